Background: an optimization exercise with open tools, aiming at small area. Do not read the settings as production practice. RTL that was checked went through simulation tests only; none was proved equivalent to the original. Runs are listed by start time; runs that overlapped did not see each other's results, and the first one shown may already differ from the original design. The series may have gaps, and a smaller design here may also do less where the tests do not look. For runs 8 and 9, only the layout was checked, not whether the RTL still works. The clock input has no modelled driver; a real chip could not lean on it and would need a root buffer or a full tree. No activity file was given, so power comes from the tool's default toggle rates.

**design/flow/run.sh**
```bash
#!/bin/bash
# synth_recipe.tcl (not shown) runs the flow's synth.tcl, then flattens the netlist and writes it again
# the make line also repeats each setting of config.mk as NAME=value (left out here)
make -C /OpenROAD-flow-scripts/flow DESIGN_CONFIG=/design/flow/config.mk WORK_HOME=/design/flow/orfs CLKGATE_MAP_FILE= SYNTH_SCRIPT=/design/flow/synth_recipe.tcl finish
```
**design/flow/config.mk**
```make
export PLATFORM = sky130hd
export DESIGN_NAME = Top_module
export DESIGN_NICKNAME = Top_module
export VERILOG_FILES = /design/flow/design.v
export SDC_FILE = /design/flow/constraint.sdc
export NUM_CORES = 4
export LEC_CHECK = 0
export CAP_MARGIN = 20
export CORE_MARGIN = 2
export CORE_UTILIZATION = 40
export SLEW_MARGIN = 20
```
**design/flow/constraint.sdc**
```tcl
create_clock -name core_clock -period 10.0 [get_ports {clk}]
set_input_delay 2.0000 -clock core_clock [delete_from_list [all_inputs] [get_ports {clk}]]
set_output_delay 2.0000 -clock core_clock [all_outputs]
set_load 0.01 [all_outputs]
```
**design/flow/design.v**
```verilog
`timescale 1ns / 1ps
module Top_module(
input clk,
input rst,
input sw,
input btnC,
input btnU,
input btnR,
output [6:0] seg,
output [3:0] an,
output [7:0] led );
wire [3:0] s1, s2, m1, m2, h1, h2;
reg hrup, minup;
wire btnCclr, btnUclr, btnRclr;
reg btnCclr_prev, btnUclr_prev, btnRclr_prev;
debounce dbC(btnC,clk, rst, btnCclr);
debounce dbU(btnU,clk, rst, btnUclr);
debounce dbR(btnR,clk, rst, btnRclr);
sevenseg_driver seg7(clk, rst, h2, h1, m2, m1, seg, an);
digital_clock clock(
    .clk(clk),
    .reset(rst),
    .en(sw),
    .rst(btnCclr),
    .hrup(hrup),
    .minup(minup),
    .s1(s1),
    .s2(s2),
    .m1(m1),
    .m2(m2),
    .h1(h1),
    .h2(h2)
);
always @(posedge clk)
begin 
if(rst)
begin
btnUclr_prev<=1'b0;
btnRclr_prev<=1'b0;
hrup<=1'b0;
minup<=1'b0;
end
else
begin
btnUclr_prev<=btnUclr;
btnRclr_prev<=btnRclr;
if(btnUclr_prev==1'b0 && btnUclr==1'b1) hrup <=1'b1; else hrup<=1'b0;
if(btnRclr_prev==1'b0 && btnRclr==1'b1) minup <=1'b1; else minup<=1'b0;
end
end
assign led[7:0]={s2,s1};
endmodule
`timescale 1ns / 1ps
module digital_clock(
input clk,
input reset,
input en,
input rst,
input hrup,
input minup,
output[3:0] s1,
output[3:0] s2,
output[3:0] m1,
output[3:0] m2,
output[3:0] h1,
output[3:0] h2
);
reg[5:0] hour, min, sec; 
reg[6:0] clkc;
localparam onesec=99;  
always @ (posedge clk)
begin
if(reset==1'b1)
begin
{hour,min,sec}<=0;
clkc<=0;
end
else if(rst==1'b1)
{hour,min,sec}<=0;
else if (minup==1'b1)
begin
if(min==6'd59)
min<=0;
else min<=min+1'd1;
end
else if(hrup ==1'b1)
begin
if(hour==23)
hour<=0;
else hour<=hour+1'd1;
end 
else if(en==1'b1)
if(clkc==onesec)
begin
clkc<=0;
if(sec==6'd59)
begin
sec<=0;
if(min==6'd59)
begin min<=0;
if(hour==6'd23)
hour<=0;
else
hour<=hour+1'd1;
end
else 
min<=min+1'd1;
end
else
sec<=sec+1'd1;
end
else
clkc<=clkc+1;
end
binarytoBCD secs(.binary({6'd0,sec}), .thos(),.huns(),.tens(s2),. ones(s1));
binarytoBCD mins(.binary({6'd0,min}), .thos(),.huns(),.tens(m2),. ones(m1));
binarytoBCD hours(.binary({6'd0,hour}), .thos(),.huns(),.tens(h2),. ones(h1));
endmodule
`timescale 1ns / 1ps
module sevenseg_driver(
input clk,
input clr,
input [3:0] in1,
input [3:0] in2,
input [3:0] in3,
input [3:0] in4,
output reg [6:0] seg,
output reg [3:0]  an
);
wire [6:0] seg1, seg2, seg3, seg4;
reg [3:0] segclk;
wire segtick = (segclk==4'b0111);
localparam LEFT=2'b00, MIDLEFT=2'b01, MIDRIGHT =2'b10, RIGHT=2'b11;
reg [1:0] state;
always@(posedge clk)
if(clr==1)
segclk<=4'b0000;
else
segclk<=segclk+1'b1;
always@(posedge clk)
begin 
if(clr==1)
begin
seg<=7'b0000000;
an<=4'b0000;
state<=LEFT;
end
else if(segtick)
begin 
case(state)
            LEFT: begin
                seg <= seg1;
                an <= 4'b0111;
                state <= MIDLEFT;
            end
            MIDLEFT: begin
                seg <= seg2;
                an <= 4'b1011;
                state <= MIDRIGHT;
            end
            MIDRIGHT: begin
                seg <= seg3;
                an <= 4'b1101;
                state <= RIGHT;
            end
            RIGHT: begin
                seg <= seg4;
                an <= 4'b1110;
                state <= LEFT;
            end
        endcase
end 
end
Decoder_7_segment a(in1,seg1);
Decoder_7_segment b(in2,seg2);
Decoder_7_segment c(in3,seg3);
Decoder_7_segment d(in4,seg4);
endmodule
`timescale 1ns / 1ps
module debounce(
input pb, clk_in, rst,
output led);
wire clk_out, tick;
wire Q1, Q2, Q2_bar;
Slow_Clock_4Hz u1(clk_in, rst, clk_out, tick);
D_FF d1(clk_in, rst, tick, pb, Q1);
D_FF d2(clk_in, rst, tick, Q1, Q2);
assign Q2_bar=~Q2;
assign led= Q1 & Q2_bar;
endmodule
`timescale 1ns / 1ps
module Slow_Clock_4Hz(
input clk_in,
input rst,
output reg clk_out,
output tick);
localparam DIV = 9;  
reg [3:0] count;
assign tick = (count==DIV) && !clk_out;
always @(posedge clk_in)
begin
if(rst)
begin
count<=0;
clk_out<=1'b0;
end
else
begin
count<=count+1;
if(count==DIV)
begin
count<=0;
clk_out<=~clk_out;
end
end
end
endmodule
`timescale 1ns / 1ps
module D_FF(
input clk,
input rst,
input en,
input D,
output reg Q
);
always@(posedge clk)
begin
if(rst)
Q<=1'b0;
else if(en)
Q<=D;
end
endmodule
`timescale 1ns / 1ps
module binarytoBCD(
input [11:0] binary,
output reg[3:0] thos,  
output reg[3:0] huns,
output reg[3:0] tens,
output reg[3:0] ones
);
reg[11:0]bcd_data;
always @(binary)
begin
bcd_data=binary;
thos=bcd_data/1000;
bcd_data=bcd_data%1000;
huns=bcd_data/100;
bcd_data=bcd_data%100;
tens= bcd_data/10;
ones=bcd_data%10;
end
endmodule
`timescale 1ns / 1ps
module Decoder_7_segment(
input [3:0] in,  
output reg [6:0] seg);  
always @(in)
begin 
case(in)
0:seg =7'b0000001; 
1:seg =7'b1001111; 
2:seg =7'b0010010;
3:seg =7'b0000110;
4:seg =7'b1001100;
5:seg =7'b0100100;
6:seg =7'b0100000;
7:seg =7'b0001111;
8:seg =7'b0000000;
9:seg =7'b0010000;
default: seg=7'b0101010;
endcase
end
endmodule
```
==> flow_metrics.tcl, run 1 <==
set metrics [dict create \
    syn_to_final_growth_pct 13.0 \
    fp.dieW_um 110 \
    fmax_mhz 188 \
    start_util_pct 41.2 \
    seqCellArea_um2 1340 \
    syn_area_per_cell_um2 8.28 \
    placed_cells_incl_taps 687 \
    antennaDiodeCount 0 \
    htreeDepth 3 \
    dp_hpwl_um 7050 \
    place.gp.congestion 0.877 \
    multi_input_area_um2 2930 \
    irDropWorstVdd_mv 0.108 \
    hold_path.class "reg2reg" \
    yosysWarnings 7 \
    grt_pass1_wl_um 15700 \
    post-route-drc-count 0 \
    postSynthCellCount 545 \
    leakagePower_nw 2.02 \
    crit_required_ns 8.00 \
    antenna_found_initial 0 \
    drv_cap 0 \
    cts_tree "built" \
    syn_area_um2 4510 \
    fill_cells 1076 \
    numCtsBuffers 9 \
    drive_gt1_share_pct 6.04 \
    routed_wire_length_per_instance_um 13.0 \
    cts_sinks 67 \
    fin_skew_ns 0.00693 \
    layout_min_cycle_time_ns 5.32 \
    clock-root-buffer "clkbuf_16" \
    drt_iter0_markers 204 \
    io_pins 25 \
    worst_slack_ns 4.68 \
    grt.overflow.total 0 \
    worstMarginPinSlew_ns 0.659 \
    clockBufferDepth 2 \
    cp.arrival_ns 3.32 \
    viasPerCell 5.24 \
    crit_type "reg2out" \
    drt_pre_antenna_iters 4 \
    place_ws_ns 4.99 \
    routed_wl_um 9160 \
    setup_viol 0 \
    grt_pass1_vias 3532 \
    outcome "finished clean" \
    syn-num-nets 606 \
    layout_common_cells "nor2_1 (73), dfxtp_1 (67), ha_1 (55)" \
    layout.cells.non_filler 703 \
    slew_headroom_pct 56.0 \
    ctsResizeCount 0 \
    hold_buffers 0 \
    dieArea_um2 12100 \
    grt_max_degree 34 \
    clock_latency_ns 0.33 \
    num_vias 3681 \
    grt.total_usage_pct 16.2 \
    path_clk_slew_ns 0.06 \
    ant_nets 0 \
    rows 38 \
    fin_setup_tns_ns 0 \
    ys_seq_area_share_pct 29.7 \
    total_power_mw 0.586 \
    die_h_um 110 \
    hold_violations 0 \
    synth.distinct_cells 71 \
    synth.ff_latch_count 67 \
    async_flop_share_pct 0 \
    synth_edf_count 0 \
    ys.flop_type "dfxtp_1" \
    portBuffers 23 \
    nets 619 \
    critPathCaptureType "primary output" \
    finalCritPeriodShare_pct 53.2 \
    coreArea_um2 10900 \
    final_core_util_pct 46.6 \
    cp-start-kind "flop" \
    power_density_nw_per_um2 115 \
    layout_commonest_cell "nor2_1" \
    final_max_slew_viol_count 0 \
    critical_path.max_fanout 7 \
    rsz0062_at_grt "false" \
    post-cts-setup-buffers 0 \
]
-- kinds of logic (layout without fill, tap and decap cells) --
logic type / after synthesis / in the layout / synth area share, %
multiplexers: 13 / 13 / 3.00
other: 1 / 1 / 0.0831
AO/OA/AOI/OAI: 120 / 120 / 19.0
AND/OR/NAND/NOR: 196 / 196 / 20.7
flip-flops: 67 / 67 / 29.7
XOR/XNOR: 33 / 33 / 6.41
adder cells (fa/ha/maj): 57 / 57 / 15.7
buffers and inverters: 58 / 76 / 5.30
-- state kept, by name, indices dropped and copies added, names as in the netlist, 4 cells and up --
register and flops:
seg7.an 4, clock.hour 6, dbC.u1.count 4, dbR.u1.count 4
seg7.segclk 4, clock.min 6, clock.sec 6, dbU.u1.count 4
seg7.seg 7, clock.clkc 7
-- worst max-delay path, stage by stage (launching register included) --
cell             delay, ns
dfxtp_1               0.36
or2_2                 0.35
ha_1                  0.30
nand3b_1              0.16
a22oi_1               0.35
nor2_1                0.12
mux2_2                0.28
nor2_1                0.25
mux2i_1               0.24
clkdlybuf4s50_1       0.58
-- where the power goes --
| group | internal, mW | total (mW) | switching, mW | leakage, nW |
|---|---|---|---|---|
| combinational | 0.00913 | 0.0210 | 0.0119 | 1.34 |
| clock | 0.169 | 0.288 | 0.119 | 0.140 |
| sequential | 0.272 | 0.276 | 0.00412 | 0.542 |
-- cell usage after synthesis, types with 9 or more instances --
cell type | n | area [um^2]
dfxtp_1 | 67 | 1340
o21ai_0 | 26 | 130
nand3_1 | 18 | 90.1
xnor2_1 | 21 | 184
clkbuf_1 | 13 | 48.8
nor2b_1 | 12 | 75.1
xor2_1 | 12 | 105
a21oi_1 | 26 | 130
a211oi_1 | 9 | 67.6
ha_1 | 55 | 688
nor2_1 | 73 | 274
mux2i_1 | 9 | 90.1
nand2_1 | 44 | 165
inv_1 | 35 | 131
-- per-stage QoR --
step,area (um^2),hold slack (ns)
floorplan,4510,0.367
global placement,4820,0.376
detailed placement,4820,0.387
CTS,5100,0.403
global route,5100,0.416
finish,5100,0.398
-- layout make-up --
type                            instances  share of cell area (%)
Clock inverter                          7                    1.06
Multi-Input combinational cell        420                    57.5
Inverter                               36                    2.65
Sequential cell                        67                    26.3
Timing Repair Buffer                   24                    4.66
Tap cell                              140                    3.44
Clock buffer                            9                    4.42
-- final timing paths --
kind | endpoint | slack [ns] | cells past startpoint | startpoint
worst max-delay path | led[2] | 4.68 | 9 | clock.sec[3]
worst min-delay path | minup | 0.40 | 1 | btnRclr_prev
worst max register to register | seg7.seg[3] | 6.07 | 15 | clock.hour[3]
worst min register to register | minup | 0.40 | 1 | btnRclr_prev
-- metal layers --
layer	up-vias	GRT usage (%)	share of wire, %
met4	0	4.46	1.2
met3	11	3.70	3.1
met5	-	0	0
li1	1920	-	-
met1	1704	20.4	48
met2	46	27.7	48
==> run 2, diff against run 1 <==
==> design/flow/design.v (replaced) <==
`timescale 1ns / 1ps
module Top_module(
input clk,
input rst,
input sw,
input btnC,
input btnU,
input btnR,
output [6:0] seg,
output [3:0] an,
output [7:0] led );
reg [1:0] a;
reg [2:0] c;
reg [3:0] b;
wire a3    = a[1] & a[0];
wire c2    = ~c[2] & c[1] & ~c[0];
wire ph9   = ~a[1] & a[0] & c2;            
wire ph11  = a3 & c2;                      
wire stick = a3 & b[1] & b[0];             
always @(posedge clk)
if (rst) begin
  a <= 2'd0;
  c <= 3'd0;
  b <= 4'd2;
end else begin
  a <= a + 2'd1;
  if (a3) begin
    c <= c[2] ? 3'd0 : c + 3'd1;
    b <= b + 4'd1;
  end
end
localparam NONE = 2'd0, CLR = 2'd1, MIN = 2'd2, HR = 2'd3;
reg c1, u1, r1;
reg [1:0] act;
always @(posedge clk)
if (rst) begin
  c1 <= 1'b0; u1 <= 1'b0; r1 <= 1'b0;
  act <= NONE;
end else if (ph9) begin
  c1 <= btnC; u1 <= btnU; r1 <= btnR;
  if (btnC & ~c1)      act <= CLR;
  else if (btnR & ~r1) act <= MIN;
  else if (btnU & ~u1) act <= HR;
  else                 act <= NONE;
end
reg [6:0] pre;
reg [2:0] st; reg [3:0] so;
reg [2:0] mt; reg [3:0] mo;
reg [1:0] ht; reg [3:0] ho;
wire clr    = (act == CLR);
wire do_min = ph11 & (act == MIN);
wire do_hr  = ph11 & (act == HR);
wire run    = sw & ~clr & ~do_min & ~do_hr;
wire pre_top = pre[6] & pre[5] & pre[1] & pre[0];    
wire so9 = so[3] & so[0];
wire st5 = st[2] & st[0];
wire mo9 = mo[3] & mo[0];
wire mt5 = mt[2] & mt[0];
wire ho9 = ho[3] & ho[0];
wire h23 = ht[1] & ho[1] & ho[0];
wire s_inc = run & pre_top;
wire m_inc = do_min | (s_inc & so9 & st5);
wire h_inc = do_hr | (s_inc & so9 & st5 & mo9 & mt5);
always @(posedge clk)
if (rst) begin
  pre <= 7'd0;
  st <= 3'd0; so <= 4'd0; mt <= 3'd0; mo <= 4'd0; ht <= 2'd0; ho <= 4'd0;
end else if (clr) begin
  st <= 3'd0; so <= 4'd0; mt <= 3'd0; mo <= 4'd0; ht <= 2'd0; ho <= 4'd0;
end else begin
  if (run) pre <= pre_top ? 7'd0 : pre + 7'd1;
  if (s_inc) begin
    so <= so9 ? 4'd0 : so + 4'd1;
    if (so9) st <= st5 ? 3'd0 : st + 3'd1;
  end
  if (m_inc) begin
    mo <= mo9 ? 4'd0 : mo + 4'd1;
    if (mo9) mt <= mt5 ? 3'd0 : mt + 3'd1;
  end
  if (h_inc) begin
    if (h23) begin
      ht <= 2'd0; ho <= 4'd0;
    end else begin
      ho <= ho9 ? 4'd0 : ho + 4'd1;
      if (ho9) ht <= ht + 2'd1;
    end
  end
end
assign led = {1'b0, st, so};
reg [3:0] d;
wire [1:0] pos = b[3:2];
reg [3:0] dsel;
always @(*)
case (pos)
  2'd0: dsel = {2'b00, ht};
  2'd1: dsel = ho;
  2'd2: dsel = {1'b0, mt};
  default: dsel = mo;
endcase
always @(posedge clk)
if (rst) d <= 4'd15;
else if (stick) d <= dsel;
wire idle = d[3] & d[2];    
wire d3 = d[3], d2 = d[2], d1 = d[1], d0 = d[0];
assign seg[6] = ~(d3 | (~d2 & ~d0) | (d2 & d0) | d1);
assign seg[5] = ~(~d2 | (~d1 & ~d0) | (d1 & d0));
assign seg[4] = ~((~d3 & d0) | d2 | (~d1 & ~d0));
assign seg[3] = (~d3 & ~d2 & ~d1 & d0) | (~d3 & d2 & d1 & d0) | (d2 & ~d1 & ~d0);
assign seg[2] = (~d3 & d0) | (d2 & ~d1);
assign seg[1] = ~(d3 | (d2 & ~d1) | (d2 & ~d0) | (~d1 & ~d0));
assign seg[0] = ~(d3 | (~d2 & d1) | (d2 & ~d1) | (d2 & ~d0));
assign an = idle ? 4'b0000 :
            (pos == 2'd1) ? 4'b0111 :
            (pos == 2'd2) ? 4'b1011 :
            (pos == 2'd3) ? 4'b1101 : 4'b1110;
endmodule
==> run 2 against run 1 <==
Effect of this change: final area is 46% lower; global-route usage is 1.5 points lower; hold slack better by 0.064 ns; power is 42% lower; largest cell class unchanged; utilization is 0.56 points higher; critical endpoint is now seg[0]; via count is 50% lower; highest routed layer unchanged; flip-flop and latch count is 22 lower; cell count is 50% lower; die area is 46% lower.
==> flow_metrics.tcl, run 2 <==
set metrics [dict create \
    clock_latency_ns 0.30 \
    leakagePower_nw 1.02 \
    start_util_pct 40.8 \
    hold_path.class "reg2reg" \
    r2r_start "a[0]" \
    critical_path.max_fanout 12 \
    drt_iter0_markers 97 \
    nets 294 \
    layout.cells.non_filler 354 \
    crit_family "buffers and inverters" \
    synthTopCellsByArea "dfxtp_1 (38%), ha_1 (5.3%), a21oi_1 (4.0%)" \
    ys_seq_area_share_pct 38.0 \
    netlist.area_leader.share_pct 38.0 \
    async_flop_share_pct 0 \
    dieArea_um2 6560 \
    rows 28 \
    cp_num_cells 3 \
    grt_pass1_wl_um 7740 \
    yosysMostFrequentCell "dfxtp_1" \
    synth.distinct_cells 53 \
    path_clk_slew_ns 0.09 \
    clockBufferDepth 2 \
    dp_hpwl_um 3060 \
    drv_cap 0 \
    io_pins 25 \
    grt_max_degree 29 \
    crit_required_ns 8.00 \
    cts_sinks 45 \
    irDropWorstVdd_mv 0.0783 \
    final_max_slew_viol_count 0 \
    syn_area_per_cell_um2 8.95 \
    critPathCaptureType "primary output" \
    top_register "pre" \
    startpoint "d[2]" \
    layout_commonest_cell "dfxtp_1" \
    post-route-drc-count 0 \
    crit_type "reg2out" \
    hold_violations 0 \
    path_cells "or2_2 > a21oi_1 > clkdlybuf4s50_1" \
    r2r_slack_ns 7.93 \
    fill_cells 579 \
    routed_wire_length_per_instance_um 12.4 \
    cp.arrival_ns 1.75 \
    post-cts-setup-buffers 0 \
    ant_nets 0 \
    portBuffers 23 \
    numCtsBuffers 5 \
    fmax_mhz 267 \
    postSynthCellCount 265 \
    path_buf_inv 1 \
    antennaDiodeCount 0 \
    place.gp.congestion 0.736 \
    ys_top_cells_by_count "dfxtp_1 (45), nor2_1 (25), nand2_1 (21)" \
    worstMarginPinSlew_ns 0.577 \
    grt.overflow.total 0 \
    syn_to_final_growth_pct 15.7 \
    synth_edf_count 0 \
    outcome "finished clean" \
    power_density_nw_per_um2 124 \
    slowest_delay_ns 0.56 \
    antenna_found_initial 0 \
    fp.dieW_um 81.0 \
    grt_pass1_vias 1719 \
    cp-start-kind "flop" \
    worstRegToRegCells 6 \
    grt.total_usage_pct 14.7 \
    synth_top_area_cell "dfxtp_1" \
    layout_common_cells "dfxtp_1 (45), nor2_1 (25), clkdlybuf4s50_1 (23)" \
    num_vias 1833 \
    coreArea_um2 5820 \
    fin_skew_ns 0.00767 \
    routed_wl_um 4380 \
    r2r_end "st[2]" \
    synth.ff_latch_count 45 \
    syn_area_um2 2370 \
    placed_cells_incl_taps 346 \
    finalCritPeriodShare_pct 37.5 \
    hold_buffers 0 \
    crit_end "seg[0]" \
    rsz0062_at_grt "false" \
    drt_pre_antenna_iters 4 \
    fin_setup_tns_ns 0 \
    yosysWarnings 1 \
    setup_viol 0 \
    viasPerCell 5.18 \
    slew_headroom_pct 61.4 \
    layout_min_cycle_time_ns 3.75 \
    largest_reg_flops 7 \
    cts_tree "built" \
    ctsResizeCount 0 \
    drive_gt1_share_pct 9.32 \
    clock-root-buffer "clkbuf_8" \
    ys.flop_type "dfxtp_1" \
    die_h_um 81.0 \
    slowest_stage "clkdlybuf4s50_1" \
    htreeDepth 2 \
    syn-num-nets 281 \
]
-- run 2: worst register-to-register path, stage by stage (launching register included) --
cell and delay, ns:
dfxtp_1 0.34, ha_1 0.32, nor2b_4 0.21, a311oi_4 0.49, nor3b_4 0.37, o211a_1 0.20, nor3_1 0.04
-- run 2: metal layers --
layer  share of wire [%]  global-route usage [%]
met2                  44                    23.0
met1                  53                    20.5
met4                0.75                    3.56
met3                 2.1                    3.33
met5                   0                       0
-- run 2: final cells by class --
| cell class | instances | area, um^2 | share of cell area, % |
|---|---|---|---|
| Multi-Input combinational cell | 198 | 1380 | 50.3 |
| Timing Repair Buffer | 24 | 238 | 8.66 |
| Clock buffer | 5 | 68.8 | 2.51 |
| Tap cell | 75 | 93.8 | 3.42 |
| Inverter | 4 | 15.0 | 0.547 |
| Clock inverter | 3 | 46.3 | 1.69 |
| Sequential cell | 45 | 901 | 32.8 |
-- run 2: metrics by stage --
stage	worst slack (ns)	hold slack, ns	area, um^2	total power [mW]	utilization (%)
global route	6.07	0.496	2740	0.356	47.2
finish	6.25	0.462	2740	0.341	47.2
detailed placement	6.13	0.446	2630	0.206	45.2
floorplan	6.72	0.421	2370	0.200	-
global placement	6.15	0.433	2630	0.206	45.2
CTS	6.22	0.463	2740	0.346	47.2
-- run 2: where the power goes --
group / leakage (nW) / internal, mW / switching, mW / total [mW]
Sequential: 0.364 / 0.182 / 0.00294 / 0.185
Combinational: 0.603 / 0.00803 / 0.00898 / 0.0170
Clock: 0.0543 / 0.0748 / 0.0644 / 0.139
-- run 2: logic make-up (layout without fill, tap and decap cells) --
kind of cell,after synthesis,after routing,share of synthesized area [%]
DFF,45,45,38.0
other,1,1,0.158
xor gates and xnor gates,15,15,5.54
AOI/OAI and AO/OA,48,48,14.2
muxes,13,13,7.12
buffers and inverters,22,36,3.80
adders and majority gates,10,10,5.27
and+or+nand+nor,111,111,25.9
-- run 2: worst min path at each step --
| stage | from | end | slack (ns) | depth (start not counted) |
|---|---|---|---|---|
| floorplan | a[0] | a[0] | 0.42 | 1 |
| global placement | a[0] | a[0] | 0.43 | 1 |
| detailed placement | a[0] | a[0] | 0.45 | 1 |
| CTS | a[0] | a[0] | 0.46 | 1 |
| global route | a[0] | a[0] | 0.50 | 1 |
| finish | a[0] | a[0] | 0.46 | 1 |
==> run 3, diff against run 2 <==
--- a/design/flow/config.mk
+++ b/design/flow/config.mk
@@ -5,6 +5,7 @@
 export SDC_FILE = /design/flow/constraint.sdc
 export NUM_CORES = 4
 export LEC_CHECK = 0
+export ABC_AREA = 1
 export CAP_MARGIN = 20
 export CORE_MARGIN = 2
 export CORE_UTILIZATION = 40
==> run 3 against run 2 <==
Effect of this change: still clean on timing, DRC and antenna; combinational power shrank 3%; power up 0.56%; non-clock buffer count decreased by 1; area after synthesis decreased by 1.0%; first-iteration DRC count is 48% lower; synthesized cell count is 20% higher; global-route usage grew 0.54 points; clock-buffer cell count rose by 2; sequential share of layout area is 0.15 points lower; fmax shrank 0.20%; utilization up 2.3 points; largest cell class unchanged.
==> flow_metrics.tcl, run 3 <==
set metrics [dict create \
    synthMuxAreaShare_pct 0 \
    ctsResizeCount 0 \
    grt.overflow.total 0 \
    start_util_pct 42.1 \
    layout_min_cycle_time_ns 3.76 \
    crit_family "buffers and inverters" \
    fin_setup_tns_ns 0 \
    num_vias 2027 \
    hold_path.class "reg2reg" \
    synth_compound_area_share_pct 17.7 \
    final_max_slew_viol_count 0 \
    largest_reg_flops 7 \
    nets 358 \
    holdWs_ns 0.457 \
    postSynthCellCount 317 \
    post-cts-setup-buffers 0 \
    rows 27 \
    cp_num_cells 5 \
    cts_tree "built" \
    antennaDiodeCount 0 \
    fin_skew_ns 0.00903 \
    combPwrFrac_pct 4.8 \
    worstRegToRegCells 9 \
    ant_nets 0 \
    rsz0062_at_grt "false" \
    yosys.area_share.xor_xnor_pct 1.12 \
    routed_wire_length_per_instance_um 10.7 \
    numCtsBuffers 5 \
    outcome "finished clean" \
    dp_hpwl_um 3390 \
    routed_wl_um 4460 \
    final_core_util_pct 49.5 \
    portBuffers 23 \
    syn_area_per_cell_um2 7.41 \
    htreeDepth 2 \
    yosysWarnings 1 \
    placed_cells_incl_taps 407 \
    path_cells "inv_1 > o21ai_0 > nand2_1 > a21oi_1 > clkdlybuf4s50_1" \
    irDropWorstVdd_mv 0.0700 \
    critical_path.max_fanout 5 \
    synth_top_area_cell "dfxtp_1" \
    fmax_mhz 266 \
    netlist.area_leader.share_pct 38.4 \
    async_flop_share_pct 0 \
    viasPerCell 4.88 \
    ys.flop_type "dfxtp_1" \
    grt_pass1_wl_um 7800 \
    antenna_found_initial 0 \
    cts_sinks 45 \
    drive_gt1_share_pct 7.58 \
    crit_required_ns 8.00 \
    setup_viol 0 \
    syn_area_um2 2350 \
    layout_commonest_cell "nand2_1" \
    leakagePower_nw 1.19 \
    finalCritPeriodShare_pct 37.6 \
    cp.arrival_ns 1.76 \
    clock_latency_ns 0.30 \
    cp-start-kind "flop" \
    p_sw_mw 0.0730 \
    place.gp.congestion 0.789 \
    hold_buffers 0 \
    synth_top_family_by_area "simple AND/OR/NAND/NOR gates" \
    die_h_um 80.6 \
    syn_to_final_growth_pct 17.4 \
    grt.total_usage_pct 15.2 \
    grt_max_degree 15 \
    hold_violations 0 \
    drt_iter0_markers 50 \
    slowest_stage "clkdlybuf4s50_1" \
    yosys.area_share.simple_pct 27.7 \
    ys_top_cells_by_count "nand2_1 (55), inv_1 (48), dfxtp_1 (45)" \
    syn-num-nets 333 \
    fp.dieW_um 80.6 \
    synthAdderAreaFrac_pct 5.33 \
    coreArea_um2 5570 \
    layout_common_cells "nand2_1 (55), inv_1 (48), dfxtp_1 (45)" \
    post-route-drc-count 0 \
    fill_cells 586 \
    top_register "pre" \
    total_power_mw 0.343 \
    power_density_nw_per_um2 124 \
    layout.cells.non_filler 415 \
    critPathCaptureType "primary output" \
    clkPwrFrac_pct 41.6 \
    p_sw_share_pct 21.3 \
    ys_seq_area_share_pct 38.4 \
    grt_pass1_vias 1809 \
    io_pins 25 \
    synth.distinct_cells 39 \
    intPower_mw 0.270 \
    drv_cap 0 \
    slowest_delay_ns 0.54 \
    synth_edf_count 0 \
    clockBufferDepth 2 \
    clock-root-buffer "clkbuf_8" \
    hold_depth 2 \
    yosysMostFrequentCell "nand2_1" \
    dieArea_um2 6500 \
    path_clk_slew_ns 0.09 \
    drt_pre_antenna_iters 4 \
    crit_type "reg2out" \
    synth.ff_latch_count 45 \
    r2r_slack_ns 8.26 \
    synthTopCellsByArea "dfxtp_1 (38%), nand2_1 (8.8%), a21oi_1 (7.7%)" \
    p_seq_share_pct 53.6 \
    path_buf_inv 2 \
]
-- run 3: changes by cell type after synthesis, sizes merged, moves of 9 or more --
cell / previous run / this run
clkbuf: 13 / 1
nor2b: 11 / 0
inv: 4 / 50
nand3: 8 / 17
a21oi: 19 / 37
nand2: 21 / 59
mux2i: 10 / 0
nor2: 25 / 36
o21ai: 6 / 23
-- run 3: stage by stage --
stage               setup WS (ns)  area (um^2)
detailed placement           6.18         2640
global route                 6.01         2760
finish                       6.24         2760
global placement             6.31         2640
CTS                          6.22         2760
floorplan                    7.05         2350
-- run 3: kinds of logic (layout without fill, tap and decap cells) --
family                     count (synthesis)  count (layout)
and+or+nand+nor                          129             129
DFF                                       45              45
buffers and inverters                     56              82
other                                      1               1
adders and majority gates                 10              10
AOI/OAI and AO/OA                         73              73
xor gates and xnor gates                   3               3
-- run 3: worst paths after layout --
check	startpoint	endpoint
worst max-delay path	d[1]	seg[0]
worst min-delay path	c1	c1
worst max register to register	a[0]	pre[6]
worst min register to register	c1	c1
-- run 3: power groups by stage --
| stage | clock network [mW] | registers, mW | logic, mW |
|---|---|---|---|
| floorplan | 0 | 0.187 | 0.0120 |
| global placement | 0 | 0.188 | 0.0162 |
| detailed placement | 0 | 0.188 | 0.0167 |
| CTS | 0.147 | 0.184 | 0.0168 |
| global route | 0.153 | 0.184 | 0.0189 |
| finish | 0.142 | 0.184 | 0.0165 |
-- run 3: routing by layer --
layer / vias to the layer above / routed length [um] / track usage [%]
met4: 0 / 62 / 5.08
met2: 32 / 2050 / 25.8
met1: 900 / 2190 / 18.9
met5: - / 0 / 0
li1: 1089 / - / -
met3: 6 / 158 / 3.37
-- run 3: area by class of cell --
cell class                      instances  area (um^2)  area share, %
Clock buffer                            7         86.3           3.13
Clock inverter                          1         30.0           1.09
Inverter                               51          198           7.17
Multi-Input combinational cell        216         1220           44.3
Sequential cell                        45          901           32.7
Tap cell                               72         90.1           3.27
Timing Repair Buffer                   23          230           8.35
-- run 3: worst reg2reg max path, cell delays in order (launching register included) --
cell and delay (ns):
dfxtp_1 0.37, ha_1 0.36, nand2_4 0.11, o21ai_4 0.27, nor2_8 0.09, inv_6 0.09, nand2_1 0.07, inv_1 0.12
o21ai_0 0.09, a21oi_1 0.11
==> run 4, diff against run 3 <==
==> design/flow/flow/run.sh (new file) <==
#!/bin/bash
# Own layout flow: the standard synthesis, then its combinational logic re-mapped
# by ABC for area (registers, their names and cells untouched), then the standard
# ORFS layout with small port buffers and a small clock tree.
set -euo pipefail
WORK=$(pwd)
F=$WORK/flow
R=$WORK/orfs/results/$FLOW_PLATFORM/Top_module/base
YOSYS=${YOSYS_EXE:-$FLOW_HOME/../tools/install/yosys/bin/yosys}
LIB=$FLOW_HOME/platforms/$FLOW_PLATFORM/lib/sky130_fd_sc_hd__tt_025C_1v80.lib

bash standard.sh synth > $WORK/1_standard_synth.log 2>&1

cp $R/1_2_yosys.v $WORK/std_synth.v
DU=$(sed -n '/DONT_USE_CELLS += /,/^$/p' $FLOW_HOME/platforms/$FLOW_PLATFORM/config.mk | tr -d '\\' \
     | grep -o 'sky130_fd_sc_hd__[a-z0-9_]*' | sed 's/^/-dont_use /' | tr '\n' ' ')

best=""; best_area=""
for s in $F/a*.abc; do
  n=$(basename $s .abc)
  cat > $WORK/remap_$n.ys <<YS
read_liberty -ignore_miss_func $LIB
read_verilog $WORK/std_synth.v
hierarchy -top $FLOW_TOP
setattr -mod -set keep_hierarchy 1 sky130_fd_sc_hd__dfxtp_1 sky130_fd_sc_hd__dfxtp_2 sky130_fd_sc_hd__dfxtp_4 sky130_fd_sc_hd__conb_1
flatten
opt_clean
select $FLOW_TOP
abc -liberty $LIB $DU -script $s
opt_clean -purge
splitnets
opt_clean -purge
hilomap -singleton -hicell sky130_fd_sc_hd__conb_1 HI -locell sky130_fd_sc_hd__conb_1 LO
insbuf -buf sky130_fd_sc_hd__buf_4 A X
opt_clean -purge
select -clear
select $FLOW_TOP
write_verilog -noattr -nohex -nodec -selected $WORK/remap_$n.v
YS
  if $YOSYS -s $WORK/remap_$n.ys > $WORK/2_remap_$n.log 2>&1; then
    a=$(python3 $F/area.py $LIB $WORK/remap_$n.v)
    echo "$n $a" >> $WORK/remap_areas.txt
    if [[ -z "$best" ]] || python3 -c "import sys; sys.exit(0 if $a < $best_area else 1)"; then
      best=$n; best_area=$a
    fi
  fi
done
std_area=$(python3 $F/area.py $LIB $WORK/std_synth.v)
echo "standard $std_area; best $best $best_area" >> $WORK/remap_areas.txt
if [[ -n "$best" ]] && python3 -c "import sys; sys.exit(0 if $best_area < $std_area else 1)"; then
  cp $WORK/remap_$best.v $R/1_2_yosys.v
  rm -f $R/1_synth.odb $R/1_synth.sdc
fi

bash standard.sh \
  "BUFFER_PORTS_ARGS=-buffer_cell sky130_fd_sc_hd__buf_1" \
  "CTS_ARGS=${CTS_ARGS_OVERRIDE:--sink_clustering_enable -repair_clock_nets -dont_use_dummy_load}" \
  finish > $WORK/3_standard_layout.log 2>&1
==> design/flow/flow/a1.abc (new file) <==
strash
&get -n
&st
&dch -f
&nf -R 1000
&put
==> design/flow/flow/a2.abc (new file) <==
strash
&get -n
&st
&dch -f
&nf -R 1000
&put
strash
&get -n
&st
&dch -f
&nf -R 1000
&put
==> design/flow/flow/a3.abc (new file) <==
strash
&get -n
&st
&syn2
&dch -f
&nf -a -R 1000
&put
==> design/flow/flow/a4.abc (new file) <==
strash
&get -n
&st
&synch2
&dch -f
&nf -R 1000
&put
==> design/flow/flow/a5.abc (new file) <==
strash
dch -f
map -a
strash
dch -f
map -a
==> design/flow/flow/area.py (new file) <==
# Sum the liberty cell areas of a flat netlist: area.py LIB NETLIST
import re, sys
lib = open(sys.argv[1]).read()
areas = {m.group(1): float(m.group(2)) for m in
         re.finditer(r'cell\s*\(\s*"?(\w+)"?\s*\)\s*\{[^{}]*?area\s*:\s*([\d.]+)', lib, re.S)}
net = open(sys.argv[2]).read()
print("%.3f" % sum(areas.get(c, 1e6) for c in re.findall(r'^\s*(sky130_fd_sc_hd__\w+)\s', net, re.M)))
==> design/flow/standard.sh (new file) <==
#!/bin/bash
# synth_recipe.tcl (not shown) runs the flow's synth.tcl, then flattens the netlist and writes it again
# the make line also repeats each setting of config.mk as NAME=value (left out here)
make -C /OpenROAD-flow-scripts/flow DESIGN_CONFIG=/design/flow/config.mk WORK_HOME=/design/flow/orfs CLKGATE_MAP_FILE= SYNTH_SCRIPT=/design/flow/synth_recipe.tcl "${@:-finish}"
--- a/design/flow/config.mk
+++ b/design/flow/config.mk
@@ -5,7 +5,6 @@
 export SDC_FILE = /design/flow/constraint.sdc
 export NUM_CORES = 4
 export LEC_CHECK = 0
-export ABC_AREA = 1
 export CAP_MARGIN = 20
 export CORE_MARGIN = 2
 export CORE_UTILIZATION = 40
removed: design/flow/run.sh
==> run 4 against run 3 <==
Effect of this change: still clean on timing, DRC and antenna; combinational power shrank 34%; clock-buffer cell count shrank 2; worst setup slack gained 0.20 ns; via count shrank 20%.
==> flow_metrics.tcl, run 4 <==
set metrics [dict create \
    outcome "finished clean" \
    layout_commonest_cell "dfxtp_1" \
    fmax_mhz 281 \
    r2r_start "a[0]" \
    setup_viol 0 \
    viasPerCell 5.15 \
    hold_depth 2 \
    top_register "pre" \
    fp.dieW_um 74.5 \
    clockBufferDepth 2 \
    postSynthCellCount 227 \
    hold_buffers 0 \
    cp.arrival_ns 3.76 \
    grt_max_degree 23 \
    leakagePower_nw 0.740 \
    power_density_nw_per_um2 136 \
    numCtsBuffers 5 \
    final_core_util_pct 45.6 \
    fill_cells 513 \
    p_sw_mw 0.0652 \
    clkPwrFrac_pct 34.3 \
    worstRegToRegCells 6 \
    largest_reg_flops 7 \
    placement.cell_area_um2 2100 \
    syn_area_um2 1990 \
    ant_nets 0 \
    portBuffers 23 \
    fin_setup_tns_ns 0 \
    antenna_found_initial 0 \
    drt_iter0_markers 31 \
    post-route-drc-count 0 \
    drt_pre_antenna_iters 4 \
    rsz0062_at_grt "false" \
    crit_required_ns 10.20 \
    layout.cells.non_filler 314 \
    worstMarginPinSlew_ns 0.891 \
    r2r_slack_ns 7.68 \
    critical_path.max_fanout 22 \
    clock-root-buffer "clkbuf_8" \
    multi_input_area_um2 1000 \
    placed_cells_incl_taps 309 \
    io_pins 25 \
    p_seq_share_pct 62.0 \
    syn-num-nets 233 \
    worstHoldStart "pre[6]" \
    min_delay_worst_endpoint "pre[6]" \
    finalInstanceArea_um2 2170 \
    drv_cap 0 \
    htreeDepth 2 \
    hold_path.class "reg2reg" \
    coreArea_um2 4750 \
    final_max_slew_viol_count 0 \
    routed_wl_um 3670 \
    layout_min_cycle_time_ns 3.56 \
    combPwrFrac_pct 3.7 \
    grt_pass1_vias 1354 \
    num_vias 1618 \
    routed_wire_length_per_instance_um 11.7 \
    hold_violations 0 \
    drive_gt1_share_pct 2.83 \
    critPathCaptureType "flop" \
    slew_headroom_pct 40.6 \
    nets 255 \
    dieArea_um2 5550 \
    clock_latency_ns 0.30 \
    start_util_pct 41.8 \
    cts_sinks 45 \
    dp_hpwl_um 2570 \
    fin_skew_ns 0.0143 \
    rows 25 \
    grt.overflow.total 0 \
    r2r_end "mo[2]" \
    die_h_um 74.5 \
    grt_pass1_wl_um 6240 \
    syn_to_final_growth_pct 9.00 \
    cp-start-kind "input pin" \
    yosysWarnings 1 \
    seqCellArea_um2 901 \
    grt.total_usage_pct 14.8 \
    cts_tree "built" \
    antennaDiodeCount 0 \
    ctsResizeCount 0 \
    p_sw_share_pct 22.1 \
    crit_type "in2reg" \
    irDropWorstVdd_mv 0.0714 \
    finalCritPeriodShare_pct 35.6 \
    place.gp.congestion 0.745 \
    post-cts-setup-buffers 0 \
    intPower_mw 0.230 \
    holdWs_ns 0.481 \
    layout_common_cells "dfxtp_1 (45), nor2_1 (34), buf_1 (23)" \
    path_clk_slew_ns 0.08 \
    syn_area_per_cell_um2 8.76 \
]
run 4: cell types whose count changed in the layout (fill, tap and decap cells not counted), sizes merged, moves of 9 or more:
| cell | delta |
|---|---|
| o21ai | -16 |
| nor3 | +10 |
| nand3 | -14 |
| a21oi | -16 |
| buf | +23 |
| ha | -10 |
| clkdlybuf4s50 | -23 |
| nand2 | -52 |
| inv | -50 |
| and2 | +9 |
run 4: how the worst max path moves through the flow:
stage | slack, ns | end | startpoint
after detailed placement | 6.08 | ht[0] | rst
after global placement | 6.13 | ht[0] | rst
after global routing | 6.26 | ht[0] | rst
after floorplan | 6.73 | mo[2] | sw
after CTS | 6.41 | ht[0] | rst
final | 6.44 | ht[0] | rst
run 4: area by class of cell:
type	count	area share [%]
Multi-Input combinational cell	167	46.2
Sequential cell	45	41.6
Timing Repair Buffer	23	3.98
Tap cell	67	3.87
Clock buffer	5	3.18
Inverter	7	1.21
run 4: worst max-delay path: stages:
cell and delay, ns:
buf_1 0.65, nand2b_1 0.69, nor2_1 0.16, a22o_1 0.26
run 4: power by group through the flow:
| stage | registers [mW] | logic, mW | clock network, mW |
|---|---|---|---|
| after global placement | 0.187 | 0.0108 | 0 |
| final | 0.183 | 0.0109 | 0.101 |
| after global routing | 0.184 | 0.0126 | 0.110 |
| after detailed placement | 0.188 | 0.0110 | 0 |
| after CTS | 0.183 | 0.0111 | 0.106 |
| after floorplan | 0.187 | 0.00756 | 0 |
run 4: metal layers:
layer,up-vias,part of all wire [%],GRT usage (%)
met5,-,0,0
met4,0,1.6,7.14
met3,4,3.9,5.15
met2,24,43,22.0
met1,727,52,19.2
li1,863,-,-
run 4: through the flow:
| step | setup WS, ns | power, mW |
|---|---|---|
| 2_1_floorplan | 6.73 | 0.194 |
| 3_3_place_gp | 6.13 | 0.198 |
| 3_5_place_dp | 6.08 | 0.199 |
| 4_1_cts | 6.41 | 0.300 |
| 5_1_grt | 6.26 | 0.306 |
| 6_report | 6.44 | 0.295 |
==> run 5, diff against run 4 <==
--- a/design/flow/flow/run.sh
+++ b/design/flow/flow/run.sh
@@ -23,15 +23,16 @@
 read_verilog $WORK/std_synth.v
 hierarchy -top $FLOW_TOP
 setattr -mod -set keep_hierarchy 1 sky130_fd_sc_hd__dfxtp_1 sky130_fd_sc_hd__dfxtp_2 sky130_fd_sc_hd__dfxtp_4 sky130_fd_sc_hd__conb_1
-flatten
-opt_clean
+flatten -noscopeinfo
 select $FLOW_TOP
+rename -hide w:*.*
+opt_clean -purge
 abc -liberty $LIB $DU -script $s
 opt_clean -purge
 splitnets
 opt_clean -purge
 hilomap -singleton -hicell sky130_fd_sc_hd__conb_1 HI -locell sky130_fd_sc_hd__conb_1 LO
-insbuf -buf sky130_fd_sc_hd__buf_4 A X
+insbuf -buf sky130_fd_sc_hd__buf_1 A X
 opt_clean -purge
 select -clear
 select $FLOW_TOP
@@ -54,5 +55,5 @@
 
 bash standard.sh \
   "BUFFER_PORTS_ARGS=-buffer_cell sky130_fd_sc_hd__buf_1" \
-  "CTS_ARGS=${CTS_ARGS_OVERRIDE:--sink_clustering_enable -repair_clock_nets -dont_use_dummy_load}" \
+  "CTS_ARGS=$(cat $F/cts_args.txt)" \
   finish > $WORK/3_standard_layout.log 2>&1
==> design/flow/flow/a4.abc (replaced) <==
strash
&get -n
&fraig -x
&st
&dc2
&syn2
&dch -f
&nf -R 1000
&put
strash
&get -n
&st
&dch -f
&nf -R 1000
&put
==> design/flow/flow/a5.abc (replaced) <==
strash
&get -n
&st
&syn3
&dch -f
&nf -R 1000
&put
strash
&get -n
&st
&dch -f
&nf -R 1000
&put
==> design/flow/flow/area.py (replaced) <==
# Sum the liberty cell areas of a flat netlist: area.py LIB NETLIST
import re, sys
lib = open(sys.argv[1]).read()
areas = {m.group(1): float(m.group(2)) for m in
         re.finditer(r'cell\s*\(\s*"?(sky130_fd_sc_hd__\w+)"?\s*\)\s*\{(?:.*?)area\s*:\s*([\d.]+)', lib, re.S)}
net = open(sys.argv[2]).read()
print("%.3f" % sum(areas.get(c, 1e6) for c in re.findall(r'^\s*(sky130_fd_sc_hd__\w+)\s', net, re.M)))
==> design/flow/flow/cts_args.txt (new file) <==
-sink_clustering_enable -repair_clock_nets -dont_use_dummy_load -sink_clustering_size 50 -sink_clustering_max_diameter 500 -buf_list sky130_fd_sc_hd__clkbuf_8
==> run 5 against run 4 <==
Effect of this change: still clean; cell count decreased by 5.4%; synthesized cell count shrank 4.4%; die area fell by 6.0%; via count decreased by 4.3%; worst setup slack got worse by 0.53 ns; critical path type unchanged; critical endpoint is now ht[1].
==> flow_metrics.tcl, run 5 <==
set metrics [dict create \
    syn-num-nets 223 \
    use_met3_pct 5.14 \
    slowest_stage "and2_0" \
    syn_area_per_cell_um2 8.59 \
    finalCritPeriodShare_pct 40.8 \
    cts_tree "built" \
    htreeDepth 2 \
    cp-start-kind "input pin" \
    grt_pass1_vias 1369 \
    place_ws_ns 5.63 \
    grtUsageMet1_pct 21.4 \
    slowest_delay_ns 0.31 \
    fin_setup_tns_ns 0 \
    hold_buffers 0 \
    antennaDiodeCount 0 \
    drv_cap 0 \
    layout_min_cycle_time_ns 4.08 \
    outcome "finished clean" \
    worstMarginPinSlew_ns 0.518 \
    clockBufferDepth 2 \
    grt.overflow.total 0 \
    routed_wl_um 3550 \
    clock-root-buffer "clkbuf_8" \
    grt_util_met2_pct 21.0 \
    ctsResizeCount 0 \
    portBuffers 23 \
    rsz0062_at_grt "false" \
    io_pins 25 \
    start_util_pct 42.2 \
    clock_latency_ns 0.29 \
    grt_pass1_wl_um 6140 \
    drive_gt1_share_pct 2.45 \
    path_cells "buf_1 > and3_1 > and3_1 > and2_0 > and3_1 > nand2_1 > o22ai_1 > and2_0 > o21ai_0 > nand2_1 > o21ai_0 > a32o_1" \
    slew_headroom_pct 65.3 \
    fp.dieW_um 72.2 \
    path_clk_slew_ns 0.08 \
    multi_input_area_um2 947 \
    cpMostUsedCell "and3_1" \
    postSynthCellCount 217 \
    intPower_mw 0.230 \
    routed_wire_length_per_instance_um 12.0 \
    cp.arrival_ns 4.25 \
    critical_path.max_fanout 8 \
    irDropWorstVdd_mv 0.0856 \
    syn_area_um2 1860 \
    critPathCaptureType "flop" \
    yosysWarnings 1 \
    post-route-drc-count 0 \
    dp_hpwl_um 2520 \
    total_power_mw 0.293 \
    setup_viol 0 \
    place.gp.congestion 0.719 \
    top_register "pre" \
    rows 24 \
    ant_nets 0 \
    worst_slack_ns 5.92 \
    hold_violations 0 \
    nets 253 \
    path_buf_inv 1 \
    layout_commonest_cell "dfxtp_1" \
    viasPerCell 5.21 \
    drt_pre_antenna_iters 4 \
    fmax_mhz 245 \
    cts_sinks 45 \
    coreArea_um2 4410 \
    hold_path.class "reg2reg" \
    drt_iter0_markers 56 \
    grt_max_degree 24 \
    crit_required_ns 10.17 \
    crit_family "simple AND/OR/NAND/NOR gates" \
    numCtsBuffers 5 \
    leakagePower_nw 0.748 \
    crit_type "in2reg" \
    p_sw_mw 0.0625 \
    busiest_layer "met1" \
    fill_cells 440 \
    p_sw_share_pct 21.4 \
    num_vias 1548 \
    largest_reg_flops 7 \
    finalInstanceArea_um2 2090 \
    final_max_slew_viol_count 0 \
    post-cts-setup-buffers 0 \
    antenna_found_initial 0 \
    p_seq_share_pct 62.5 \
    fin_skew_ns 0.0167 \
    die_h_um 72.2 \
    placement.cell_area_um2 2020 \
    grt.total_usage_pct 14.9 \
    dieArea_um2 5220 \
    seqCellArea_um2 901 \
    syn_to_final_growth_pct 12.0 \
    combPwrFrac_pct 3.8 \
    layout_common_cells "dfxtp_1 (45), nor2_1 (37), a21oi_1 (26)" \
    clkPwrFrac_pct 33.7 \
    power_density_nw_per_um2 140 \
]
-- run 5: final timing paths --
kind              start    end  slack (ns)  depth (start not counted)
hold / removal    mt[1]  mt[1]        0.48                          1
hold reg to reg   mt[1]  mt[1]        0.48                          1
setup reg to reg   a[0]  mt[1]        6.81                         13
setup / recovery     sw  ht[1]        5.92                         12
-- run 5: final cells by class --
cell class / instances / area share (%)
Clock buffer: 5 / 3.30
Inverter: 3 / 0.540
Multi-Input combinational cell: 168 / 45.4
Sequential cell: 45 / 43.2
Tap cell: 52 / 3.12
Timing Repair Buffer: 24 / 4.50
-- run 5: metal layers --
layer	wire, um	vias to the layer above
met1	1880	687
li1	-	838
met4	26	0
met3	127	2
met2	1520	21
met5	0	-
-- run 5: worst register-to-register path, stage by stage, from the launching register on --
cell,delay (ns)
dfxtp_1,0.38
and2_0,0.38
nand3_1,0.22
and3_1,0.26
and3_1,0.19
and2_0,0.26
and3_1,0.28
nand2_1,0.11
o21ai_0,0.10
and2_0,0.28
and3_1,0.29
a21oi_1,0.17
o21ai_0,0.11
a21oi_1,0.11
-- run 5: power groups by stage --
stage	registers (mW)	clock network, mW	logic (mW)
after detailed placement	0.187	0	0.0112
final	0.183	0.0988	0.0110
after global placement	0.187	0	0.0110
after floorplan	0.187	0	0.00717
after CTS	0.183	0.103	0.0112
after global routing	0.183	0.111	0.0127
-- run 5: per-stage QoR --
step | util (%) | std cells | hold slack (ns)
global placement | 45.7 | 292 | 0.449
floorplan | - | 217 | 0.432
global route | 47.3 | 297 | 0.506
finish | 47.3 | 297 | 0.480
detailed placement | 45.7 | 292 | 0.459
CTS | 47.3 | 297 | 0.478
==> run 6, diff against run 5 <==
==> design/flow/flow/cts_args.txt (replaced) <==
-sink_clustering_enable -repair_clock_nets -dont_use_dummy_load -sink_clustering_size 50 -sink_clustering_max_diameter 1000 -buf_list sky130_fd_sc_hd__clkbuf_16
==> run 6 against run 5 <==
Effect of this change: cell count stayed put; sequential power hardly changed; hold slack worse by 0.0072 ns; still clean; worst setup slack worse by 0.037 ns; sequential share of layout area is 1.1 points lower; global-route usage is 0.15 points higher; via count is 1.3% higher; clock skew is 0.0048 ns lower.
==> flow_metrics.tcl, run 6 <==
set metrics [dict create \
    post-route-drc-count 0 \
    irDropWorstVdd_mv 0.103 \
    r2r_start "a[0]" \
    start_util_pct 42.2 \
    path_clk_slew_ns 0.06 \
    grt.overflow.total 0 \
    post-cts-setup-buffers 0 \
    holdWs_ns 0.473 \
    grt.total_usage_pct 15.0 \
    fin_skew_ns 0.0119 \
    cp.arrival_ns 4.28 \
    place.gp.congestion 0.719 \
    critPathCaptureType "flop" \
    syn-num-nets 223 \
    hold_violations 0 \
    power_density_nw_per_um2 159 \
    path_cells "buf_1 > and3_1 > and3_1 > and2_0 > and3_1 > nand2_1 > o22ai_1 > and2_0 > o21ai_0 > nand2_1 > o21ai_0 > a32o_1" \
    dp_hpwl_um 2520 \
    min_delay_worst_endpoint "a[0]" \
    finalCritPeriodShare_pct 41.2 \
    fmax_mhz 243 \
    routed_wire_length_per_instance_um 12.2 \
    leakagePower_nw 0.773 \
    top_register "pre" \
    crit_type "in2reg" \
    clock_latency_ns 0.28 \
    slowest_delay_ns 0.31 \
    syn_to_final_growth_pct 15.0 \
    grt_pass1_vias 1382 \
    rows 24 \
    layout_common_cells "dfxtp_1 (45), nor2_1 (37), a21oi_1 (26)" \
    clock-root-buffer "clkbuf_16" \
    hold_path.class "reg2reg" \
    slew_headroom_pct 65.9 \
    syn_area_um2 1860 \
    htreeDepth 2 \
    io_pins 25 \
    coreArea_um2 4410 \
    drive_gt1_share_pct 2.45 \
    crit_required_ns 10.16 \
    fill_cells 433 \
    hold_depth 1 \
    largest_reg_flops 7 \
    ctsResizeCount 0 \
    r2r_end "mt[1]" \
    finalInstanceArea_um2 2140 \
    die_h_um 72.2 \
    routed_wl_um 3630 \
    rsz0062_at_grt "false" \
    portBuffers 23 \
    worstHoldStart "a[0]" \
    nets 253 \
    outcome "finished clean" \
    layout.cells.non_filler 297 \
    syn_area_per_cell_um2 8.59 \
    placement.cell_area_um2 2020 \
    ant_nets 0 \
    grt_pass1_wl_um 6210 \
    dieArea_um2 5220 \
    final_max_slew_viol_count 0 \
    worstRegToRegCells 13 \
    slowest_stage "and2_0" \
    clockBufferDepth 2 \
    antenna_found_initial 0 \
    worstMarginPinSlew_ns 0.510 \
    drt_pre_antenna_iters 4 \
    drt_iter0_markers 74 \
    hold_buffers 0 \
    critical_path.max_fanout 8 \
    placed_cells_incl_taps 292 \
    drv_cap 0 \
    total_power_mw 0.341 \
    grt_max_degree 24 \
    setup_viol 0 \
    yosysWarnings 1 \
    layout_commonest_cell "dfxtp_1" \
    cpMostUsedCell "and3_1" \
    postSynthCellCount 217 \
    r2r_slack_ns 6.80 \
    layout_min_cycle_time_ns 4.12 \
    num_vias 1568 \
    cts_sinks 45 \
    antennaDiodeCount 0 \
    fin_setup_tns_ns 0 \
    cts_tree "built" \
    numCtsBuffers 5 \
    cp-start-kind "input pin" \
    fp.dieW_um 72.2 \
    viasPerCell 5.28 \
]
[run 6: worst max-delay path, delay by kind of cell]
family                 cells  cell delay, ns
AOI/OAI and AO/OA          4            0.72
buffers and inverters      1            0.07
and+or+nand+nor            7            1.49
[run 6: how the worst max path moves through the flow]
| stage | startpoint | end | slack, ns | cells past startpoint |
|---|---|---|---|---|
| final | sw | ht[1] | 5.88 | 12 |
| after detailed placement | sw | ht[1] | 5.63 | 12 |
| after global routing | sw | ht[1] | 5.52 | 12 |
| after CTS | sw | ht[1] | 5.89 | 12 |
| after global placement | sw | ht[1] | 5.71 | 12 |
| after floorplan | sw | ht[1] | 5.95 | 11 |
[run 6: routing by layer]
metal  wire (um)  vias up  GRT usage [%]
met5           0        -              0
met3         144        2           5.14
li1            -      842              -
met1        1900      704           21.3
met4          26        0           4.40
met2        1570       20           21.6
[run 6: where the power goes]
group	switching, mW	leakage [nW]	internal (mW)
Sequential	0.00184	0.364	0.181
Clock	0.0584	0.0616	0.0881
Combinational	0.00705	0.348	0.00404
[run 6: cell type report]
| class | count | area [um^2] | share of cell area [%] |
|---|---|---|---|
| Sequential cell | 45 | 901 | 42.0 |
| Timing Repair Buffer | 24 | 93.8 | 4.38 |
| Tap cell | 52 | 65.1 | 3.04 |
| Clock buffer | 5 | 125 | 5.84 |
| Inverter | 3 | 11.3 | 0.525 |
| Multi-Input combinational cell | 168 | 947 | 44.2 |
[run 6: per-stage QoR]
step           setup WS (ns)  utilization, %
2_1_floorplan           5.95               -
3_3_place_gp            5.71            45.7
3_5_place_dp            5.63            45.7
4_1_cts                 5.89            48.6
5_1_grt                 5.52            48.6
6_report                5.88            48.6
==> run 7, diff against run 6 <==
==> design/flow/flow/cts_args.txt (replaced) <==
-repair_clock_nets -dont_use_dummy_load -buf_list sky130_fd_sc_hd__clkbuf_16 -root_buf sky130_fd_sc_hd__clkbuf_16
==> run 7 against run 6 <==
Effect of this change: critical path type unchanged; die area unchanged; via count stayed put; largest cell class unchanged; clock skew unchanged; still clean on timing, DRC and antenna; critical path depth is the same.
==> flow_metrics.tcl, run 7 <==
set metrics [dict create \
    fmax_mhz 243 \
    final_max_slew_viol_count 0 \
    worst_slack_ns 5.88 \
    syn_to_final_growth_pct 15.0 \
    worstRegToRegCells 13 \
    path_clk_slew_ns 0.06 \
    drv_cap 0 \
    r2r_start "a[0]" \
    antennaDiodeCount 0 \
    hold_violations 0 \
    routed_wire_length_per_instance_um 12.2 \
    cpMostUsedCell "and3_1" \
    fp.dieW_um 72.2 \
    slew_headroom_pct 65.9 \
    slowest_delay_ns 0.31 \
    min_delay_worst_endpoint "a[0]" \
    num_vias 1568 \
    p_seq_share_pct 53.8 \
    grt.overflow.total 0 \
    largest_reg_flops 7 \
    clockBufferDepth 2 \
    yosysWarnings 1 \
    final_core_util_pct 48.6 \
    syn_area_um2 1860 \
    drive_gt1_share_pct 2.45 \
    power_density_nw_per_um2 159 \
    leakagePower_nw 0.773 \
    clock-root-buffer "clkbuf_16" \
    hold_buffers 0 \
    htreeDepth 2 \
    slowest_stage "and2_0" \
    clock_latency_ns 0.28 \
    postSynthCellCount 217 \
    viasPerCell 5.28 \
    antenna_found_initial 0 \
    start_util_pct 42.2 \
    setup_viol 0 \
    worstHoldStart "a[0]" \
    io_pins 25 \
    crit_required_ns 10.16 \
    place_ws_ns 5.63 \
    r2r_slack_ns 6.80 \
    cp.arrival_ns 4.28 \
    r2r_end "mt[1]" \
    dieArea_um2 5220 \
    cts_sinks 45 \
    grt_max_degree 24 \
    intPower_mw 0.274 \
    hold_path.class "reg2reg" \
    layout_commonest_cell "dfxtp_1" \
    finalCritPeriodShare_pct 41.2 \
    p_sw_mw 0.0673 \
    rows 24 \
    syn-num-nets 223 \
    dp_hpwl_um 2520 \
    layout_min_cycle_time_ns 4.12 \
    numCtsBuffers 5 \
    ctsResizeCount 0 \
    total_power_mw 0.341 \
    nets 253 \
    outcome "finished clean" \
    grt_pass1_wl_um 6210 \
    crit_family "simple AND/OR/NAND/NOR gates" \
    place.gp.congestion 0.719 \
    hold_depth 1 \
    post-route-drc-count 0 \
    drt_pre_antenna_iters 4 \
    clkPwrFrac_pct 43.0 \
    combPwrFrac_pct 3.3 \
    syn_area_per_cell_um2 8.59 \
    fin_skew_ns 0.0119 \
    path_cells "buf_1 > and3_1 > and3_1 > and2_0 > and3_1 > nand2_1 > o22ai_1 > and2_0 > o21ai_0 > nand2_1 > o21ai_0 > a32o_1" \
    die_h_um 72.2 \
    drt_iter0_markers 74 \
    post-cts-setup-buffers 0 \
    crit_type "in2reg" \
    ant_nets 0 \
    cp-start-kind "input pin" \
    grt_pass1_vias 1382 \
    path_buf_inv 1 \
    fin_setup_tns_ns 0 \
    irDropWorstVdd_mv 0.103 \
    grt.total_usage_pct 15.0 \
    routed_wl_um 3630 \
    rsz0062_at_grt "false" \
    layout_common_cells "dfxtp_1 (45), nor2_1 (37), a21oi_1 (26)" \
    top_register "pre" \
    coreArea_um2 4410 \
    critical_path.max_fanout 8 \
    cts_tree "built" \
    worstMarginPinSlew_ns 0.510 \
    p_sw_share_pct 19.7 \
    critPathCaptureType "flop" \
    portBuffers 23 \
]
## run 7: worst max-delay path by stage
stage | from | end | slack, ns | cells after the start
2_1_floorplan | sw | ht[1] | 5.95 | 11
3_3_place_gp | sw | ht[1] | 5.71 | 12
3_5_place_dp | sw | ht[1] | 5.63 | 12
4_1_cts | sw | ht[1] | 5.89 | 12
5_1_grt | sw | ht[1] | 5.52 | 12
6_report | sw | ht[1] | 5.88 | 12
## run 7: metal layers
metal	routed length, um	part of all wire (%)	track usage, %	up-vias
met5	0	0	0	-
li1	-	-	-	842
met1	1900	52	21.3	704
met4	26	0.72	4.40	0
met3	144	4.0	5.14	2
met2	1570	43	21.6	20
## run 7: area by class of cell
class	count	area [um^2]
sequential	45	901
multi-input combinational	168	947
fill	433	2270
inverter	3	11.3
clock buffer	5	125
timing repair buffer	24	93.8
tap	52	65.1
## run 7: stage by stage
step           cell area, um^2  cells  hold WS [ns]
4_1_cts                   2140    297         0.473
3_5_place_dp              2020    292         0.459
2_1_floorplan             1860    217         0.432
3_3_place_gp              2020    292         0.449
5_1_grt                   2140    297         0.499
6_report                  2140    297         0.473
## run 7: power by group through the flow
stage	registers (mW)	clock network (mW)	logic (mW)
final	0.183	0.147	0.0111
after global routing	0.184	0.160	0.0127
after CTS	0.183	0.151	0.0112
after detailed placement	0.187	0	0.0112
after global placement	0.187	0	0.0110
after floorplan	0.187	0	0.00717
## run 7: worst reg2reg max path: cells and delay by family (launching register included)
family	cells	cell delay (ns)
and+or+nand+nor	9	2.27
AOI/OAI and AO/OA	4	0.49
DFF	1	0.37
==> run 8, diff against run 7 <==
==> design/flow/design.v (replaced) <==
`timescale 1ns / 1ps
module Top_module(
input clk,
input rst,
input sw,
input btnC,
input btnU,
input btnR,
output [6:0] seg,
output [3:0] an,
output [7:0] led );
localparam C0 = 3'b000, C1 = 3'b001, C3 = 3'b010, C4 = 3'b011;
localparam C2 = 3'b100, C2M = 3'b101, C2H = 3'b110, C2C = 3'b111;
reg [1:0] a;
reg [2:0] c;
reg [3:0] b;
wire a3    = a[1] & ~a[0];                
wire ph9   = ~a[1] & a[0] & c[2];          
wire stick = a3 & b[1] & b[0];             
reg c1, u1, r1;
wire [1:0] pick = (btnC & ~c1) ? 2'b11 :
                  (btnR & ~r1) ? 2'b01 :
                  (btnU & ~u1) ? 2'b10 : 2'b00;
always @(posedge clk)
if (rst) begin
  a <= 2'd0;
  c <= C0;
  b <= 4'd2;
end else begin
  a <= {a[0], ~a[1]};
  if (ph9)
    c <= {1'b1, pick};
  else if (a3) begin
    case (c)
      C0: c <= C1;
      C1: c <= C2;
      C3: c <= C4;
      C4: c <= C0;
      default: c <= C3;
    endcase
  end
  if (a3) b <= b + 4'd1;
end
always @(posedge clk)
if (rst) begin
  c1 <= 1'b0; u1 <= 1'b0; r1 <= 1'b0;
end else if (ph9) begin
  c1 <= btnC; u1 <= btnU; r1 <= btnR;
end
reg [6:0] pre;
reg [2:0] st; reg [3:0] so;
reg [2:0] mt; reg [3:0] mo;
reg hx; reg [3:0] ho;
wire clr_now = (c == C2C);
wire clr_on  = ~hx & ho[3] & ho[2];
wire do_min = a3 & (c == C2M);
wire do_hr  = a3 & (c == C2H);
wire run    = sw & ~clr_now & ~clr_on & ~do_min & ~do_hr;
wire pre_top = pre[6] & pre[5] & pre[1] & pre[0];    
wire so9 = so[3] & so[0];
wire st5 = st[2] & st[0];
wire mo9 = mo[3] & mo[0];
wire mt5 = mt[2] & mt[0];
wire ho9 = ho[3] & ~ho[2] & ho[0];
wire h23 = hx & ho[3] & ho[2] & ho[1] & ho[0];
wire s_inc = run & pre_top;
wire m_inc = do_min | (s_inc & so9 & st5);
wire h_inc = do_hr | (s_inc & so9 & st5 & mo9 & mt5);
always @(posedge clk)
if (rst) begin
  pre <= 7'd0;
  st <= 3'd0; so <= 4'd0; mt <= 3'd0; mo <= 4'd0; hx <= 1'b0; ho <= 4'd0;
end else if (clr_now) begin
  st <= 3'd0; so <= 4'd0; mt <= 3'd0; mo <= 4'd0; hx <= 1'b0; ho <= 4'd12;
end else if (clr_on) begin
  if (ph9) ho <= 4'd0;
end else begin
  if (run) pre <= pre_top ? 7'd0 : pre + 7'd1;
  if (s_inc) begin
    so <= so9 ? 4'd0 : so + 4'd1;
    if (so9) st <= st5 ? 3'd0 : st + 3'd1;
  end
  if (m_inc) begin
    mo <= mo9 ? 4'd0 : mo + 4'd1;
    if (mo9) mt <= mt5 ? 3'd0 : mt + 3'd1;
  end
  if (h_inc) begin
    if (ho9) begin
      hx <= 1'b1; ho <= {hx, hx, 2'b00};
    end else begin
      if (h23) hx <= 1'b0;
      ho <= ho + 4'd1;
    end
  end
end
assign led = {1'b0, st, so};
reg [3:0] d;
wire [1:0] pos = b[3:2];
reg [3:0] dsel;
always @(*)
case (pos)
  2'd0: dsel = {2'b00, hx & ho[3] & ho[2], hx & ~(ho[3] & ho[2])};
  2'd1: dsel = {ho[3] & ~ho[2], ho[2] & ~ho[3], ho[1], ho[0]};
  2'd2: dsel = {1'b0, mt};
  default: dsel = mo;
endcase
always @(posedge clk)
if (rst) d <= 4'd15;
else if (stick) d <= dsel;
wire d3 = d[3], d2 = d[2], d1 = d[1], d0 = d[0];
assign seg[6] = ~(d3 | (~d2 & ~d0) | (d2 & d0) | d1);
assign seg[5] = ~(~d2 | (~d1 & ~d0) | (d1 & d0));
assign seg[4] = ~((~d3 & d0) | d2 | (~d1 & ~d0));
assign seg[3] = (~d3 & ~d2 & ~d1 & d0) | (~d3 & d2 & d1 & d0) | (d2 & ~d1 & ~d0);
assign seg[2] = (~d3 & d0) | (d2 & ~d1);
assign seg[1] = ~(d3 | (d2 & ~d1) | (d2 & ~d0) | (~d1 & ~d0));
assign seg[0] = ~(d3 | (~d2 & d1) | (d2 & ~d1) | (d2 & ~d0));
wire idle = d3 & d2;    
assign an = idle ? 4'b0000 :
            (pos == 2'd1) ? 4'b0111 :
            (pos == 2'd2) ? 4'b1011 :
            (pos == 2'd3) ? 4'b1101 : 4'b1110;
endmodule
--- a/design/flow/flow/run.sh
+++ b/design/flow/flow/run.sh
@@ -16,7 +16,7 @@
      | grep -o 'sky130_fd_sc_hd__[a-z0-9_]*' | sed 's/^/-dont_use /' | tr '\n' ' ')
 
 best=""; best_area=""
-for s in $F/a*.abc; do
+for s in $F/*.abc; do
   n=$(basename $s .abc)
   cat > $WORK/remap_$n.ys <<YS
 read_liberty -ignore_miss_func $LIB
@@ -53,7 +53,9 @@
   rm -f $R/1_synth.odb $R/1_synth.sdc
 fi
 
-bash standard.sh \
+HOOKS=()
+if [[ -f $F/post_cts.tcl ]]; then HOOKS+=("POST_CTS_TCL=$F/post_cts.tcl"); fi
+bash standard.sh "${HOOKS[@]}" \
   "BUFFER_PORTS_ARGS=-buffer_cell sky130_fd_sc_hd__buf_1" \
   "CTS_ARGS=$(cat $F/cts_args.txt)" \
   finish > $WORK/3_standard_layout.log 2>&1
==> design/flow/flow/cts_args.txt (replaced) <==
-sink_clustering_enable -repair_clock_nets -dont_use_dummy_load -buf_list sky130_fd_sc_hd__clkbuf_4
==> design/flow/flow/x17.abc (new file) <==
strash
&get -n
&st
&dch -f
&nf -p -R 1000
&put
strash
&get -n
&st
&dch -f
&nf -p -R 1000
&put
==> design/flow/flow/x89.abc (new file) <==
strash
&get -n
&st
&dc2
&dch -f
&nf -p -R 1000
&put
strash
&get -n
&st
&dc2
&dch -f
&nf -p -R 1000
&put
==> design/flow/flow/x9.abc (new file) <==
strash
&get -n
&st
&dch
&nf -p -R 1000
&put
strash
&get -n
&st
&dch
&nf -p -R 1000
&put
strash
&get -n
&st
&dch
&nf -p -R 1000
&put
--- a/design/flow/config.mk
+++ b/design/flow/config.mk
@@ -7,5 +7,6 @@
 export LEC_CHECK = 0
 export CAP_MARGIN = 20
 export CORE_MARGIN = 2
-export CORE_UTILIZATION = 40
+export CORE_UTILIZATION = 70
+export PLACE_DENSITY = 0.85
 export SLEW_MARGIN = 20
removed: design/flow/flow/a1.abc
removed: design/flow/flow/a3.abc
removed: design/flow/flow/a5.abc
==> run 8 against run 7 <==
Effect of this change: cell count decreased by 3.4%; worst setup slack improved by 0.46 ns; critical endpoint is now mt[1]; synthesized cell count is 6.0% higher; sequential share of layout area shrank 0.24 points; still clean; global-route usage is 10 points higher; critical path type unchanged; die area is 41% lower; first-iteration DRC count is 12% higher; highest routed layer unchanged; flip-flop and latch count down 3; final area down 6.1%.
==> flow_metrics.tcl, run 8 <==
set metrics [dict create \
    outcome "finished clean" \
    rsz0062_at_grt "false" \
    post-route-drc-count 0 \
    cts_sinks 42 \
    dp_hpwl_um 2610 \
    dieArea_um2 3080 \
    path_clk_slew_ns 0.12 \
    hold_violations 0 \
    drv_cap 0 \
    drt_pre_antenna_iters 4 \
    largest_reg_flops 7 \
    ant_nets 0 \
    nets 265 \
    cp-start-kind "input pin" \
    rows 18 \
    grt.total_usage_pct 25.5 \
    yosysWarnings 1 \
    setup_viol 0 \
    syn-num-nets 236 \
    antenna_found_initial 0 \
    viasPerCell 6.04 \
    fin_setup_tns_ns 0 \
    syn_to_final_growth_pct 8.50 \
    combPwrFrac_pct 4.5 \
    layout_common_cells "dfxtp_1 (42), a21oi_1 (35), nor2_1 (34)" \
    fmax_mhz 273 \
    clock_latency_ns 0.36 \
    intPower_mw 0.197 \
    antennaDiodeCount 0 \
    clkPwrFrac_pct 27.9 \
    grt.overflow.total 0 \
    routed_wire_length_per_instance_um 12.6 \
    p_seq_share_pct 67.6 \
    p_sw_share_pct 22.6 \
    finalInstanceArea_um2 2010 \
    irDropWorstVdd_mv 0.138 \
    crit_type "in2reg" \
    slew_headroom_pct 39.8 \
    worstMarginPinSlew_ns 0.902 \
    fp.dieW_um 55.5 \
    syn_area_per_cell_um2 8.06 \
    p_sw_mw 0.0575 \
    start_util_pct 74.2 \
    drive_gt1_share_pct 1.95 \
    place.gp.congestion 0.846 \
    die_h_um 55.5 \
    cts_tree "built" \
    place_ws_ns 6.03 \
    crit_required_ns 10.28 \
    grt_pass1_vias 1440 \
    final_max_slew_viol_count 0 \
    holdWs_ns 0.447 \
    power_density_nw_per_um2 127 \
    leakagePower_nw 0.705 \
    worst_slack_ns 6.34 \
    io_pins 25 \
    critPathCaptureType "flop" \
    fill_cells 181 \
    routed_wl_um 3620 \
    critical_path.max_fanout 5 \
    layout_commonest_cell "dfxtp_1" \
    fin_skew_ns 0.0245 \
    seqCellArea_um2 841 \
    grt_pass1_wl_um 6370 \
    drt_iter0_markers 83 \
    multi_input_area_um2 987 \
    hold_path.class "reg2reg" \
    finalCritPeriodShare_pct 36.6 \
    layout_min_cycle_time_ns 3.66 \
    cp.arrival_ns 3.94 \
    syn_area_um2 1850 \
    postSynthCellCount 230 \
    num_vias 1734 \
    grt_max_degree 23 \
    portBuffers 23 \
    coreArea_um2 2500 \
    placement.cell_area_um2 1970 \
    top_register "pre" \
]
==> run 8: cell count changes in the layout (fill, tap and decap cells not counted), sizes merged, moves of 4 or more <==
cell    previous run  this run
nor3              13         9
a211oi             6        11
o21ai             12        16
a21oi             26        35
nand2              6        13
nand3              3        12
and2               7         2
==> run 8: final cells by class <==
cell class,instances,share of cell area (%)
multi-input cells,181,49.1
flip-flops and latches,42,41.8
repair buffers,23,4.29
clock buffers,5,1.87
well taps,30,1.87
inverters,6,1.12
==> run 8: power by group through the flow <==
stage          registers, mW  clock network (mW)  logic (mW)
2_1_floorplan          0.176                   0     0.00772
3_3_place_gp           0.176                   0      0.0111
3_5_place_dp           0.176                   0      0.0114
5_1_grt                0.173              0.0785      0.0130
6_report               0.172              0.0710      0.0115
==> run 8: metal layers <==
layer	wire, um	track usage [%]	share of wire (%)	vias up
met4	71	11.5	2.0	0
met5	0	0	0	-
met3	222	7.49	6.1	12
met1	1740	34.7	48	770
met2	1590	37.4	44	53
li1	-	-	-	899
==> run 8: worst max-delay path, cell delays in order <==
cell and delay, ns:
buf_1 0.07, nand3_1 0.10, nor2_1 0.20, and3_1 0.28, nand3_1 0.12, o21ai_0 0.30
and2_0 0.30, and3_1 0.28, a21oi_1 0.09, a211oi_1 0.20
==> run 8: final timing paths <==
path	slack (ns)	startpoint	cells past startpoint	endpoint
setup / recovery	6.34	sw	10	mt[1]
hold / removal	0.45	a[1]	1	a[0]
setup reg to reg	7.28	a[1]	11	mt[1]
hold reg to reg	0.45	a[1]	1	a[0]
==> run 8: metrics by stage <==
stage	util, %	power (mW)	instances
after floorplan	-	0.183	230
after global placement	79.0	0.187	282
after detailed placement	79.0	0.188	282
after global routing	80.5	0.265	287
final	80.5	0.255	287
==> run 9, diff against run 8 <==
==> design/flow/flow/cts_args.txt (replaced) <==
-sink_clustering_enable -repair_clock_nets -dont_use_dummy_load -buf_list sky130_fd_sc_hd__clkbuf_8 -root_buf sky130_fd_sc_hd__clkbuf_4
==> run 9 against run 8 <==
Effect of this change: area after synthesis unchanged; utilization unchanged; hold slack unchanged; power unchanged; die area is the same; flip-flop and latch count did not move; via count did not move; critical path type unchanged; sequential power barely moved; cell count stayed put; critical path depth is the same.
==> flow_metrics.tcl, run 9 <==
set metrics [dict create \
    outcome "finished clean" \
    place_ws_ns 6.03 \
    fp.dieW_um 55.5 \
    ant_nets 0 \
    grt.total_usage_pct 25.5 \
    layout_commonest_cell "dfxtp_1" \
    routed_wire_length_per_instance_um 12.6 \
    placement.cell_area_um2 1970 \
    postSynthCellCount 230 \
    worst_slack_ns 6.34 \
    rows 18 \
    place.gp.congestion 0.846 \
    grt.overflow.total 0 \
    finalCritPeriodShare_pct 36.6 \
    hold_violations 0 \
    post-route-drc-count 0 \
    cp.arrival_ns 3.94 \
    antennaDiodeCount 0 \
    dieArea_um2 3080 \
    final_core_util_pct 80.5 \
    grt_pass1_wl_um 6370 \
    power_density_nw_per_um2 127 \
    yosysWarnings 1 \
    rsz0062_at_grt "false" \
    finalInstanceArea_um2 2010 \
    syn_area_per_cell_um2 8.06 \
    coreArea_um2 2500 \
    leakagePower_nw 0.705 \
    num_vias 1734 \
    nets 265 \
    worstMarginPinSlew_ns 0.902 \
    cp-start-kind "input pin" \
    fmax_mhz 273 \
    drv_cap 0 \
    syn_area_um2 1850 \
    layout_min_cycle_time_ns 3.66 \
    critical_path.max_fanout 5 \
    slew_headroom_pct 39.8 \
    cts_sinks 42 \
    final_max_slew_viol_count 0 \
    drive_gt1_share_pct 1.95 \
    grt_max_degree 23 \
    path_clk_slew_ns 0.12 \
    drt_iter0_markers 83 \
    start_util_pct 74.2 \
    largest_reg_flops 7 \
    clock_latency_ns 0.36 \
    die_h_um 55.5 \
    cts_tree "built" \
    fin_skew_ns 0.0245 \
    io_pins 25 \
    hold_path.class "reg2reg" \
    critPathCaptureType "flop" \
    antenna_found_initial 0 \
    dp_hpwl_um 2610 \
    crit_type "in2reg" \
    viasPerCell 6.04 \
    grt_pass1_vias 1440 \
    syn-num-nets 236 \
    fin_setup_tns_ns 0 \
    syn_to_final_growth_pct 8.50 \
    crit_required_ns 10.28 \
    layout_common_cells "dfxtp_1 (42), a21oi_1 (35), nor2_1 (34)" \
    setup_viol 0 \
    irDropWorstVdd_mv 0.138 \
    drt_pre_antenna_iters 4 \
    top_register "pre" \
    portBuffers 23 \
    routed_wl_um 3620 \
]
==> run 9: path summary, 6_finish.rpt <==
check,from,endpoint,slack (ns),cells past startpoint
max reg2reg,a[1],mt[1],7.28,11
max,sw,mt[1],6.34,10
min reg2reg,a[1],a[0],0.45,1
min,a[1],a[0],0.45,1
==> run 9: worst max-delay path, stage by stage <==
cell and delay, ns:
buf_1 0.07, nand3_1 0.10, nor2_1 0.20, and3_1 0.28, nand3_1 0.12, o21ai_0 0.30
and2_0 0.30, and3_1 0.28, a21oi_1 0.09, a211oi_1 0.20
==> run 9: stage by stage <==
step	std cells	hold WS, ns	total power [mW]
after floorplan	230	0.397	0.183
after global routing	287	0.475	0.265
after detailed placement	282	0.429	0.188
final	287	0.447	0.255
after global placement	282	0.411	0.187
==> run 9: final cells by class <==
type | count | area (um^2)
Sequential cell | 42 | 841
Fill cell | 181 | 488
Timing Repair Buffer | 23 | 86.3
Multi-Input combinational cell | 181 | 987
Clock buffer | 5 | 37.5
Inverter | 6 | 22.5
Tap cell | 30 | 37.5
==> run 9: where the power goes <==
part	internal, mW	leakage, nW	switching (mW)	total, mW
logic	0.00422	0.342	0.00723	0.0115
registers	0.170	0.340	0.00280	0.172
clock network	0.0235	0.0230	0.0475	0.0710
total	0.197	0.705	0.0575	0.255
==> run 9: routing by layer <==
metal	track usage [%]	routed length [um]
met3	7.49	222
met2	37.4	1590
met4	11.5	71
met5	0	0
met1	34.7	1740
==> run 10, diff against run 9 <==
--- a/design/flow/design.v
+++ b/design/flow/design.v
@@ -108,14 +108,14 @@
 if (rst) d <= 4'd15;
 else if (stick) d <= dsel;
 wire d3 = d[3], d2 = d[2], d1 = d[1], d0 = d[0];
-assign seg[6] = ~(d3 | (~d2 & ~d0) | (d2 & d0) | d1);
-assign seg[5] = ~(~d2 | (~d1 & ~d0) | (d1 & d0));
-assign seg[4] = ~((~d3 & d0) | d2 | (~d1 & ~d0));
-assign seg[3] = (~d3 & ~d2 & ~d1 & d0) | (~d3 & d2 & d1 & d0) | (d2 & ~d1 & ~d0);
+assign seg[6] = ~((d3) | (~d2 & ~d0) | (d2 & d0) | (d1));
+assign seg[5] = ~((~d2) | (~d1 & ~d0) | (d1 & d0));
+assign seg[4] = ~((~d3 & d0) | (d2) | (~d1 & ~d0));
+assign seg[3] = ~((d3) | (~d2 & d1) | (~d2 & ~d0) | (d2 & ~d1 & d0) | (d1 & ~d0));
 assign seg[2] = (~d3 & d0) | (d2 & ~d1);
-assign seg[1] = ~(d3 | (d2 & ~d1) | (d2 & ~d0) | (~d1 & ~d0));
-assign seg[0] = ~(d3 | (~d2 & d1) | (d2 & ~d1) | (d2 & ~d0));
-wire idle = d3 & d2;    
+assign seg[1] = ~((d3) | (d2 & ~d1) | (d2 & ~d0) | (~d1 & ~d0));
+assign seg[0] = (~d3 & ~d2 & ~d1) | (~d3 & d2 & d1 & d0);
+wire idle = (d3 & d2);
 assign an = idle ? 4'b0000 :
             (pos == 2'd1) ? 4'b0111 :
             (pos == 2'd2) ? 4'b1011 :
==> design/flow/flow/run.sh (replaced) <==
#!/bin/bash
# Own layout flow: the standard synthesis; then the smallest of several
# netlists with the standard synthesis's registers (its combinational logic
# re-mapped by ABC for area, or design.v synthesized with the same options
# and registers named as the standard synthesis names them); then the
# standard ORFS layout with small port buffers and a small clock tree.
set -euo pipefail
export WORK=$(pwd)
export F=$WORK/flow
R=$WORK/orfs/results/$FLOW_PLATFORM/Top_module/base
export YOSYS=${YOSYS_EXE:-$FLOW_HOME/../tools/install/yosys/bin/yosys}
export LIB=$FLOW_HOME/platforms/$FLOW_PLATFORM/lib/sky130_fd_sc_hd__tt_025C_1v80.lib
export DU=$(sed -n '/DONT_USE_CELLS += /,/^$/p' $FLOW_HOME/platforms/$FLOW_PLATFORM/config.mk | tr -d '\\' \
     | grep -o 'sky130_fd_sc_hd__[a-z0-9_]*' | sed 's/^/-dont_use /' | tr '\n' ' ')

bash standard.sh synth > $WORK/1_standard_synth.log 2>&1
cp $R/1_2_yosys.v $WORK/std_synth.v

for k in std rtl; do for s in $F/*.abc; do echo "$k $s"; done; done \
  | xargs -P ${NUM_CORES:-4} -n 2 bash $F/map_one.sh > $WORK/candidates.txt 2> $WORK/candidates_rejected.txt || true
echo "$(python3 $F/area.py $LIB $WORK/std_synth.v) standard" >> $WORK/candidates.txt
best=$(sort -n $WORK/candidates.txt | head -1 | awk '{print $2}')
echo "chosen: $best" >> $WORK/candidates.txt
if [[ $best != standard ]]; then
  cp $WORK/cand_$best.v $R/1_2_yosys.v
  rm -f $R/1_synth.odb $R/1_synth.sdc
fi

bash standard.sh \
  "BUFFER_PORTS_ARGS=-buffer_cell sky130_fd_sc_hd__buf_1" \
  "CTS_ARGS=$(cat $F/cts_args.txt)" \
  finish > $WORK/2_standard_layout.log 2>&1
==> design/flow/flow/cts_args.txt (replaced) <==
-sink_clustering_enable -repair_clock_nets -dont_use_dummy_load -buf_list sky130_fd_sc_hd__clkbuf_4
==> design/flow/flow/map_one.sh (new file) <==
#!/bin/bash
# map_one.sh KIND SCRIPT: one candidate netlist. KIND "std" re-maps the
# combinational logic of the standard synthesis netlist; KIND "rtl"
# synthesizes design.v directly (same yosys synth options as the standard
# synthesis: -flatten -nofsm -noshare) and names each register as the
# standard synthesis does. Writes cand_KIND_NAME.v and its log.
set -uo pipefail
KIND=$1; S=$2; N=$(basename $S .abc)
OUT=$WORK/cand_${KIND}_$N
if [[ $KIND == std ]]; then
  READ="read_liberty -ignore_miss_func $LIB
read_verilog $WORK/std_synth.v
hierarchy -top $FLOW_TOP
setattr -mod -set keep_hierarchy 1 sky130_fd_sc_hd__dfxtp_1 sky130_fd_sc_hd__dfxtp_2 sky130_fd_sc_hd__dfxtp_4 sky130_fd_sc_hd__conb_1
flatten -noscopeinfo
select $FLOW_TOP
rename -hide w:*.*
opt_clean -purge"
else
  READ="read_verilog -sv $WORK/design.v
hierarchy -check -top $FLOW_TOP
synth -top $FLOW_TOP -flatten -nofsm -noshare
rename -wire
opt -purge
dfflibmap -liberty $LIB $DU
opt
rename -hide w:*\$func\$*"
fi
cat > $OUT.ys <<YS
$READ
abc -liberty $LIB $DU -script $S
opt_clean -purge
splitnets
opt_clean -purge
hilomap -singleton -hicell sky130_fd_sc_hd__conb_1 HI -locell sky130_fd_sc_hd__conb_1 LO
insbuf -buf sky130_fd_sc_hd__buf_1 A X
opt_clean -purge
select -clear
select $FLOW_TOP
write_verilog -noattr -nohex -nodec -selected $OUT.v
YS
if $YOSYS -s $OUT.ys > $OUT.log 2>&1; then
  if [[ "$(grep -oE '^\s*sky130_fd_sc_hd__df\S+ \S+' $OUT.v | sort)" == "$(grep -oE '^\s*sky130_fd_sc_hd__df\S+ \S+' $WORK/std_synth.v | sort)" ]]; then
    echo "$(python3 $F/area.py $LIB $OUT.v) ${KIND}_$N"
  else
    echo "registers differ: ${KIND}_$N" >&2
  fi
fi
==> design/flow/flow/s9.abc (new file) <==
strash
&get -n
&st
&dch -f
&nf -R 1000
&put
strash
&get -n
&st
&dch -f
&nf -R 1000
&put
==> design/flow/flow/t4.abc (new file) <==
strash
&get -n
&fraig -x
&st
&dc2
&syn2
&dch -f
&nf -R 1000
&put
strash
&get -n
&st
&dch -f
&nf -R 1000
&put
==> design/flow/flow/x11.abc (new file) <==
strash
&get -n
&st
&dch -f
&nf -R 1000
&put
strash
&get -n
&st
&dch -f
&nf -R 1000
&put
==> design/flow/flow/x12.abc (new file) <==
strash
&get -n
&st
&dch -f
&nf -R 1000
&put
strash
&get -n
&st
&dch -f
&nf -R 1000
&put
strash
&get -n
&st
&dch -f
&nf -R 1000
&put
==> design/flow/flow/x18.abc (new file) <==
strash
&get -n
&st
&dch -f
&nf -p -R 1000
&put
strash
&get -n
&st
&dch -f
&nf -p -R 1000
&put
strash
&get -n
&st
&dch -f
&nf -p -R 1000
&put
==> design/flow/flow/x2.abc (new file) <==
strash
&get -n
&st
&dch
&nf -R 1000
&put
strash
&get -n
&st
&dch
&nf -R 1000
&put
==> design/flow/flow/x3.abc (new file) <==
strash
&get -n
&st
&dch
&nf -R 1000
&put
strash
&get -n
&st
&dch
&nf -R 1000
&put
strash
&get -n
&st
&dch
&nf -R 1000
&put
==> design/flow/flow/x74.abc (new file) <==
strash
&get -n
&st
&dc2
&dch
&nf -R 1000
&put
strash
&get -n
&st
&dc2
&dch
&nf -R 1000
&put
==> design/flow/flow/x75.abc (new file) <==
strash
&get -n
&st
&dc2
&dch
&nf -R 1000
&put
strash
&get -n
&st
&dc2
&dch
&nf -R 1000
&put
strash
&get -n
&st
&dc2
&dch
&nf -R 1000
&put
==> design/flow/flow/x8.abc (new file) <==
strash
&get -n
&st
&dch
&nf -p -R 1000
&put
strash
&get -n
&st
&dch
&nf -p -R 1000
&put
==> design/flow/flow/x80.abc (new file) <==
strash
&get -n
&st
&dc2
&dch
&nf -p -R 1000
&put
strash
&get -n
&st
&dc2
&dch
&nf -p -R 1000
&put
==> design/flow/flow/x81.abc (new file) <==
strash
&get -n
&st
&dc2
&dch
&nf -p -R 1000
&put
strash
&get -n
&st
&dc2
&dch
&nf -p -R 1000
&put
strash
&get -n
&st
&dc2
&dch
&nf -p -R 1000
&put
==> design/flow/flow/x83.abc (new file) <==
strash
&get -n
&st
&dc2
&dch -f
&nf -R 1000
&put
strash
&get -n
&st
&dc2
&dch -f
&nf -R 1000
&put
==> design/flow/flow/x84.abc (new file) <==
strash
&get -n
&st
&dc2
&dch -f
&nf -R 1000
&put
strash
&get -n
&st
&dc2
&dch -f
&nf -R 1000
&put
strash
&get -n
&st
&dc2
&dch -f
&nf -R 1000
&put
==> design/flow/flow/x90.abc (new file) <==
strash
&get -n
&st
&dc2
&dch -f
&nf -p -R 1000
&put
strash
&get -n
&st
&dc2
&dch -f
&nf -p -R 1000
&put
strash
&get -n
&st
&dc2
&dch -f
&nf -p -R 1000
&put
--- a/design/flow/config.mk
+++ b/design/flow/config.mk
@@ -7,6 +7,6 @@
 export LEC_CHECK = 0
 export CAP_MARGIN = 20
 export CORE_MARGIN = 2
-export CORE_UTILIZATION = 70
+export CORE_UTILIZATION = 45
 export PLACE_DENSITY = 0.85
 export SLEW_MARGIN = 20
removed: design/flow/flow/a2.abc
removed: design/flow/flow/a4.abc
==> run 10 against run 9 <==
Effect of this change: still clean; register-to-register slack lost 0.67 ns; sequential share of layout area grew 0.37 points; via count shrank 4.7%; hold slack lost 0.0077 ns; clock power grew 0.6%; critical endpoint is now ho[2]; largest power group unchanged.
==> flow_metrics.tcl, run 10 <==
set metrics [dict create \
    path_cells "buf_1 > nand2_1 > nor3_1 > and3_1 > and3_1 > nand3_1 > nor2b_1 > nand2_1 > o21ai_0 > nor2b_1 > a21o_1 > nand3_1 > a31oi_1" \
    coreArea_um2 3940 \
    nets 256 \
    syn-num-nets 227 \
    drt_pre_antenna_iters 4 \
    leakagePower_nw 0.753 \
    crit_type "in2reg" \
    path_clk_slew_ns 0.11 \
    largest_reg_flops 7 \
    fmax_mhz 233 \
    outcome "finished clean" \
    grt.overflow.total 0 \
    numCtsBuffers 5 \
    power_density_nw_per_um2 128 \
    cts_sinks 42 \
    worstHoldStart "a[1]" \
    drive_gt1_share_pct 2.02 \
    worstMarginPinSlew_ns 0.986 \
    min_delay_worst_endpoint "a[0]" \
    fin_setup_tns_ns 0 \
    grt_max_degree 24 \
    r2r_slack_ns 6.61 \
    use_met3_pct 6.00 \
    post-cts-setup-buffers 0 \
    fill_cells 384 \
    critical_path.max_fanout 7 \
    routed_wire_length_per_instance_um 12.2 \
    start_util_pct 46.0 \
    place.gp.congestion 0.899 \
    io_pins 25 \
    hold_buffers 0 \
    grtUsageMet1_pct 21.6 \
    yosysWarnings 1 \
    placed_cells_incl_taps 293 \
    rsz0062_at_grt "false" \
    portBuffers 23 \
    rows 23 \
    routed_wl_um 3630 \
    slowest_delay_ns 0.34 \
    dieArea_um2 4550 \
    hold_violations 0 \
    layout.cells.non_filler 298 \
    crit_required_ns 10.26 \
    syn_area_per_cell_um2 8.20 \
    hold_path.class "reg2reg" \
    die_h_um 67.5 \
    finalCritPeriodShare_pct 43.0 \
    final_max_slew_viol_count 0 \
    drt_iter0_markers 98 \
    antenna_found_initial 0 \
    ant_nets 0 \
    slew_headroom_pct 34.2 \
    grt.total_usage_pct 17.8 \
    multi_input_area_um2 960 \
    grt_util_met2_pct 29.7 \
    hold_depth 1 \
    clock_latency_ns 0.35 \
    grt_pass1_wl_um 6120 \
    fin_skew_ns 0.0144 \
    grt_pass1_vias 1470 \
    slowest_stage "nor3_1" \
    r2r_start "a[1]" \
    clockBufferDepth 2 \
    clock-root-buffer "clkbuf_4" \
    drv_cap 0 \
    busiest_layer "met2" \
    layout_min_cycle_time_ns 4.30 \
    ctsResizeCount 0 \
    syn_to_final_growth_pct 10.1 \
    syn_area_um2 1810 \
    fp.dieW_um 67.5 \
    num_vias 1653 \
    r2r_end "ho[2]" \
    seqCellArea_um2 841 \
    layout_commonest_cell "dfxtp_1" \
    cp.arrival_ns 4.55 \
    layout_common_cells "dfxtp_1 (42), a21oi_1 (34), nor2_1 (29)" \
    post-route-drc-count 0 \
    worstRegToRegCells 15 \
    dp_hpwl_um 2650 \
    irDropWorstVdd_mv 0.0997 \
    cp-start-kind "input pin" \
    viasPerCell 5.55 \
    htreeDepth 2 \
    antennaDiodeCount 0 \
    cts_tree "built" \
    setup_viol 0 \
    postSynthCellCount 221 \
    critPathCaptureType "flop" \
    top_register "pre" \
]
-- run 10: routing by layer --
metal	part of all wire (%)	wire, um
met1	47	1700
met4	1.1	40
met2	47	1710
met3	5.0	181
met5	0	0
-- run 10: through the flow --
stage | util [%] | power (mW) | cell area [um^2] | hold WS [ns] | worst slack [ns]
6_report | 50.6 | 0.256 | 1990 | 0.439 | 5.70
2_1_floorplan | - | 0.184 | 1810 | 0.402 | 5.83
3_3_place_gp | 49.6 | 0.188 | 1960 | 0.420 | 5.60
3_5_place_dp | 49.6 | 0.188 | 1960 | 0.426 | 5.40
5_1_grt | 50.6 | 0.267 | 1990 | 0.463 | 5.50
4_1_cts | 50.6 | 0.257 | 1990 | 0.442 | 5.74
-- run 10: worst max path at each step --
| stage | from | to | slack (ns) |
|---|---|---|---|
| 2_1_floorplan | sw | ho[1] | 5.83 |
| 3_3_place_gp | sw | ho[1] | 5.60 |
| 3_5_place_dp | sw | ho[2] | 5.40 |
| 4_1_cts | sw | ho[2] | 5.74 |
| 5_1_grt | sw | ho[1] | 5.50 |
| 6_report | sw | ho[2] | 5.70 |
-- run 10: final cells by class --
type / instances / share of cell area [%]
inverters: 2 / 0.376
repair buffers: 23 / 4.33
multi-input cells: 176 / 48.1
well taps: 50 / 3.14
clock buffers: 5 / 1.88
flip-flops and latches: 42 / 42.2
-- run 10: worst max-delay path: cells and delay by family --
family / cells / cell delay [ns]
AO/OA/AOI/OAI: 3 / 0.54
buffers and inverters: 1 / 0.07
AND/OR/NAND/NOR: 9 / 1.93
-- run 10: where the power goes --
group / internal (mW) / leakage [nW] / switching [mW]
registers: 0.170 / 0.340 / 0.00246
logic: 0.00474 / 0.391 / 0.00750
clock network: 0.0235 / 0.0230 / 0.0479
==> run 11, diff against run 10 <==
==> design/flow/flow/ds0A.abc (new file) <==
strash
&get -n
&deepsyn -T 30 -S 0
&put
strash
&get -n
&st
&dch
&nf -R 1000
&put
==> design/flow/flow/ds0B.abc (new file) <==
strash
&get -n
&deepsyn -T 30 -S 0
&put
strash
&get -n
&st
&dch
&nf -p -R 1000
&put
==> design/flow/flow/ds0C.abc (new file) <==
strash
&get -n
&deepsyn -T 30 -S 0
&put
strash
&get -n
&st
&dch
&nf -R 1000
&put
strash
&get -n
&st
&dch
&nf -p -R 1000
&put
==> design/flow/flow/ds1A.abc (new file) <==
strash
&get -n
&deepsyn -T 30 -S 1
&put
strash
&get -n
&st
&dch
&nf -R 1000
&put
==> design/flow/flow/ds2A.abc (new file) <==
strash
&get -n
&deepsyn -T 30 -S 2
&put
strash
&get -n
&st
&dch
&nf -R 1000
&put
==> design/flow/flow/ds2B.abc (new file) <==
strash
&get -n
&deepsyn -T 30 -S 2
&put
strash
&get -n
&st
&dch
&nf -p -R 1000
&put
==> design/flow/flow/ds3A.abc (new file) <==
strash
&get -n
&deepsyn -T 30 -S 3
&put
strash
&get -n
&st
&dch
&nf -R 1000
&put
==> design/flow/flow/ds3C.abc (new file) <==
strash
&get -n
&deepsyn -T 30 -S 3
&put
strash
&get -n
&st
&dch
&nf -R 1000
&put
strash
&get -n
&st
&dch
&nf -p -R 1000
&put
==> design/flow/flow/ds4A.abc (new file) <==
strash
&get -n
&deepsyn -T 30 -S 4
&put
strash
&get -n
&st
&dch
&nf -R 1000
&put
==> design/flow/flow/ds5A.abc (new file) <==
strash
&get -n
&deepsyn -T 30 -S 5
&put
strash
&get -n
&st
&dch
&nf -R 1000
&put
==> design/flow/flow/ds6A.abc (new file) <==
strash
&get -n
&deepsyn -T 30 -S 6
&put
strash
&get -n
&st
&dch
&nf -R 1000
&put
==> design/flow/flow/ds7A.abc (new file) <==
strash
&get -n
&deepsyn -T 30 -S 7
&put
strash
&get -n
&st
&dch
&nf -R 1000
&put
removed: design/flow/flow/s9.abc
removed: design/flow/flow/x11.abc
removed: design/flow/flow/x12.abc
removed: design/flow/flow/x17.abc
removed: design/flow/flow/x18.abc
removed: design/flow/flow/x3.abc
removed: design/flow/flow/x74.abc
removed: design/flow/flow/x75.abc
removed: design/flow/flow/x80.abc
removed: design/flow/flow/x81.abc
removed: design/flow/flow/x83.abc
removed: design/flow/flow/x89.abc
removed: design/flow/flow/x9.abc
removed: design/flow/flow/x90.abc
==> run 11 against run 10 <==
Effect of this change: final area is 3.8% lower; register-to-register slack worse by 0.87 ns; hold slack better by 0.018 ns; critical path depth is 4 higher; synthesized cell count is 3.2% lower.
==> flow_metrics.tcl, run 11 <==
set metrics [dict create \
    fin_setup_tns_ns 0 \
    drv_cap 0 \
    antenna_found_initial 0 \
    grtUsageMet1_pct 21.5 \
    crit_family "simple AND/OR/NAND/NOR gates" \
    critical_path.max_fanout 6 \
    holdWs_ns 0.457 \
    io_pins 25 \
    fill_cells 359 \
    drive_gt1_share_pct 2.07 \
    hold_buffers 0 \
    syn_area_um2 1740 \
    slowest_delay_ns 0.29 \
    grt.total_usage_pct 17.4 \
    num_vias 1579 \
    viasPerCell 5.46 \
    routed_wl_um 3360 \
    fp.dieW_um 66.2 \
    top_register "pre" \
    routed_wire_length_per_instance_um 11.6 \
    worst_slack_ns 5.09 \
    dp_hpwl_um 2530 \
    cpMostUsedCell "and3_1" \
    htreeDepth 2 \
    layout_commonest_cell "dfxtp_1" \
    place.gp.congestion 0.821 \
    path_clk_slew_ns 0.10 \
    critPathCaptureType "flop" \
    cp.arrival_ns 5.11 \
    cts_tree "built" \
    fin_skew_ns 0.0331 \
    multi_input_area_um2 887 \
    grt_pass1_wl_um 5860 \
    place_ws_ns 4.76 \
    portBuffers 23 \
    layout_common_cells "dfxtp_1 (42), nor2_1 (41), a21oi_1 (28)" \
    postSynthCellCount 214 \
    syn_to_final_growth_pct 10.4 \
    clock-root-buffer "clkbuf_4" \
    grt_pass1_vias 1413 \
    antennaDiodeCount 0 \
    largest_reg_flops 7 \
    post-cts-setup-buffers 0 \
    syn_area_per_cell_um2 8.13 \
    slowest_stage "and2_0" \
    seqCellArea_um2 841 \
    fmax_mhz 204 \
    rows 22 \
    post-route-drc-count 0 \
    worstMarginPinSlew_ns 0.852 \
    clock_latency_ns 0.35 \
    crit_type "in2reg" \
    grt_util_met2_pct 28.2 \
    hold_violations 0 \
    layout_min_cycle_time_ns 4.91 \
    ant_nets 0 \
    crit_required_ns 10.20 \
    final_max_slew_viol_count 0 \
    drt_pre_antenna_iters 4 \
    syn-num-nets 220 \
    ctsResizeCount 0 \
    outcome "finished clean" \
    drt_iter0_markers 75 \
    finalCritPeriodShare_pct 49.1 \
    clockBufferDepth 2 \
    busiest_layer "met2" \
    coreArea_um2 3690 \
    cp-start-kind "input pin" \
    start_util_pct 47.2 \
    grt_max_degree 20 \
    use_met3_pct 3.75 \
    dieArea_um2 4380 \
    total_power_mw 0.267 \
    numCtsBuffers 5 \
    setup_viol 0 \
    path_buf_inv 1 \
    irDropWorstVdd_mv 0.101 \
    grt.overflow.total 0 \
    die_h_um 66.2 \
    power_density_nw_per_um2 139 \
    leakagePower_nw 0.694 \
    yosysWarnings 1 \
    nets 249 \
    slew_headroom_pct 43.2 \
    path_cells "buf_1 > and3_1 > and3_1 > and3_1 > and3_1 > and2_0 > nand2_1 > o21ai_0 > and2_0 > and3_1 > nand2_1 > a21boi_0 > and2_0 > a21oi_1 > or2_0 > xor2_1 > a21oi_1" \
    rsz0062_at_grt "false" \
    cts_sinks 42 \
    hold_path.class "reg2reg" \
]
-- run 11: layout make-up --
cell class | count | area share [%]
sequential | 42 | 43.8
timing repair buffer | 23 | 4.50
inverter | 2 | 0.391
multi-input combinational | 169 | 46.2
tap | 48 | 3.13
clock buffer | 5 | 1.96
-- run 11: final timing paths --
check	startpoint	endpoint	slack, ns	cells past startpoint
worst max-delay path	sw	ho[3]	5.09	17
worst min-delay path	a[1]	a[0]	0.46	1
worst max register to register	a[1]	ho[2]	5.74	19
worst min register to register	a[1]	a[0]	0.46	1
-- run 11: report_power, final --
group          leakage, nW  switching (mW)  internal [mW]  total [mW]
clock network       0.0230          0.0466         0.0235      0.0701
registers            0.341         0.00507          0.173       0.178
logic                0.330          0.0116        0.00729      0.0189
-- run 11: per-stage QoR --
step,utilization (%),std cells,cell area [um^2]
floorplan,-,214,1740
global placement,51.0,284,1880
detailed placement,51.0,284,1880
CTS,52.0,289,1920
global route,52.0,289,1920
finish,52.0,289,1920
-- run 11: worst reg2reg max path: cells and delay by family (launching register included) --
kind | cells | cell delay (ns)
flip-flops | 1 | 0.38
AND/OR/NAND/NOR | 12 | 2.77
AO/OA/AOI/OAI | 7 | 0.95
-- run 11: metal layers --
layer | routed length [um] | share of wire (%)
met5 | 0 | 0
met4 | 74 | 2.2
met3 | 184 | 5.5
met2 | 1530 | 45
met1 | 1570 | 47
==> run 12, diff against run 11 <==
--- a/design/flow/flow/run.sh
+++ b/design/flow/flow/run.sh
@@ -27,6 +27,7 @@
 fi
 
 bash standard.sh \
+  "POST_CTS_TCL=$F/post_cts.tcl" \
   "BUFFER_PORTS_ARGS=-buffer_cell sky130_fd_sc_hd__buf_1" \
   "CTS_ARGS=$(cat $F/cts_args.txt)" \
   finish > $WORK/2_standard_layout.log 2>&1
==> design/flow/flow/post_cts.tcl (new file) <==
estimate_parasitics -placement
set db [ord::get_db]
set block [ord::get_db_block]
set big [$db findMaster sky130_fd_sc_hd__clkbuf_8]
set changed 0
foreach inst [$block getInsts] {
  if {[[$inst getMaster] getName] ne "sky130_fd_sc_hd__clkbuf_4"} continue
  set out [[$inst findITerm X] getNet]
  set worst 0.0
  foreach pin [get_pins -of_objects [get_nets [$out getName]]] {
    set s [get_property $pin slew_max]
    if {$s > $worst} { set worst $s }
  }
  puts "post_cts: [$inst getName] drives [$out getName], worst slew [format %.1f [expr {$worst * 1000}]] ps"
  if {$worst > 0.108} {
    $inst swapMaster $big
    incr changed
    puts "post_cts: upsized [$inst getName] to clkbuf_8"
  }
}
if {$changed > 0} {
  detailed_placement
  estimate_parasitics -placement
}
==> run 12 against run 11 <==
Effect of this change: still clean on timing, DRC and antenna; hold slack worse by 0.013 ns; register-to-register slack better by 0.22 ns; critical path depth up 1; utilization up 0.44 points; combinational power down about 30%; sequential share of layout area down 0.37 points; fmax down 4.5%; cell count up 1.7%; largest power group unchanged.
==> flow_metrics.tcl, run 12 <==
set metrics [dict create \
    portBuffers 23 \
    grt.overflow.total 0 \
    grt_pass1_wl_um 5500 \
    grt_max_degree 20 \
    antenna_found_initial 0 \
    startpoint "sw" \
    nets 254 \
    syn_area_per_cell_um2 7.96 \
    rows 22 \
    top_register "pre" \
    place.gp.congestion 0.798 \
    path_cells "buf_1 > nand2_1 > nor2_1 > o21ai_0 > nor2_1 > and2_0 > and3_1 > and2_0 > nand3_1 > o21ai_0 > and2_0 > and3_1 > nand2_1 > o21ai_0 > and2_0 > nand2_1 > o21ai_0 > o22ai_1" \
    syn_area_um2 1740 \
    r2r_slack_ns 5.96 \
    cp_num_cells 18 \
    die_h_um 66.2 \
    routed_wl_um 3260 \
    finalInstanceArea_um2 1940 \
    cp-start-kind "input pin" \
    dieArea_um2 4390 \
    setup_viol 0 \
    postSynthCellCount 219 \
    fp.dieW_um 66.2 \
    path_clk_slew_ns 0.08 \
    layout_commonest_cell "dfxtp_1" \
    slowest_stage "and2_0" \
    grt_pass1_vias 1300 \
    grt.total_usage_pct 16.4 \
    final_max_slew_viol_count 0 \
    slew_headroom_pct 49.4 \
    placement.cell_area_um2 1890 \
    coreArea_um2 3690 \
    r2r_start "ho[3]" \
    worstHoldStart "b[1]" \
    leakagePower_nw 0.697 \
    outcome "finished clean" \
    slowest_delay_ns 0.32 \
    path_buf_inv 1 \
    crit_required_ns 10.21 \
    fin_skew_ns 0.0320 \
    cts_tree "built" \
    fin_setup_tns_ns 0 \
    crit_type "in2reg" \
    antennaDiodeCount 0 \
    irDropWorstVdd_mv 0.0931 \
    layout_common_cells "dfxtp_1 (42), nor2_1 (40), a21oi_1 (26)" \
    yosysWarnings 1 \
    layout_min_cycle_time_ns 5.14 \
    crit_family "simple AND/OR/NAND/NOR gates" \
    power_density_nw_per_um2 138 \
    drive_gt1_share_pct 2.03 \
    io_pins 25 \
    r2r_end "ho[2]" \
    drv_cap 0 \
    ant_nets 0 \
    worstMarginPinSlew_ns 0.758 \
    syn_to_final_growth_pct 11.1 \
    place_ws_ns 4.53 \
    worstRegToRegCells 18 \
    routed_wire_length_per_instance_um 11.1 \
    largest_reg_flops 7 \
    critical_path.max_fanout 7 \
    cp.arrival_ns 5.35 \
    post-route-drc-count 0 \
    hold_path.class "reg2reg" \
    drt_pre_antenna_iters 5 \
    crit_end "ho[2]" \
    critPathCaptureType "flop" \
    dp_hpwl_um 2380 \
    start_util_pct 47.3 \
    worst_slack_ns 4.86 \
    cts_sinks 42 \
    fmax_mhz 195 \
    fill_cells 380 \
    viasPerCell 5.24 \
    drt_iter0_markers 101 \
    syn-num-nets 225 \
    num_vias 1542 \
    finalCritPeriodShare_pct 51.4 \
    total_power_mw 0.267 \
    hold_violations 0 \
    clock_latency_ns 0.36 \
    rsz0062_at_grt "false" \
]
[run 12: metrics by stage]
stage | instances | utilization, % | hold WS, ns
2_1_floorplan | 219 | - | 0.421
3_3_place_gp | 289 | 51.1 | 0.430
3_5_place_dp | 289 | 51.1 | 0.436
5_1_grt | 294 | 52.5 | 0.471
6_report | 294 | 52.5 | 0.444
[run 12: worst min-delay path by stage]
stage / end / cells after the start
floorplan: b[1] / 2
global placement: b[1] / 2
detailed placement: b[1] / 2
global route: b[1] / 2
finish: b[1] / 2
[run 12: per-layer routing]
layer,GRT usage (%),up-vias,part of all wire (%)
li1,-,819,-
met1,21.6,677,48
met5,0,-,0
met4,8.16,0,1.6
met3,6.64,8,5.3
met2,23.1,38,45
[run 12: report_power, final]
part / total [mW] / internal [mW] / switching [mW]
Sequential: 0.173 / 0.170 / 0.00300
Clock: 0.0810 / 0.0320 / 0.0491
Combinational: 0.0132 / 0.00515 / 0.00807
[run 12: cell type report]
class / instances / area, um^2 / area share [%]
Multi-Input combinational cell: 168 / 868 / 44.9
Sequential cell: 42 / 841 / 43.4
Timing Repair Buffer: 23 / 86.3 / 4.46
Tap cell: 48 / 60.1 / 3.10
Clock buffer: 5 / 50.0 / 2.59
Inverter: 8 / 30.0 / 1.55
[run 12: worst register-to-register path, cell delays in order, from the launching register on]
cell	delay (ns)
dfxtp_1	0.38
nand2_1	0.17
nor2_1	0.10
nor2_1	0.10
o21ai_0	0.10
nor2_1	0.17
and2_0	0.27
and3_1	0.22
and2_0	0.29
nand3_1	0.18
o21ai_0	0.21
and2_0	0.32
and3_1	0.29
nand2_1	0.09
o21ai_0	0.19
and2_0	0.31
nand2_1	0.11
o21ai_0	0.27
o22ai_1	0.13
==> run 13, diff against run 12 <==
--- a/design/flow/flow/run.sh
+++ b/design/flow/flow/run.sh
@@ -16,7 +16,8 @@
 bash standard.sh synth > $WORK/1_standard_synth.log 2>&1
 cp $R/1_2_yosys.v $WORK/std_synth.v
 
-for k in std rtl; do for s in $F/*.abc; do echo "$k $s"; done; done \
+# deepsyn scripts (ds*) only on design.v, which does better with them
+{ for s in $F/*.abc; do echo "rtl $s"; done; for s in $F/[^d]*.abc; do echo "std $s"; done; } \
   | xargs -P ${NUM_CORES:-4} -n 2 bash $F/map_one.sh > $WORK/candidates.txt 2> $WORK/candidates_rejected.txt || true
 echo "$(python3 $F/area.py $LIB $WORK/std_synth.v) standard" >> $WORK/candidates.txt
 best=$(sort -n $WORK/candidates.txt | head -1 | awk '{print $2}')
==> design/flow/flow/ds10A.abc (new file) <==
strash
&get -n
&deepsyn -T 30 -S 10
&put
strash
&get -n
&st
&dch
&nf -R 1000
&put
==> design/flow/flow/ds11A.abc (new file) <==
strash
&get -n
&deepsyn -T 30 -S 11
&put
strash
&get -n
&st
&dch
&nf -R 1000
&put
==> design/flow/flow/ds12A.abc (new file) <==
strash
&get -n
&deepsyn -T 30 -S 12
&put
strash
&get -n
&st
&dch
&nf -R 1000
&put
==> design/flow/flow/ds13A.abc (new file) <==
strash
&get -n
&deepsyn -T 30 -S 13
&put
strash
&get -n
&st
&dch
&nf -R 1000
&put
==> design/flow/flow/ds14A.abc (new file) <==
strash
&get -n
&deepsyn -T 30 -S 14
&put
strash
&get -n
&st
&dch
&nf -R 1000
&put
==> design/flow/flow/ds15A.abc (new file) <==
strash
&get -n
&deepsyn -T 30 -S 15
&put
strash
&get -n
&st
&dch
&nf -R 1000
&put
==> design/flow/flow/ds8A.abc (new file) <==
strash
&get -n
&deepsyn -T 30 -S 8
&put
strash
&get -n
&st
&dch
&nf -R 1000
&put
==> design/flow/flow/ds9A.abc (new file) <==
strash
&get -n
&deepsyn -T 30 -S 9
&put
strash
&get -n
&st
&dch
&nf -R 1000
&put
--- a/design/flow/flow/map_one.sh
+++ b/design/flow/flow/map_one.sh
@@ -33,6 +33,7 @@
 splitnets
 opt_clean -purge
 hilomap -singleton -hicell sky130_fd_sc_hd__conb_1 HI -locell sky130_fd_sc_hd__conb_1 LO
+opt_clean -purge
 insbuf -buf sky130_fd_sc_hd__buf_1 A X
 opt_clean -purge
 select -clear
removed: design/flow/flow/x2.abc
removed: design/flow/flow/x84.abc
==> run 13 against run 12 <==
Effect of this change: power decreased by 2.6%; fmax about the same; die area shrank 0.21%.
==> flow_metrics.tcl, run 13 <==
set metrics [dict create \
    path_buf_inv 1 \
    syn_area_um2 1740 \
    r2r_start "c[0]" \
    finalCritPeriodShare_pct 51.4 \
    slowest_stage "and2_0" \
    total_power_mw 0.260 \
    critPathCaptureType "flop" \
    portBuffers 23 \
    final_core_util_pct 52.3 \
    r2r_end "ho[2]" \
    worstRegToRegCells 18 \
    worstMarginPinSlew_ns 0.734 \
    outcome "finished clean" \
    final_max_slew_viol_count 0 \
    coreArea_um2 3690 \
    clock_latency_ns 0.34 \
    layout_min_cycle_time_ns 5.14 \
    hold_depth 2 \
    layout.cells.non_filler 294 \
    drt_iter0_markers 60 \
    place_ws_ns 4.53 \
    place.gp.congestion 0.799 \
    io_pins 25 \
    hold_path.class "reg2reg" \
    crit_type "in2reg" \
    fill_cells 354 \
    syn-num-nets 224 \
    ant_nets 0 \
    r2r_slack_ns 5.97 \
    layout_commonest_cell "dfxtp_1" \
    antenna_found_initial 0 \
    grt_pass1_vias 1362 \
    slowest_delay_ns 0.32 \
    worstHoldStart "b[1]" \
    start_util_pct 47.2 \
    grt_pass1_wl_um 5750 \
    antennaDiodeCount 0 \
    nets 254 \
    viasPerCell 5.22 \
    rsz0062_at_grt "false" \
    drive_gt1_share_pct 2.03 \
    irDropWorstVdd_mv 0.104 \
    crit_required_ns 10.19 \
    cts_tree "built" \
    routed_wl_um 3160 \
    num_vias 1534 \
    drt_pre_antenna_iters 5 \
    worst_slack_ns 4.86 \
    path_cells "buf_1 > nand2_1 > nor2_1 > o21ai_0 > nor2_1 > and2_0 > and3_1 > and2_0 > nand3_1 > o21ai_0 > and2_0 > and3_1 > nand2_1 > o21ai_0 > and2_0 > nand2_1 > o21ai_0 > o22ai_1" \
    grt_max_degree 20 \
    top_register "pre" \
    dieArea_um2 4380 \
    post-route-drc-count 0 \
    syn_area_per_cell_um2 7.98 \
    drv_cap 0 \
    slew_headroom_pct 51.1 \
    fp.dieW_um 66.2 \
    power_density_nw_per_um2 135 \
    critical_path.max_fanout 7 \
    cts_sinks 42 \
    layout_common_cells "dfxtp_1 (42), nor2_1 (40), a21oi_1 (26)" \
    dp_hpwl_um 2400 \
    grt.overflow.total 0 \
    die_h_um 66.2 \
    yosysWarnings 1 \
    routed_wire_length_per_instance_um 10.7 \
    rows 22 \
    placed_cells_incl_taps 289 \
    hold_violations 0 \
    fin_skew_ns 0.0174 \
    syn_to_final_growth_pct 10.9 \
    postSynthCellCount 218 \
    grt.total_usage_pct 17.1 \
    fmax_mhz 195 \
    min_delay_worst_endpoint "b[1]" \
    crit_family "simple AND/OR/NAND/NOR gates" \
    setup_viol 0 \
    cp.arrival_ns 5.33 \
    fin_setup_tns_ns 0 \
    path_clk_slew_ns 0.10 \
    largest_reg_flops 7 \
    leakagePower_nw 0.694 \
    cp-start-kind "input pin" \
]
-- run 13: cell types whose count changed in the layout (fill, tap and decap cells not counted) --
| cell | change |
|---|---|
| clkbuf_4 | +1 |
| clkbuf_8 | -1 |
-- run 13: metrics by stage --
stage,instance area (um^2),hold WS [ns]
after global routing,1930,0.479
after floorplan,1740,0.421
after detailed placement,1890,0.441
final,1930,0.447
after global placement,1890,0.431
-- run 13: how the worst max path moves through the flow --
stage | from | end | slack, ns | depth (start not counted)
3_3_place_gp | sw | ho[2] | 4.72 | 18
2_1_floorplan | sw | ho[2] | 5.04 | 17
6_report | sw | ho[2] | 4.86 | 18
5_1_grt | sw | ho[2] | 4.40 | 18
3_5_place_dp | sw | ho[2] | 4.53 | 18
-- run 13: cell type report --
class	instances	area, um^2	area share (%)
well taps	48	60.1	3.11
inverters	8	30.0	1.56
repair buffers	23	86.3	4.47
flip-flops and latches	42	841	43.6
clock buffers	5	43.8	2.27
multi-input cells	168	868	45.0
-- run 13: per-layer routing --
metal	up-vias	track usage, %	wire length (um)
met4	0	9.44	59
li1	820	-	-
met1	685	21.4	1510
met2	24	26.1	1460
met3	5	5.28	132
met5	-	0	0
-- run 13: tightest hold or removal path, delay by kind of cell, from the launching register on --
| kind | cells | cell delay (ns) |
|---|---|---|
| compound gates | 1 | 0.04 |
| flops | 1 | 0.32 |
| buf+inv | 1 | 0.04 |
-- run 13: report_power, final --
group / switching [mW] / internal (mW) / total [mW] / leakage [nW]
combinational: 0.00798 / 0.00515 / 0.0131 / 0.329
sequential: 0.00302 / 0.170 / 0.173 / 0.340
clock: 0.0465 / 0.0278 / 0.0743 / 0.0256
==> run 14, diff against run 13 <==
--- a/design/flow/flow/post_cts.tcl
+++ b/design/flow/flow/post_cts.tcl
@@ -22,3 +22,31 @@
   detailed_placement
   estimate_parasitics -placement
 }
+
+set clk_net [$block findNet clk]
+set roots {}
+foreach it [$clk_net getITerms] { lappend roots [$it getInst] }
+if {[llength $roots] == 1} {
+  set root [lindex $roots 0]
+  if {[string match "sky130_fd_sc_hd__clkbuf_*" [[$root getMaster] getName]]} {
+    set root_out [[$root findITerm X] getNet]
+    set sinks {}
+    foreach it [$root_out getITerms] {
+      if {[$it getInst] ne $root} { lappend sinks $it }
+    }
+    set all_bufs 1
+    foreach it $sinks {
+      if {![string match "sky130_fd_sc_hd__clkbuf_*" [[[$it getInst] getMaster] getName]]} { set all_bufs 0 }
+    }
+    if {[llength $sinks] <= 4 && $all_bufs} {
+      foreach it $sinks { $it disconnect; $it connect $clk_net }
+      [$root findITerm A] disconnect
+      [$root findITerm X] disconnect
+      odb::dbInst_destroy $root
+      odb::dbNet_destroy $root_out
+      puts "post_cts: removed the root clock buffer; the clock port drives [llength $sinks] leaf buffers"
+      detailed_placement
+      estimate_parasitics -placement
+    }
+  }
+}
==> run 14 against run 13 <==
Effect of this change: final area increased by 0.39%; via count increased by 2.5%; power decreased by 4.6%; hold slack got worse by 0.0052 ns; sequential share of layout area decreased by 0.17 points; synthesized cell count decreased by 2.3%.
==> flow_metrics.tcl, run 14 <==
set metrics [dict create \
    grt_max_degree 19 \
    yosysWarnings 1 \
    fin_skew_ns 0.0314 \
    leakagePower_nw 0.696 \
    outcome "finished clean" \
    layout_commonest_cell "dfxtp_1" \
    ant_nets 0 \
    hold_violations 0 \
    cp-start-kind "input pin" \
    num_vias 1573 \
    drt_iter0_markers 65 \
    postSynthCellCount 213 \
    slew_headroom_pct 51.2 \
    place_ws_ns 4.81 \
    syn_area_um2 1750 \
    clock_latency_ns 0.16 \
    rows 22 \
    final_core_util_pct 52.5 \
    grt.total_usage_pct 17.8 \
    final_max_slew_viol_count 0 \
    fmax_mhz 199 \
    power_density_nw_per_um2 128 \
    start_util_pct 47.4 \
    fp.dieW_um 66.3 \
    post-route-drc-count 0 \
    layout_common_cells "dfxtp_1 (42), nor2_1 (35), a21oi_1 (27)" \
    drv_cap 0 \
    layout_min_cycle_time_ns 5.01 \
    finalCritPeriodShare_pct 50.1 \
    crit_required_ns 10.04 \
    io_pins 25 \
    critPathCaptureType "flop" \
    die_h_um 66.3 \
    top_register "pre" \
    drt_pre_antenna_iters 4 \
    syn_area_per_cell_um2 8.20 \
    grt_pass1_wl_um 6090 \
    fill_cells 375 \
    routed_wl_um 3410 \
    worstMarginPinSlew_ns 0.731 \
    cp.arrival_ns 5.05 \
    place.gp.congestion 0.817 \
    viasPerCell 5.44 \
    antennaDiodeCount 0 \
    fin_setup_tns_ns 0 \
    portBuffers 23 \
    dieArea_um2 4400 \
    irDropWorstVdd_mv 0.0983 \
    dp_hpwl_um 2650 \
    routed_wire_length_per_instance_um 11.8 \
    nets 249 \
    critical_path.max_fanout 7 \
    hold_path.class "reg2reg" \
    antenna_found_initial 0 \
    setup_viol 0 \
    worst_slack_ns 4.99 \
    rsz0062_at_grt "false" \
    drive_gt1_share_pct 2.07 \
    grt_pass1_vias 1461 \
    crit_type "in2reg" \
    syn-num-nets 219 \
    coreArea_um2 3690 \
    cts_sinks 42 \
    largest_reg_flops 7 \
    path_clk_slew_ns 0.10 \
    grt.overflow.total 0 \
    syn_to_final_growth_pct 10.9 \
]
run 14: report_power, final:
part           total [mW]  internal (mW)  switching [mW]
Combinational      0.0135        0.00519         0.00828
Sequential          0.173          0.170         0.00341
Clock              0.0617         0.0235          0.0382
run 14: metal layers:
layer | track usage, % | up-vias | routed length [um]
met5 | 0 | - | 0
met2 | 30.1 | 30 | 1580
met3 | 5.28 | 6 | 184
li1 | - | 818 | -
met1 | 21.2 | 719 | 1590
met4 | 6.63 | 0 | 54
run 14: critical path, cell delays in order:
cell	delay (ns)
buf_1	0.07
and4_1	0.20
and3_1	0.23
and3_1	0.20
and2_0	0.31
nand3_1	0.18
nor2_1	0.12
a41oi_1	0.06
nor2b_1	0.33
and3_1	0.29
nand2_1	0.09
o21ai_0	0.28
and2_0	0.23
nand2_1	0.06
o21ai_0	0.28
o22ai_1	0.13
run 14: area by class of cell:
cell class | count | area [um^2] | share of cell area, %
repair buffers | 24 | 93.8 | 4.84
well taps | 48 | 60.1 | 3.10
flip-flops and latches | 42 | 841 | 43.4
clock buffers | 4 | 36.3 | 1.87
multi-input cells | 166 | 887 | 45.8
inverters | 5 | 18.8 | 0.969
run 14: metrics by stage:
stage | area (um^2) | hold slack, ns | power [mW] | instances
global route | 1940 | 0.476 | 0.259 | 289
detailed placement | 1900 | 0.439 | 0.191 | 285
finish | 1940 | 0.442 | 0.249 | 289
global placement | 1900 | 0.416 | 0.190 | 285
floorplan | 1750 | 0.393 | 0.186 | 213
run 14: final timing paths:
path | slack [ns] | from | to | depth (start not counted)
max | 4.99 | sw | ho[2] | 16
min reg2reg | 0.44 | a[1] | a[0] | 1
max reg2reg | 6.05 | ho[3] | ho[2] | 17
min | 0.44 | a[1] | a[0] | 1
==> run 15, diff against run 14 <==
==> design/flow/flow/ds0A.abc (replaced) <==
strash
&get -n
&deepsyn -J 1000 -T 300 -S 0
&put
strash
&get -n
&st
&dch
&nf -R 1000
&put
==> design/flow/flow/ds0B.abc (replaced) <==
strash
&get -n
&deepsyn -J 1000 -T 300 -S 0
&put
strash
&get -n
&st
&dch
&nf -p -R 1000
&put
==> design/flow/flow/ds1A.abc (replaced) <==
strash
&get -n
&deepsyn -J 1000 -T 300 -S 1
&put
strash
&get -n
&st
&dch
&nf -R 1000
&put
==> design/flow/flow/ds1B.abc (new file) <==
strash
&get -n
&deepsyn -J 1000 -T 300 -S 1
&put
strash
&get -n
&st
&dch
&nf -p -R 1000
&put
==> design/flow/flow/ds2A.abc (replaced) <==
strash
&get -n
&deepsyn -J 1000 -T 300 -S 2
&put
strash
&get -n
&st
&dch
&nf -R 1000
&put
==> design/flow/flow/ds2B.abc (replaced) <==
strash
&get -n
&deepsyn -J 1000 -T 300 -S 2
&put
strash
&get -n
&st
&dch
&nf -p -R 1000
&put
==> design/flow/flow/ds3A.abc (replaced) <==
strash
&get -n
&deepsyn -J 1000 -T 300 -S 3
&put
strash
&get -n
&st
&dch
&nf -R 1000
&put
==> design/flow/flow/ds4A.abc (replaced) <==
strash
&get -n
&deepsyn -J 1000 -T 300 -S 4
&put
strash
&get -n
&st
&dch
&nf -R 1000
&put
==> design/flow/flow/ds5A.abc (replaced) <==
strash
&get -n
&deepsyn -J 1000 -T 300 -S 5
&put
strash
&get -n
&st
&dch
&nf -R 1000
&put
==> design/flow/flow/ds6A.abc (replaced) <==
strash
&get -n
&deepsyn -J 1000 -T 300 -S 6
&put
strash
&get -n
&st
&dch
&nf -R 1000
&put
==> design/flow/flow/ds7A.abc (replaced) <==
strash
&get -n
&deepsyn -J 1000 -T 300 -S 7
&put
strash
&get -n
&st
&dch
&nf -R 1000
&put
--- a/design/flow/config.mk
+++ b/design/flow/config.mk
@@ -8,5 +8,5 @@
 export CAP_MARGIN = 20
 export CORE_MARGIN = 2
 export CORE_UTILIZATION = 45
-export PLACE_DENSITY = 0.85
+export PLACE_DENSITY = 0.95
 export SLEW_MARGIN = 20
removed: design/flow/flow/ds0C.abc
removed: design/flow/flow/ds10A.abc
removed: design/flow/flow/ds11A.abc
removed: design/flow/flow/ds12A.abc
removed: design/flow/flow/ds13A.abc
removed: design/flow/flow/ds14A.abc
removed: design/flow/flow/ds15A.abc
removed: design/flow/flow/ds3C.abc
removed: design/flow/flow/ds8A.abc
removed: design/flow/flow/ds9A.abc
==> run 15 against run 14 <==
Effect of this change: via count fell by 0.83%; flip-flop and latch count unchanged; clock power rose by about 10%; area after synthesis down 0.43%; critical path depth rose by 2; clock-buffer cell count stayed put; fmax fell by 6.4%; critical path type unchanged.
==> flow_metrics.tcl, run 15 <==
set metrics [dict create \
    top_register "pre" \
    leakagePower_nw 0.692 \
    hold_path.class "reg2reg" \
    intPower_mw 0.203 \
    coreArea_um2 3690 \
    syn_to_final_growth_pct 10.9 \
    worstMarginPinSlew_ns 0.742 \
    grt_max_degree 20 \
    fin_setup_tns_ns 0 \
    layout_common_cells "dfxtp_1 (42), nor2_1 (40), a21oi_1 (26)" \
    layout_min_cycle_time_ns 5.36 \
    fmax_mhz 187 \
    drv_cap 0 \
    worstHoldStart "b[1]" \
    combPwrFrac_pct 5.2 \
    die_h_um 66.2 \
    drt_pre_antenna_iters 4 \
    worst_slack_ns 4.64 \
    rows 22 \
    worstRegToRegCells 18 \
    slowest_delay_ns 0.33 \
    io_pins 25 \
    yosysWarnings 1 \
    rsz0062_at_grt "false" \
    slowest_stage "and2_0" \
    viasPerCell 5.32 \
    final_max_slew_viol_count 0 \
    fp.dieW_um 66.2 \
    ant_nets 0 \
    finalCritPeriodShare_pct 53.6 \
    slew_headroom_pct 50.5 \
    hold_depth 2 \
    holdWs_ns 0.455 \
    nets 253 \
    dp_hpwl_um 2610 \
    grt_pass1_wl_um 5790 \
    path_clk_slew_ns 0.09 \
    start_util_pct 47.2 \
    p_sw_share_pct 20.2 \
    place_ws_ns 4.50 \
    grt_pass1_vias 1400 \
    busiest_layer "met2" \
    clock_latency_ns 0.16 \
    antenna_found_initial 0 \
    num_vias 1560 \
    r2r_slack_ns 5.97 \
    r2r_end "ho[2]" \
    antennaDiodeCount 0 \
    syn_area_per_cell_um2 7.98 \
    postSynthCellCount 218 \
    syn_area_um2 1740 \
    critPathCaptureType "flop" \
    p_sw_mw 0.0513 \
    portBuffers 23 \
    outcome "finished clean" \
    routed_wire_length_per_instance_um 11.5 \
    fill_cells 374 \
    drive_gt1_share_pct 1.63 \
    grtUsageMet1_pct 20.2 \
    power_density_nw_per_um2 132 \
    clkPwrFrac_pct 26.8 \
    r2r_start "ho[3]" \
    setup_viol 0 \
    dieArea_um2 4380 \
    hold_violations 0 \
    min_delay_worst_endpoint "b[1]" \
    use_met3_pct 5.28 \
    fin_skew_ns 0.0241 \
    routed_wl_um 3370 \
    place.gp.congestion 0.850 \
    layout.cells.non_filler 293 \
    p_seq_share_pct 68.0 \
    crit_required_ns 10.03 \
    cp-start-kind "input pin" \
    grt.total_usage_pct 17.1 \
    syn-num-nets 224 \
    cp.arrival_ns 5.38 \
    cts_sinks 42 \
    irDropWorstVdd_mv 0.0915 \
    layout_commonest_cell "dfxtp_1" \
    drt_iter0_markers 77 \
    grt.overflow.total 0 \
    startpoint "sw" \
    crit_type "in2reg" \
    critical_path.max_fanout 7 \
    placed_cells_incl_taps 289 \
    post-route-drc-count 0 \
    path_cells "buf_1 > nand2_1 > nor2_1 > o21ai_0 > nor2_1 > and2_0 > and3_1 > and2_0 > nand3_1 > o21ai_0 > and2_0 > and3_1 > nand2_1 > o21ai_0 > and2_0 > nand2_1 > o21ai_0 > o22ai_1" \
    largest_reg_flops 7 \
    grt_util_met2_pct 28.9 \
]
-- run 15: power groups by stage --
| stage | combinational [mW] | sequential [mW] | clock [mW] |
|---|---|---|---|
| detailed placement | 0.0134 | 0.177 | 0 |
| floorplan | 0.00949 | 0.176 | 0 |
| global placement | 0.0129 | 0.177 | 0 |
| global route | 0.0154 | 0.174 | 0.0751 |
| finish | 0.0133 | 0.173 | 0.0681 |
-- run 15: per-layer routing --
| layer | vias to the layer above | wire length (um) |
|---|---|---|
| li1 | 822 | - |
| met1 | 701 | 1490 |
| met2 | 32 | 1660 |
| met3 | 5 | 156 |
| met4 | 0 | 64 |
| met5 | - | 0 |
-- run 15: final cells by class --
type / count / area, um^2 / area share [%]
Clock buffer: 4 / 42.5 / 2.21
Inverter: 8 / 30.0 / 1.56
Multi-Input combinational cell: 168 / 868 / 45.0
Sequential cell: 42 / 841 / 43.6
Tap cell: 48 / 60.1 / 3.11
Timing Repair Buffer: 23 / 86.3 / 4.48
-- run 15: how the worst max path moves through the flow --
| stage | to | slack, ns | cells past startpoint |
|---|---|---|---|
| detailed placement | ho[2] | 4.50 | 18 |
| floorplan | ho[2] | 5.04 | 17 |
| global placement | ho[2] | 4.73 | 18 |
| finish | ho[2] | 4.64 | 18 |
| global route | ho[2] | 4.10 | 18 |
-- run 15: worst max-delay path: cells and delay by family --
kind                   cells  cell delay (ns)
buffers and inverters      1             0.07
AOI/OAI and AO/OA          5             0.98
and+or+nand+nor           12             2.32
-- run 15: through the flow --
stage | util [%] | power (mW) | instance area [um^2]
global placement | 51.1 | 0.190 | 1890
finish | 52.3 | 0.254 | 1930
detailed placement | 51.1 | 0.190 | 1890
floorplan | - | 0.186 | 1740
global route | 52.3 | 0.264 | 1930

## separate check: timing with driven ports
The flow's constraints put no driver on any port. The routed layouts listed below were extracted and timed again, unchanged, in two steps.
Step 1: set_driving_cell puts a clkbuf_16 on clk and a buf_2 on each other input, an assumption about the parent block.
Step 2 adds t to the input delays and takes it off the output delays; t is the mean of the earliest and latest rising clock arrival at the registers after step 1. Input paths then give back, and output paths get back, about the clock's delay inside the block.
Three values: ideal, step 1, step 2; two values: the first two.
run | t (ns) | setup WS [ns] | worst setup path after step 2 | worst register clock-pin slew, ns | worst data-port slew with drivers (ns)
run 1 | 0.358 | 4.683 / 4.647 / 5.006 | register to output | 0.06 / 0.06 | 0.03
run 2 | 0.319 | 6.248 / 6.224 / 6.128 | input to register | 0.09 / 0.09 | 0.03
run 3 | 0.320 | 6.241 / 6.213 / 6.217 | input to register | 0.09 / 0.09 | 0.03
run 4 | 0.320 | 6.441 / 6.446 / 6.126 | input to register | 0.08 / 0.08 | 0.03
run 5 | 0.308 | 5.916 / 5.920 / 5.612 | input to register | 0.08 / 0.08 | 0.03
run 6 | 0.304 | 5.879 / 5.887 / 5.583 | input to register | 0.06 / 0.06 | 0.03
run 7 | 0.304 | 5.879 / 5.887 / 5.583 | input to register | 0.06 / 0.06 | 0.03
run 8 | 0.365 | 6.343 / 6.339 / 5.973 | input to register | 0.12 / 0.12 | 0.03
run 9 | 0.365 | 6.343 / 6.339 / 5.973 | input to register | 0.12 / 0.12 | 0.03
run 10 | 0.360 | 5.705 / 5.696 / 5.336 | input to register | 0.11 / 0.11 | 0.03
run 11 | 0.360 | 5.093 / 5.092 / 4.732 | input to register | 0.13 / 0.13 | 0.03
run 12 | 0.362 | 4.860 / 4.858 / 4.496 | input to register | 0.10 / 0.10 | 0.03
run 13 | 0.354 | 4.863 / 4.864 / 4.510 | input to register | 0.10 / 0.10 | 0.03
run 14 | 0.198 | 4.985 / 5.012 / 4.814 | input to register | 0.10 / 0.10 | 0.03
run 15 | 0.193 | 4.645 / 4.670 / 4.478 | input to register | 0.09 / 0.09 | 0.03
After both steps every run listed still meets setup and hold.
